Source: an optimization exercise on an open RTL-to-GDS flow (aim: small area, a short achievable clock period and few clock cycles). Production flows keep margins and buffers that such runs may drop.
The RTL was checked by simulation tests, not by an equivalence proof against the original design.
The runs stand in the order in which they began. Some may have run side by side, so a run need not build on the results above it, and the first need not be the original design.
Not every run is shown, and edits may drop behaviour that the tests do not exercise.
Power is estimated from default activity; no workload was simulated.

==> flow/design.v <==
typedef struct packed {
	logic [2:0] funct3;
	logic [2:0] alu_operation;
	logic	valid;
	logic		instruction_length;
	logic [4:0] rs1_index;
	logic [4:0] rs2_index;
	logic [4:0] rd_index;
	logic [1:0] alu_op1_src;	 
	logic alu_op2_src;	 
	logic [1:0] rd_select;	 
	logic sign;	 
	logic branch;		 
	logic branch_if_zero;	 
	logic jump;		 
	logic jalr;		 
	logic lui;	 
	logic auipc;	 
	logic u_type;	 
	logic rf_write_en;
	logic mem_write_en;
	logic [1:0] instruction_type;
	logic alloc_rob_entry;
	logic alloc_ldq_entry;
	logic alloc_stq_entry;
	logic fold;
	logic [1:0] op1_src;
	logic [1:0] op2_src;
} control_signal_bus;
module alu #(parameter XLEN=32) (
	input logic [XLEN-1:0] a,
	input logic [XLEN-1:0] b,	 
	input logic [2:0] funct3,
	input logic sign,	 
	output logic [XLEN-1:0] result,	 
	output logic zero		 
	);
	logic [XLEN-1:0] sum;	 
	logic [XLEN-1:0] right_shift;	 
	logic [XLEN-1:0] _xor;
	logic [XLEN-1:0] _or;
	logic [XLEN-1:0] _and;
	assign sum = a + (sign ? -b : b);
	assign right_shift = sign
			? $signed($signed(a) >>> b[4:0])	 
			: (a >> b[4:0]);			 
	assign _xor = a ^ b;
	assign _or = a | b;
	assign _and = a & b;
	always_comb
		case (funct3)
			3'b000:	result = sum;			 
			3'b001: result = a << b[4:0];		 
			3'b010: result = ($signed(a) < $signed(b)) ? 1 : 0;	 
			3'b011: result = (a < b) ? 1 : 0;	 
			3'b100: result = _xor;			 
			3'b101: result = right_shift;		 
			3'b110: result = _or;			 
			3'b111: result = _and;			 
		endcase
	assign zero = (result == 0);
endmodule
module alu_operand_select #(parameter XLEN=32) (
	input logic [XLEN-1:0] rs1,
	input logic [XLEN-1:0] rs2,
	input logic [XLEN-1:0] immediate,
	input logic [XLEN-1:0] pc,
	input logic [1:0] alu_op1_src,
	input logic alu_op2_src,
	output logic [XLEN-1:0] alu_op1,
	output logic [XLEN-1:0] alu_op2);
	always_comb
		case (alu_op1_src)
			0:		alu_op1 = rs1;
			1:		alu_op1 = pc;	 
			2:		alu_op1 = 0;	 
			default:	alu_op1 = 0;	 
		endcase
	always_comb
		case (alu_op2_src)
			0:		alu_op2 = rs2;
			1:		alu_op2 = immediate;
			default:	alu_op2 = 0;	 
		endcase
endmodule
module branch_evaluator #(parameter XLEN=32) (
	input logic [XLEN-1:0] pc_plus_four,
	input logic [XLEN-1:0] predicted_next_instruction,
	input logic [XLEN-1:0] evaluated_branch_target,	 
	input logic jump,	 
	input logic branch,
	input logic branch_if_zero,
	input logic zero,
	input logic branch_prediction,
	output logic [XLEN-1:0] next_instruction,
	output logic branch_mispredicted
	);
	logic branch_taken;
	assign branch_taken = jump || (branch && (branch_if_zero == zero));
	always_comb
		if (branch_taken)
			next_instruction = evaluated_branch_target;
		else
			next_instruction = pc_plus_four;
	assign branch_mispredicted = (branch_taken != branch_prediction)
			|| (jump && (next_instruction != predicted_next_instruction));
endmodule
module branch_predictor #(parameter XLEN=32) (
	input logic [XLEN-1:0]	pc,	 
	input logic [XLEN-1:0]	branch_target,
	input logic		jump,
	input logic 		branch,
	output logic		branch_predicted_taken
	);
	always_comb begin
		if (jump)
			branch_predicted_taken = 1;
		else if (branch)
			if (branch_target < pc)
				branch_predicted_taken = 1;
			else
				branch_predicted_taken = 0;
		else
			branch_predicted_taken = 0;
	end
endmodule
module branch_target #(parameter XLEN=32) (
	input logic [XLEN-1:0]	pc,
	input logic [XLEN-1:0]	rs1,
	input logic [XLEN-1:0]	immediate,
	input logic		jalr,
	output logic [XLEN-1:0]	branch_target
);
	assign branch_target = (jalr ? rs1 : pc) + immediate;
endmodule
module data_forwarding_unit #(parameter XLEN=32) (
	input logic [XLEN-1:0] EX_alu_result,
	input logic [1:0] EX_rd_select,
	input logic [4:0] EX_rd_index,
	input logic EX_rf_write_en,
	input logic [XLEN-1:0] DM_alu_result,
	input logic [XLEN-1:0] DM_memory_data_out,
	input logic [1:0] DM_rd_select,
	input logic [4:0] DM_rd_index,
	input logic DM_rf_write_en,
	input logic [XLEN-1:0] WB_rd,
	input logic [4:0] WB_rd_index,
	input logic WB_rf_write_en,
	input logic [XLEN-1:0] register_file_rs,
	input logic [4:0] register_file_rs_index,
	output logic [XLEN-1:0] rs
	);
	always_comb begin
		if (register_file_rs_index == 0)
			rs = register_file_rs;
		else if (register_file_rs_index == EX_rd_index && EX_rf_write_en && EX_rd_select == 0)
			rs = EX_alu_result;
		else if (register_file_rs_index == DM_rd_index && DM_rf_write_en && DM_rd_select == 0)
				rs = DM_alu_result;
		else if (register_file_rs_index == DM_rd_index && DM_rf_write_en && DM_rd_select == 1)
				rs = DM_memory_data_out;
		else if (register_file_rs_index == WB_rd_index && WB_rf_write_en)
			rs = WB_rd;
		else
			rs = register_file_rs;
	end
endmodule
module immediate_decode #(parameter XLEN=32) (
	input logic [31:0] instruction,
	output logic [XLEN-1:0] immediate
	);
	logic [6:0] opcode;
	assign opcode = instruction[6:0];
	always_comb
		case (opcode)
			'b0010011, 'b0000011, 'b1100111:	 
				immediate = {
					{XLEN{instruction[31]}}, instruction[31:20]
				};
			'b1100011:	 
				immediate = {
					{XLEN{instruction[31]}},
					instruction[7],
					instruction[30:25],
					instruction[11:8],
					1'b0
				};
			'b0100011:	 
				immediate = {
					{XLEN{instruction[31]}},
					instruction[31:25],
					instruction[11:7]
				};
			'b1101111:	 
				immediate = {
					{XLEN{instruction[31]}},
					instruction[19:12],
					instruction[20],
					instruction[30:21],
					1'b0
				};
			'b0110111, 'b0010111:	 
				immediate = {
					instruction[31:12],
					{12{1'b0}}
				};
			default:
				immediate = 0;
		endcase
endmodule
module branch_decode (
	input logic [6:0] opcode,
	input logic [2:0] funct3,
	output logic jump,
	output logic jalr,
	output logic branch,
	output logic branch_if_zero
	);
	assign jump = (opcode == 'b1101111 || opcode == 'b1100111) ? 1 : 0;
	assign jalr = opcode == 'b1100111;
	assign branch = (opcode == 'b1100011) ? 1 : 0;	 
	always_comb
		case (funct3)
			'b000,	 
			'b101,	 
			'b111:	 
				branch_if_zero = 1;
			default:
				branch_if_zero = 0;
		endcase
endmodule
module alu_decode (
	input logic [31:0] instruction,
	output logic [2:0] alu_operation,
	output logic sign,
	output logic [1:0] op1_src,
	output logic op2_src
	);
	logic [6:0] opcode;
	logic [2:0] funct3;
	assign opcode = instruction[6:0];
	assign funct3 = instruction[14:12];
	always_comb
		if (opcode == 'b1100011)	 
			unique case (funct3)
				'b000, 'b001:	 
				begin
					alu_operation = 'b000;
					sign = 1;
				end
				'b100, 'b101:	 
				begin
					alu_operation = 'b010;
					sign = 0;
				end
				'b110, 'b111:	 
				begin
					alu_operation = 'b011;
					sign = 0;
				end
				default:	 
				begin
					alu_operation = 'b000;
					sign = 0;
				end
			endcase
		else if (opcode == 'b0110111		 
				|| opcode == 'b0010111	 
				|| opcode == 'b0000011	 
				|| opcode == 'b0100011)	 
		begin
			alu_operation = 'b000;
			sign = 0;
		end
		else	 
		begin
			alu_operation = funct3;
			sign = (opcode == 'b0110011 || (opcode == 'b0010011 && funct3 == 'b101)) ? instruction[30] : 0;
		end
	always_comb
		case (opcode)
			'b0110111:	 
				op1_src = 2;
			'b0010111:	 
				op1_src = 1;
			default:
				op1_src = 0;
		endcase
	always_comb
		case (opcode)
			'b0110011,	 
			'b1100011:	 
				op2_src = 0;
			'b0010011,	 
			'b0000011,	 
			'b1100111,	 
			'b0100011,	 
			'b0110111,	 
			'b0010111:	 
				op2_src = 1;
			default:	 
				op2_src = 0;
		endcase
endmodule
module out_of_order_decode (
	input logic [6:0] opcode,
	output logic [1:0] instruction_type,
	output logic alloc_rob_entry,
	output logic alloc_ldq_entry,
	output logic alloc_stq_entry,
	output logic [1:0]	op1_src,
	output logic [1:0]	op2_src
	);
	always_comb begin
		case (opcode)
			'b0110011,	 
			'b0010011,	 
			'b0110111,	 
			'b0010111:	 
				instruction_type = 'b00;	 
			'b1100111,	 
			'b1100011,	 
			'b1101111:	 
				instruction_type = 'b01;	 
			'b0000011:	 
				instruction_type = 'b10;	 
			'b0100011:	 
				instruction_type = 'b11;	 
			default:
				instruction_type = 'b00;
		endcase
	end
	assign alloc_rob_entry = 1'b1;
	assign alloc_ldq_entry = (opcode == 'b0000011);	 
	assign alloc_stq_entry = (opcode == 'b0100011);	 
	always_comb begin
		unique case (opcode)
			'b0110111,	 
			'b0000000:	 
				op1_src = 2'b00;
			'b1101111,	 
			'b0010111:	 
				op1_src = 2'b01;
			'b0110011,	 
			'b0010011,	 
			'b0000011,	 
			'b1100111,	 
			'b1100011,	 
			'b0100011:	 
				op1_src = 2'b10;
			default:
				op1_src = 2'b00;
		endcase
	end
	always_comb begin
		unique case (opcode)
			'b0000000:
				op2_src = 2'b00;
			'b0010011,	 
			'b0000011,	 
			'b1100111,	 
			'b1101111,	 
			'b0110111,	 
			'b0010111:	 
				op2_src = 2'b01;
			'b0110011,	 
			'b1100011,	 
			'b0100011:	 
				op2_src = 2'b10;
			default:
				op2_src = 2'b00;
		endcase
	end
endmodule
module instruction_decode #(parameter XLEN=32) (
	input logic [31:0] instruction,
	output logic [XLEN-1:0] immediate,
	output control_signal_bus control_signals
	);
	logic [6:0] opcode;
	logic [2:0] funct3;
	assign opcode = instruction[6:0];
	assign funct3 = instruction[14:12];
	assign control_signals.funct3 = funct3;
	assign control_signals.valid =
		opcode == 'b0110011 ||	 
		opcode == 'b0010011 ||	 
		opcode == 'b0000011 ||	 
		opcode == 'b1100111 ||	 
		opcode == 'b1100011 ||	 
		opcode == 'b0100011 ||	 
		opcode == 'b1101111 ||	 
		opcode == 'b0110111 ||	 
		opcode == 'b0010111;	 
	assign control_signals.fold = 0;	 
	assign control_signals.instruction_length = 1;
	assign control_signals.rs1_index = instruction[19:15];
	assign control_signals.rs2_index = instruction[24:20];
	assign control_signals.rd_index = instruction[11:7];
	branch_decode branch_decode(
		.opcode(opcode),
		.funct3(funct3),
		.jump(control_signals.jump),
		.branch(control_signals.branch),
		.branch_if_zero(control_signals.branch_if_zero),
		.jalr(control_signals.jalr));
	immediate_decode #(.XLEN(32)) immediate_decode(
		.instruction(instruction),
		.immediate(immediate));
	alu_decode alu_decode(
		.instruction(instruction),
		.alu_operation(control_signals.alu_operation),
		.sign(control_signals.sign),
		.op1_src(control_signals.alu_op1_src),
		.op2_src(control_signals.alu_op2_src));
	always_comb
		case (opcode)
			'b0110011,	 
			'b0010011,	 
			'b0110111,	 
			'b0010111:	 
				control_signals.rd_select = 0;
			'b0000011:	 
				control_signals.rd_select = 1;
			'b1101111,	 
			'b1100111:	 
				control_signals.rd_select = 2;
			default:
				control_signals.rd_select = 0;
		endcase
	always_comb
		case (opcode)
			'b0110111,	 
			'b0010111,	 
			'b0110011,	 
			'b1101111,	 
			'b0010011,	 
			'b0000011,	 
			'b1100111:	 
				control_signals.rf_write_en = 1;
			default:
				control_signals.rf_write_en = 0;
		endcase
	assign control_signals.mem_write_en = (opcode == 'b0100011) ? 1 : 0;	 
	out_of_order_decode ooo_decode (
		.opcode(opcode),
		.instruction_type(control_signals.instruction_type),
		.alloc_rob_entry(control_signals.alloc_rob_entry),
		.alloc_ldq_entry(control_signals.alloc_ldq_entry),
		.alloc_stq_entry(control_signals.alloc_stq_entry),
		.op1_src(control_signals.op1_src),
		.op2_src(control_signals.op2_src)
	);
	logic lui;
	logic auipc;
	assign lui = (opcode == 'b0110111);
	assign auipc = (opcode == 'b0010111);
	assign control_signals.lui = lui;
	assign control_signals.auipc = auipc;
	assign control_signals.u_type = (lui || auipc);
endmodule
module pc_select #(parameter XLEN=32) (
	input logic [XLEN-1:0] pc_plus_four,
	input logic [XLEN-1:0] evaluated_next_instruction,
	input logic [XLEN-1:0] predicted_next_instruction,
	input logic evaluated_branch_mispredicted,
	input logic predicted_branch_predicted_taken,
	output logic [XLEN-1:0] pc_next
	);
	always_comb
		if (evaluated_branch_mispredicted)
			pc_next = evaluated_next_instruction;
		else if (predicted_branch_predicted_taken)
			pc_next = predicted_next_instruction;
		else
			pc_next = pc_plus_four;
endmodule
module register_file #(parameter XLEN=32) (
	input logic clk,
	input logic reset,
	input logic [4:0]	rs1_index,
	input logic [4:0]	rs2_index,
	input logic [4:0]	rd_index,
	input logic [XLEN-1:0]	rd,
	input logic		write_en,
	output logic [XLEN-1:0]	rs1,
	output logic [XLEN-1:0]	rs2
);
	reg [31:0][XLEN-1:0]	registers;
	always_ff @(posedge clk) begin
		registers[0] <= 0;
		for (int i = 1; i < 32; i = i + 1) begin
			if (!reset)
				registers[i] <= 0;
			else
				if (i[4:0] == rd_index && write_en)
					registers[i] <= rd;
		end
	end
	assign rs1 = registers[rs1_index];
	assign rs2 = registers[rs2_index];
endmodule
module rf_wb_select #(parameter XLEN=32) (
	input logic [XLEN-1:0] alu_result,
	input logic [XLEN-1:0] memory_data_out,
	input logic [XLEN-1:0] pc_plus_four,
	input logic [1:0] select,
	output logic [XLEN-1:0] rd
);
	always_comb
		case (select)
			0:		rd = alu_result;
			1:		rd = memory_data_out;
			2:		rd = pc_plus_four;
			default:	rd = 0;	 
		endcase
endmodule
module stall_generator #(parameter XLEN=32) (
	input logic [4:0] ID_rs1_index,
	input logic [4:0] ID_rs2_index,
	input logic [4:0] RF_rd_index,
	input logic [1:0] RF_rd_select,	 
	input logic RF_rf_write_en,	 
	output logic stall
	);
	assign stall = (RF_rd_select == 1)	 
		&& RF_rf_write_en		 
		&& ((RF_rd_index == ID_rs1_index) || (RF_rd_index == ID_rs2_index));	 
endmodule
module six_stage_pipeline #(parameter XLEN=32) (
	input logic clk,
	input logic reset,	 
	output logic [XLEN-1:0] imem_addr,
	input logic [31:0] imem_rdata,
	output logic [XLEN-1:0] dmem_addr,
	output logic [XLEN-1:0] dmem_wdata,
	output logic dmem_we,
	input logic [XLEN-1:0] dmem_rdata
);
	logic [XLEN-1:0] IF_pc;
	logic [XLEN-1:0] WB_rd;	 
	logic [XLEN-1:0] ID_pc;
	logic [XLEN-1:0] RF_pc;
	logic [XLEN-1:0] EX_pc;
	logic [31:0] IF_instruction;
	logic [31:0] ID_instruction;
	control_signal_bus ID_control_signals;
	control_signal_bus RF_control_signals;
	control_signal_bus EX_control_signals;
	control_signal_bus DM_control_signals;
	control_signal_bus WB_control_signals;
	logic [XLEN-1:0] RF_register_file_rs1;	 
	logic [XLEN-1:0] RF_rs1;	 
	logic [XLEN-1:0] EX_rs1;
	logic [XLEN-1:0] RF_register_file_rs2;	 
	logic [XLEN-1:0] RF_rs2;	 
	logic [XLEN-1:0] EX_rs2;
	logic [XLEN-1:0] DM_rs2;	 
	logic [XLEN-1:0] ID_immediate;
	logic [XLEN-1:0] RF_immediate;
	logic [XLEN-1:0] EX_immediate;
	logic [XLEN-1:0] EX_alu_op1;
	logic [XLEN-1:0] EX_alu_op2;
	logic [XLEN-1:0] EX_alu_result;
	logic [XLEN-1:0] DM_alu_result;
	logic [XLEN-1:0] WB_alu_result;
	logic EX_alu_zero;
	logic DM_alu_zero;
	logic RF_branch_predicted_taken;
	logic EX_branch_predicted_taken;
	logic DM_branch_predicted_taken;
	logic DM_branch_mispredicted;
	logic [XLEN-1:0] RF_predicted_next_instruction;
	logic [XLEN-1:0] EX_predicted_next_instruction;
	logic [XLEN-1:0] DM_predicted_next_instruction;
	logic [XLEN-1:0] DM_memory_data_out;
	logic [XLEN-1:0] WB_memory_data_out;
	logic [XLEN-1:0] IF_pc_plus_four;
	logic [XLEN-1:0] ID_pc_plus_four;
	logic [XLEN-1:0] RF_pc_plus_four;
	logic [XLEN-1:0] EX_pc_plus_four;
	logic [XLEN-1:0] DM_pc_plus_four;
	logic [XLEN-1:0] WB_pc_plus_four;
	logic [XLEN-1:0] RF_branch_target;	 
	logic [XLEN-1:0] EX_branch_target;
	logic [XLEN-1:0] DM_branch_target;	 
	logic [XLEN-1:0] DM_evaluated_next_instruction;
	logic [XLEN-1:0] pc_next;
	logic stall;
	always_ff @(posedge clk) begin: pc_register
		if (!reset)
			IF_pc <= 0;
		else if (!stall || DM_branch_mispredicted)
			IF_pc <= pc_next;
	end: pc_register
	always_ff @(posedge clk) begin: IF_ID_pipeline_register
		if (!reset || RF_branch_predicted_taken || DM_branch_mispredicted) begin
			ID_pc <= 0;
			ID_pc_plus_four <= 0;
			ID_instruction <= 0;
		end else if (!stall) begin
			ID_pc <= IF_pc;
			ID_pc_plus_four <= IF_pc_plus_four;
			ID_instruction <= IF_instruction;
		end
	end: IF_ID_pipeline_register
	always_ff @(posedge clk) begin: ID_RF_pipeline_register
		if (!reset || stall || RF_branch_predicted_taken || DM_branch_mispredicted) begin
			RF_pc <= 0;
			RF_pc_plus_four <= 0;
			RF_control_signals <= 0;
			RF_immediate <= 0;
		end else begin
			RF_pc <= ID_pc;
			RF_pc_plus_four <= ID_pc_plus_four;
			RF_control_signals <= ID_control_signals;
			RF_immediate <= ID_immediate;
		end
	end: ID_RF_pipeline_register
	always_ff @(posedge clk) begin: RF_EX_pipeline_register
		if (!reset || DM_branch_mispredicted) begin
			EX_pc <= 0;
			EX_pc_plus_four <= 0;
			EX_control_signals <= 0;
			EX_branch_predicted_taken <= 0;
			EX_branch_target <= 0;
			EX_predicted_next_instruction <= 0;
			EX_rs1 <= 0;
			EX_rs2 <= 0;
			EX_immediate <= 0;
		end else begin
			EX_pc <= RF_pc;
			EX_pc_plus_four <= RF_pc_plus_four;
			EX_control_signals <= RF_control_signals;
			EX_branch_predicted_taken <= RF_branch_predicted_taken;
			EX_branch_target <= RF_branch_target;
			EX_predicted_next_instruction <= RF_predicted_next_instruction;
			EX_rs1 <= RF_rs1;
			EX_rs2 <= RF_rs2;
			EX_immediate <= RF_immediate;
		end
	end: RF_EX_pipeline_register
	always_ff @(posedge clk) begin: EX_DM_pipeline_register
		if (!reset || DM_branch_mispredicted) begin
			DM_pc_plus_four <= 0;
			DM_control_signals <= 0;
			DM_branch_predicted_taken <= 0;
			DM_branch_target <= 0;
			DM_predicted_next_instruction <= 0;
			DM_rs2 <= 0;
			DM_alu_result <= 0;
			DM_alu_zero <= 0;
		end else begin
			DM_pc_plus_four <= EX_pc_plus_four;
			DM_control_signals <= EX_control_signals;
			DM_branch_predicted_taken <= EX_branch_predicted_taken;
			DM_branch_target <= EX_branch_target;
			DM_predicted_next_instruction <= EX_predicted_next_instruction;
			DM_rs2 <= EX_rs2;
			DM_alu_result <= EX_alu_result;
			DM_alu_zero <= EX_alu_zero;
		end
	end: EX_DM_pipeline_register
	always_ff @(posedge clk) begin: DM_WB_pipeline_register
		if (!reset) begin
			WB_pc_plus_four <= 0;
			WB_control_signals <= 0;
			WB_alu_result <= 0;
			WB_memory_data_out <= 0;
		end else begin
			WB_pc_plus_four <= DM_pc_plus_four;
			WB_control_signals <= DM_control_signals;
			WB_alu_result <= DM_alu_result;
			WB_memory_data_out <= DM_memory_data_out;
		end
	end: DM_WB_pipeline_register
	assign imem_addr = IF_pc;
	assign IF_instruction = imem_rdata;
	instruction_decode #(.XLEN(XLEN)) instruction_decode(
		.instruction(ID_instruction),
		.immediate(ID_immediate),
		.control_signals(ID_control_signals));
	stall_generator #(.XLEN(XLEN)) stall_generator(
		.ID_rs1_index(ID_control_signals.rs1_index),
		.ID_rs2_index(ID_control_signals.rs2_index),
		.RF_rd_index(RF_control_signals.rd_index),
		.RF_rd_select(RF_control_signals.rd_select),
		.RF_rf_write_en(RF_control_signals.rf_write_en),
		.stall(stall));
	rf_wb_select #(.XLEN(XLEN)) rf_wb_select(
		.alu_result(WB_alu_result),
		.memory_data_out(WB_memory_data_out),
		.pc_plus_four(WB_pc_plus_four),
		.select(WB_control_signals.rd_select),
		.rd(WB_rd));
	register_file #(.XLEN(XLEN)) rf(
		.clk(clk),
		.reset(reset),
		.rs1_index(RF_control_signals.rs1_index),
		.rs2_index(RF_control_signals.rs2_index),
		.rd_index(WB_control_signals.rd_index),
		.rd(WB_rd),
		.write_en(WB_control_signals.rf_write_en),
		.rs1(RF_register_file_rs1),
		.rs2(RF_register_file_rs2));
	data_forwarding_unit #(.XLEN(XLEN)) rs1_data_forwarding_unit(
		.EX_alu_result(EX_alu_result),
		.EX_rd_select(EX_control_signals.rd_select),
		.EX_rd_index(EX_control_signals.rd_index),
		.EX_rf_write_en(EX_control_signals.rf_write_en),
		.DM_alu_result(DM_alu_result),
		.DM_memory_data_out(DM_memory_data_out),
		.DM_rd_select(DM_control_signals.rd_select),
		.DM_rd_index(DM_control_signals.rd_index),
		.DM_rf_write_en(DM_control_signals.rf_write_en),
		.WB_rd(WB_rd),
		.WB_rd_index(WB_control_signals.rd_index),
		.WB_rf_write_en(WB_control_signals.rf_write_en),
		.register_file_rs(RF_register_file_rs1),
		.register_file_rs_index(RF_control_signals.rs1_index),
		.rs(RF_rs1));
	data_forwarding_unit #(.XLEN(XLEN)) rs2_data_forwarding_unit(
		.EX_alu_result(EX_alu_result),
		.EX_rd_select(EX_control_signals.rd_select),
		.EX_rd_index(EX_control_signals.rd_index),
		.EX_rf_write_en(EX_control_signals.rf_write_en),
		.DM_alu_result(DM_alu_result),
		.DM_memory_data_out(DM_memory_data_out),
		.DM_rd_select(DM_control_signals.rd_select),
		.DM_rd_index(DM_control_signals.rd_index),
		.DM_rf_write_en(DM_control_signals.rf_write_en),
		.WB_rd(WB_rd),
		.WB_rd_index(WB_control_signals.rd_index),
		.WB_rf_write_en(WB_control_signals.rf_write_en),
		.register_file_rs(RF_register_file_rs2),
		.register_file_rs_index(RF_control_signals.rs2_index),
		.rs(RF_rs2));
	assign IF_pc_plus_four = IF_pc + 4;
	alu_operand_select #(.XLEN(XLEN)) alu_operand_select(
		.rs1(EX_rs1),
		.rs2(EX_rs2),
		.immediate(EX_immediate),
		.pc(EX_pc),
		.alu_op1_src(EX_control_signals.alu_op1_src),
		.alu_op2_src(EX_control_signals.alu_op2_src),
		.alu_op1(EX_alu_op1),
		.alu_op2(EX_alu_op2));
	alu #(.XLEN(XLEN)) alu(
		.a(EX_alu_op1),
		.b(EX_alu_op2),
		.funct3(EX_control_signals.alu_operation),
		.sign(EX_control_signals.sign),
		.result(EX_alu_result),
		.zero(EX_alu_zero));
	assign dmem_addr = DM_alu_result;
	assign dmem_wdata = DM_rs2;
	assign dmem_we = DM_control_signals.mem_write_en;
	assign DM_memory_data_out = dmem_rdata;
	branch_target #(.XLEN(XLEN)) branch_target_calculator (
		.pc(RF_pc),
		.rs1(RF_rs1),
		.immediate(RF_immediate),
		.jalr(RF_control_signals.jalr),
		.branch_target(RF_branch_target)
	);
	branch_predictor #(.XLEN(XLEN)) branch_predictor(
		.pc(RF_pc),
		.branch_target(RF_branch_target),
		.jump(RF_control_signals.jump),
		.branch(RF_control_signals.branch),
		.branch_predicted_taken(RF_branch_predicted_taken));
	assign RF_predicted_next_instruction = RF_branch_predicted_taken ? RF_branch_target : RF_pc_plus_four;
	branch_evaluator #(.XLEN(XLEN)) branch_evaluator(
		.pc_plus_four(DM_pc_plus_four),
		.predicted_next_instruction(DM_predicted_next_instruction),
		.evaluated_branch_target(DM_branch_target),
		.jump(DM_control_signals.jump),
		.branch(DM_control_signals.branch),
		.branch_if_zero(DM_control_signals.branch_if_zero),
		.zero(DM_alu_zero),
		.branch_prediction(DM_branch_predicted_taken),
		.next_instruction(DM_evaluated_next_instruction),
		.branch_mispredicted(DM_branch_mispredicted));
	pc_select #(.XLEN(XLEN)) pc_select(
		.pc_plus_four(IF_pc_plus_four),
		.evaluated_next_instruction(DM_evaluated_next_instruction),
		.predicted_next_instruction(RF_predicted_next_instruction),
		.evaluated_branch_mispredicted(DM_branch_mispredicted),
		.predicted_branch_predicted_taken(RF_branch_predicted_taken),
		.pc_next(pc_next));
endmodule
==> flow/run.sh <==
#!/bin/bash
# synth_recipe.tcl (not shown) runs the flow's synth.tcl, then flattens the netlist and writes it again
# the make line also repeats each setting of config.mk as NAME=value (left out here)
make -C /OpenROAD-flow-scripts/flow DESIGN_CONFIG=/design/flow/config.mk WORK_HOME=/design/flow/orfs CLKGATE_MAP_FILE= SYNTH_SCRIPT=/design/flow/synth_recipe.tcl finish
==> flow/config.mk <==
export PLATFORM = sky130hd
export DESIGN_NAME = six_stage_pipeline
export DESIGN_NICKNAME = six_stage_pipeline
export VERILOG_FILES = /design/flow/design.v
export SDC_FILE = /design/flow/constraint.sdc
export NUM_CORES = 4
export LEC_CHECK = 0
export CAP_MARGIN = 20
export CORE_MARGIN = 2
export CORE_UTILIZATION = 40
export SLEW_MARGIN = 20
==> flow/constraint.sdc <==
create_clock -name core_clock -period 12.0 [get_ports {clk}]
set_input_delay 2.4000 -clock core_clock [delete_from_list [all_inputs] [get_ports {clk}]]
set_output_delay 2.4000 -clock core_clock [all_outputs]
set_load 0.01 [all_outputs]
==> results.sh, run 1 <==
export IMPL_ys_types=93
export IMPL_rows=172
export IMPL_worstSetupStartpointType="flip-flop"
export IMPL_grt_overflow_total=0
export IMPL_firstDrtPassIters=6
export IMPL_hold_start="EX_predicted_next_instruction[17]$_SDFF_PP0_"
export IMPL_hold_worst_slack_ns=0.421
export IMPL_rr_worst_depth=40
export IMPL_grt_pass1_wl_um=510000
export IMPL_die_h_um=474
export IMPL_holdCritPathClass="reg2reg"
export IMPL_die_w_um=474
export IMPL_worstPathRequired_ns=12.81
export IMPL_core_area_um2=220000
export IMPL_floorplan_initialDensity=0.402
export IMPL_hold_end="DM_predicted_next_instruction[17]$_SDFF_PP0_"
export IMPL_fin_nets=9308
export IMPL_portBuffers=162
export IMPL_cts_clk_slew_worst_paths_ns=0.08
export IMPL_drtIter0Drc=8801
export IMPL_crit_type="reg2reg"
export IMPL_cts_root_buf="clkbuf_16"
export IMPL_synth_area_leaders="dfxtp_1, mux4_2, a211oi_1, nor2_1, mux2i_1"
export IMPL_whs_path_depth=1
export IMPL_reg2reg_from="EX_control_signals[22]$_SDFF_PP0_"
export IMPL_syn_area_per_cell_um2=9.46
export IMPL_cp_arrival_ns=11.73
export IMPL_drc=0
export IMPL_worstPathMaxFanout=32
export IMPL_maxCapViolCount=0
export IMPL_grt_total_usage=0.308
export IMPL_vias=75297
export IMPL_synth_ff_type="dfxtp_1"
export IMPL_wirelength_um=356000
export IMPL_cts_resized=0
export IMPL_io_pins=163
export IMPL_cts_buffers_inserted=188
export IMPL_synthDominantCellAreaShare=0.400
export IMPL_h_tree_depth=4
export IMPL_relSlewSlack=0.200
export IMPL_final_util=0.453
export IMPL_status="finished clean"
export IMPL_drive_gt1_frac=0.148
export IMPL_viasPerCell=6.22
export IMPL_power_total_mw=12.9
export IMPL_clock_latency_ns=0.88
export IMPL_die_area_um2=224000
export IMPL_drv_slew=0
export IMPL_final_hold_viol_count=0
export IMPL_leakagePower_nw=33.9
export IMPL_setup_viol=0
export IMPL_ys_warnings_count=18
export IMPL_antenna_left=0
export IMPL_clock_skew_ns=0.0882
export IMPL_synth_seq_cells=1762
export IMPL_crit_top_cell="nor2_1"
export IMPL_hold_buffers=0
export IMPL_place_area_um2=92800
export IMPL_antenna_found_initial=23
export IMPL_fin_tns_setup_ns=0
export IMPL_cts_sinks=1762
export IMPL_period_share=0.910
export IMPL_tightest_slew_ns=1.20
export IMPL_r2r_end="RF_immediate[14]$_SDFF_PP0_"
export IMPL_grt_max_degree=206
export IMPL_yosys_area_top_type="dfxtp_1"
export IMPL_power_density_nw_per_um2=129
export IMPL_syn_inst=9324
export IMPL_cp_slowest_stage_delay_ns=0.90
export IMPL_cts_tree="built"
export IMPL_r2r_setup_slack_ns=1.08
export IMPL_grt_pass1_vias=71196
export IMPL_ys_seq_area_frac=0.400
export IMPL_stdcell_area_um2=99400
export IMPL_peakVddDrop_v=0.000159
export IMPL_clockBufferDepth=3
export IMPL_routedWlPerCell_um=29.5
export IMPL_syn_area_um2=88200
export IMPL_cts_setup_buffers=0
export IMPL_globalplace_congestion=1.04
export IMPL_areaGrowthSynthToFinish_pct=12.7
export IMPL_hpwl_um=237000
export IMPL_synth_edf_count=0
export IMPL_worstSetupEndpointType="flip-flop"
export IMPL_clock_fmax_mhz=91.6
export IMPL_rsz0062_at_grt="no"
export IMPL_critPathSlowestCell="dfxtp_2"
export IMPL_synthArstFlopShare=0
export IMPL_period_minus_slack_ns=10.92
[area by class of cell]
type | instances | area (um^2)
clock inverter | 70 | 981
clock buffer | 278 | 5590
antenna | 20 | 50.0
multi-input combinational | 6515 | 49400
inverter | 150 | 571
sequential | 1762 | 35300
tap | 2871 | 3590
timing repair buffer | 432 | 3900
fill | 20787 | 120000
[synthesized netlist by cell type, drive strengths merged (8+ instances only)]
cell type and n:
dfxtp 1762, nor2 1518, a211oi 1091, clkbuf 750, a21oi 493, mux4 492
and2 450, nand2 434, mux2i 346, o21ai 291, ha 191, mux2 149
buf 147, inv 147, xnor2 113, nor3 81, xor2 78, o22ai 77
nand3 66, a21o 65, a22o 62, o221ai 52, o211ai 47, and3 33
nand4 30, nand2b 28, a221oi 24, nor4 21, o21a 19, o31ai 17
a31oi 16, o21bai 16, or3 15, a22oi 14, nor2b 14, a311oi 12
or2 12, a2111oi 11, a221o 10, o311ai 10, o211a 8
[how the worst max path moves through the flow]
stage          depth (start not counted)  slack [ns]                                            to                              start
4_1_cts                               40        1.45                   RF_immediate[14]$_SDFF_PP0_  EX_control_signals[22]$_SDFF_PP0_
3_3_place_gp                          41        1.46                        IF_pc[27]$_SDFFE_PN0P_  EX_control_signals[22]$_SDFF_PP0_
6_report                              40        1.08                   RF_immediate[14]$_SDFF_PP0_  EX_control_signals[22]$_SDFF_PP0_
2_1_floorplan                         44        1.84  EX_predicted_next_instruction[12]$_SDFF_PP0_  EX_control_signals[22]$_SDFF_PP0_
3_5_place_dp                          40        1.50                   RF_immediate[14]$_SDFF_PP0_  EX_control_signals[22]$_SDFF_PP0_
5_1_grt                               40        0.58                   RF_immediate[14]$_SDFF_PP0_  EX_control_signals[22]$_SDFF_PP0_
[stage by stage]
step	instances	setup slack, ns
after floorplan	9324	1.84
after global placement	11730	1.46
after detailed placement	11730	1.50
after CTS	12078	1.45
after global routing	12080	0.580
final	12098	1.08
[kinds of logic after synthesis]
logic type,share of synthesized area
flip-flops,0.400
AND/OR/NAND/NOR,0.138
buffers and inverters,0.0456
adder cells (fa/ha/maj),0.0276
AO/OA/AOI/OAI,0.186
XOR/XNOR,0.0191
multiplexers,0.184
[per-layer routing]
| metal | up-vias | routed length, um | global-route usage |
|---|---|---|---|
| met5 | - | 48 | 0 |
| met4 | 8 | 24200 | 0.182 |
| met3 | 888 | 32300 | 0.0580 |
| met2 | 3945 | 153000 | 0.456 |
| met1 | 37048 | 147000 | 0.418 |
| li1 | 33408 | - | - |
[sequential cells by signal (all words and copies together), names as in the netlist, 32 cells and up]
| name | flops |
|---|---|
| EX_pc | 32 |
| rf.registers | 992 |
| EX_rs2 | 32 |
| ID_pc | 32 |
| WB_pc_plus_four | 32 |
| EX_branch_target | 32 |
| RF_pc | 32 |
| DM_alu_result | 32 |
| DM_pc_plus_four | 32 |
| EX_predicted_next_instruction | 32 |
| DM_branch_target | 32 |
| IF_pc | 32 |
| ID_instruction | 32 |
| EX_immediate | 32 |
| DM_predicted_next_instruction | 32 |
| DM_rs2 | 32 |
| WB_memory_data_out | 32 |
| WB_alu_result | 32 |
| RF_immediate | 32 |
| EX_rs1 | 32 |
[worst max-delay path: cells and delay by family (launching register included)]
kind	cells	cell delay, ns
mux	3	0.73
xor+xnor	3	0.39
compound gates	17	4.89
buf+inv	3	0.36
flops	1	0.90
fa+ha+maj	3	1.01
simple gates	11	2.60
[power breakdown]
group | leakage [nW] | switching [mW] | total, mW | internal [mW]
clock network | 3.23 | 2.57 | 6.12 | 3.55
logic | 16.5 | 0.544 | 0.781 | 0.237
registers | 14.2 | 0.0710 | 5.96 | 5.88
[cells in the final DEF, fill, tap and decap left out, types with 46 or more instances in the layout]
cell             count
inv_1              144
mux2i_1            341
clkbuf_16          189
o22ai_1             77
a21oi_1            460
mux2_2             149
ha_1               191
o211ai_1            46
xor2_1              77
a22o_1              62
xnor2_1            112
a211oi_1          1090
a21o_1              65
nand2_1            432
o221ai_1            52
nor3_1              70
and2_1             450
nand3_1             65
o21ai_0            288
nor2_1            1493
dfxtp_1           1747
clkbuf_8            53
buf_4              251
mux4_2             492
clkdlybuf4s50_1    161
Testbench counts, summed over its fixed seeds: cycles 123,233.
==> run 2: changes to the inputs <==
==> flow/design.v (replaced) <==
module alu (
	input logic [31:0] a,
	input logic [31:0] b,
	input logic sub,	 
	input logic arith,	 
	input logic op_add,
	input logic op_sll,
	input logic op_srl,	 
	input logic op_slt,
	input logic op_sltu,
	input logic op_xor,
	input logic op_or,
	input logic op_and,
	output logic [31:0] result,
	output logic [31:0] sum,
	output logic eq,
	output logic lt,
	output logic ltu
);
	assign sum = a + (sub ? ~b : b) + {31'b0, sub};
	assign eq = (a == b);
	assign ltu = (a < b);
	assign lt = ($signed(a) < $signed(b));
	logic [31:0] sh_in, sh_out, a_rev, sh_rev;
	always_comb
		for (int i = 0; i < 32; i++) begin
			a_rev[i] = a[31 - i];
			sh_rev[i] = sh_out[31 - i];
		end
	assign sh_in = op_sll ? a_rev : a;
	assign sh_out = 32'($signed({arith & a[31], sh_in}) >>> b[4:0]);
	assign result = ({32{op_add}} & sum)
		| ({32{op_sll}} & sh_rev)
		| ({32{op_srl}} & sh_out)
		| {31'b0, (op_slt & lt) | (op_sltu & ltu)}
		| ({32{op_xor}} & (a ^ b))
		| ({32{op_or}} & (a | b))
		| ({32{op_and}} & (a & b));
endmodule
module register_file (
	input logic clk,
	input logic reset,	 
	input logic [4:0] rs1_index,
	input logic [4:0] rs2_index,
	input logic [4:0] rd_index,
	input logic [31:0] rd,
	input logic write_en,
	output logic [31:0] rs1,
	output logic [31:0] rs2
);
	logic [31:0] registers [1:31];
	logic [31:1] written;
	always_ff @(posedge clk)
		for (int i = 1; i < 32; i++)
			if (write_en && rd_index == i[4:0])
				registers[i] <= rd;
	always_ff @(posedge clk)
		if (!reset)
			written <= '0;
		else
			for (int i = 1; i < 32; i++)
				if (write_en && rd_index == i[4:0])
					written[i] <= 1'b1;
	always_comb begin
		rs1 = '0;
		rs2 = '0;
		for (int i = 1; i < 32; i++) begin
			if (rs1_index == i[4:0] && written[i])
				rs1 = registers[i];
			if (rs2_index == i[4:0] && written[i])
				rs2 = registers[i];
		end
	end
endmodule
module six_stage_pipeline #(parameter XLEN=32) (
	input logic clk,
	input logic reset,	 
	output logic [XLEN-1:0] imem_addr,
	input logic [31:0] imem_rdata,
	output logic [XLEN-1:0] dmem_addr,
	output logic [XLEN-1:0] dmem_wdata,
	output logic dmem_we,
	input logic [XLEN-1:0] dmem_rdata
);
	localparam logic [6:0] OP_R = 7'b0110011, OP_I = 7'b0010011,
		OP_LOAD = 7'b0000011, OP_STORE = 7'b0100011, OP_BRANCH = 7'b1100011,
		OP_JAL = 7'b1101111, OP_JALR = 7'b1100111, OP_LUI = 7'b0110111,
		OP_AUIPC = 7'b0010111;
	logic [11:2] f_pc;
	logic d_valid;
	logic [31:0] d_instr;
	logic [11:2] d_pc;
	logic [31:0] e_a, e_b, e_s;	 
	logic e_fa, e_fb, e_fs;		 
	logic e_rf_we, e_load, e_store, e_branch, e_jalr, e_jump, e_pred;
	logic [2:0] e_f3;
	logic [4:0] e_rd;
	logic e_sub, e_arith, e_add, e_sll, e_srl, e_slt, e_sltu, e_xor, e_or, e_and;
	logic m_rf_we, m_load, m_store;
	logic [4:0] m_rd;
	logic [31:0] m_result, m_sdata;
	logic [31:0] wb_data;
	assign wb_data = m_load ? dmem_rdata : m_result;
	assign dmem_addr = m_result;
	assign dmem_wdata = m_sdata;
	assign dmem_we = m_store;
	logic [6:0] opcode;
	logic [2:0] f3;
	logic [4:0] rs1, rs2, rd;
	assign opcode = d_instr[6:0];
	assign f3 = d_instr[14:12];
	assign rs1 = d_instr[19:15];
	assign rs2 = d_instr[24:20];
	assign rd = d_instr[11:7];
	logic is_r, is_i, is_load, is_store, is_branch, is_jal, is_jalr, is_lui, is_auipc;
	assign is_r = opcode == OP_R;
	assign is_i = opcode == OP_I;
	assign is_load = opcode == OP_LOAD;
	assign is_store = opcode == OP_STORE;
	assign is_branch = opcode == OP_BRANCH;
	assign is_jal = opcode == OP_JAL;
	assign is_jalr = opcode == OP_JALR;
	assign is_lui = opcode == OP_LUI;
	assign is_auipc = opcode == OP_AUIPC;
	logic writes_rd, uses_rs1, uses_rs2;
	assign writes_rd = (is_r | is_i | is_load | is_jal | is_jalr | is_lui | is_auipc) && rd != 0;
	assign uses_rs1 = is_r | is_i | is_load | is_store | is_branch | is_jalr;
	assign uses_rs2 = is_r | is_store | is_branch;
	logic [31:0] imm_i, imm_s, imm_u;
	logic [11:2] imm_bw, imm_jw;
	assign imm_i = {{20{d_instr[31]}}, d_instr[31:20]};
	assign imm_s = {{20{d_instr[31]}}, d_instr[31:25], d_instr[11:7]};
	assign imm_u = {d_instr[31:12], 12'b0};
	assign imm_bw = {d_instr[7], d_instr[30:25], d_instr[11:9]};
	assign imm_jw = {d_instr[20], d_instr[30:22]};
	logic [31:0] rf_rs1, rf_rs2, rs1_val, rs2_val;
	register_file rf(
		.clk(clk), .reset(reset),
		.rs1_index(rs1), .rs2_index(rs2),
		.rd_index(m_rd), .rd(wb_data), .write_en(m_rf_we),
		.rs1(rf_rs1), .rs2(rf_rs2));
	assign rs1_val = (m_rf_we && m_rd == rs1) ? wb_data : rf_rs1;
	assign rs2_val = (m_rf_we && m_rd == rs2) ? wb_data : rf_rs2;
	logic stall;
	assign stall = d_valid && e_load
		&& ((uses_rs1 && e_rd == rs1) || (uses_rs2 && e_rd == rs2));
	logic [11:2] d_target, d_pc_plus1;
	logic d_pred, d_redirect;
	assign d_pc_plus1 = d_pc + 1'b1;
	assign d_target = d_pc + (is_jal ? imm_jw : imm_bw);
	assign d_pred = is_branch && d_instr[31];
	assign d_redirect = d_valid && !stall && (is_jal || d_pred);
	logic [12:0] d_link;
	assign d_link = {{1'b0, d_pc} + 11'd1, 2'b00};
	logic e_fwd_ok;
	assign e_fwd_ok = e_rf_we && !e_load;
	logic [31:0] a, b, s, sum, alu_result;
	logic eq, lt, ltu;
	assign a = e_fa ? m_result : e_a;
	assign b = e_fb ? m_result : e_b;
	assign s = e_fs ? m_result : e_s;
	alu alu(
		.a(a), .b(b),
		.sub(e_sub), .arith(e_arith),
		.op_add(e_add), .op_sll(e_sll), .op_srl(e_srl), .op_slt(e_slt),
		.op_sltu(e_sltu), .op_xor(e_xor), .op_or(e_or), .op_and(e_and),
		.result(alu_result), .sum(sum), .eq(eq), .lt(lt), .ltu(ltu));
	logic taken, e_redirect;
	logic [11:2] e_target;
	assign taken = (e_f3[2] ? (e_f3[1] ? ltu : lt) : eq) ^ e_f3[0];
	assign e_redirect = e_jalr || (e_branch && (taken != e_pred));
	assign e_target = e_jalr ? sum[11:2] : e_s[11:2];
	always_ff @(posedge clk) begin: fetch
		if (!reset)
			f_pc <= 0;
		else if (e_redirect)
			f_pc <= e_target;
		else if (stall)
			f_pc <= f_pc;
		else if (d_redirect)
			f_pc <= d_target;
		else
			f_pc <= f_pc + 1'b1;
	end
	always_ff @(posedge clk) begin: f_to_d
		if (!reset || e_redirect || d_redirect)
			d_valid <= 0;
		else if (!stall)
			d_valid <= 1;
		if (!stall) begin
			d_instr <= imem_rdata;
			d_pc <= f_pc;
		end
	end
	logic go;
	assign go = reset && d_valid && !stall && !e_redirect;
	always_ff @(posedge clk) begin: d_to_e
		e_rf_we <= go && writes_rd;
		e_load <= go && is_load && rd != 0;
		e_store <= go && is_store;
		e_branch <= go && is_branch;
		e_jalr <= go && is_jalr;
		e_jump <= is_jal || is_jalr;
		e_pred <= d_pred;
		e_f3 <= f3;
		e_rd <= rd;
		e_a <= is_lui ? 32'b0 : is_auipc ? {20'b0, d_pc, 2'b00} : rs1_val;
		e_b <= (is_r || is_branch) ? rs2_val
			: is_store ? imm_s
			: (is_lui || is_auipc) ? imm_u
			: imm_i;
		e_s <= is_store ? rs2_val
			: is_branch ? {20'b0, d_pred ? d_pc_plus1 : d_target, 2'b00}
			: {19'b0, d_link};
		e_fa <= e_fwd_ok && uses_rs1 && e_rd == rs1;
		e_fb <= e_fwd_ok && (is_r || is_branch) && e_rd == rs2;
		e_fs <= e_fwd_ok && is_store && e_rd == rs2;
		e_sub <= is_r && f3 == 3'b000 && d_instr[30];
		e_arith <= (is_r || is_i) && f3 == 3'b101 && d_instr[30];
		e_add <= ((is_r || is_i) && f3 == 3'b000) || is_load || is_store
			|| is_jalr || is_lui || is_auipc;
		e_sll <= (is_r || is_i) && f3 == 3'b001;
		e_slt <= (is_r || is_i) && f3 == 3'b010;
		e_sltu <= (is_r || is_i) && f3 == 3'b011;
		e_xor <= (is_r || is_i) && f3 == 3'b100;
		e_srl <= (is_r || is_i) && f3 == 3'b101;
		e_or <= (is_r || is_i) && f3 == 3'b110;
		e_and <= (is_r || is_i) && f3 == 3'b111;
	end
	always_ff @(posedge clk) begin: e_to_m
		if (!reset) begin
			m_rf_we <= 0;
			m_load <= 0;
			m_store <= 0;
		end else begin
			m_rf_we <= e_rf_we;
			m_load <= e_load;
			m_store <= e_store;
		end
		m_rd <= e_rd;
		m_result <= e_jump ? e_s : alu_result;
		m_sdata <= s;
	end
	assign imem_addr = {20'b0, f_pc, 2'b00};
endmodule
==> results.sh, run 2 <==
export IMPL_post_place_cells=7230
export IMPL_grt_pass1_wl_um=341000
export IMPL_die_area_um2=157000
export IMPL_antenna_found_initial=5
export IMPL_crit_type="reg2reg"
export IMPL_r2r_setup_slack_ns=6.53
export IMPL_areaGrowthSynthToFinish_pct=13.9
export IMPL_cts_sinks=1272
export IMPL_peakVddDrop_v=0.000198
export IMPL_worstPathRequired_ns=12.68
export IMPL_synthArstFlopShare=0
export IMPL_whs_path_depth=0
export IMPL_cp_arrival_ns=6.16
export IMPL_relSlewSlack=0.233
export IMPL_r2r_end="f_pc[5]$_SDFFE_PN0P_"
export IMPL_portBuffers=140
export IMPL_ys_warnings_count=4
export IMPL_drc=0
export IMPL_syn_area_per_cell_um2=11.6
export IMPL_n_fill_cell=13938
export IMPL_wirelength_um=239000
export IMPL_synth_edf_count=1034
export IMPL_worstSetupStartpointType="flip-flop"
export IMPL_synth_common_cells="edfxtp_1, nor2_1, o22ai_1"
export IMPL_vias=48992
export IMPL_cts_setup_buffers=0
export IMPL_cp_startpoint="e_fb$_DFF_P_"
export IMPL_crit_top_cell="nor2_1"
export IMPL_largest_register_ffs=992
export IMPL_hold_end="m_rd[0]$_DFF_P_"
export IMPL_cts_root_buf="clkbuf_16"
export IMPL_tightest_slew_ns=1.12
export IMPL_fin_nets=5537
export IMPL_worstPathMaxFanout=35
export IMPL_viasPerCell=6.54
export IMPL_cp_cell_sequence="buf_4 > mux2i_1 > ha_1 > nor4_1 > and3b_1 > nand3_1 > nor3_1 > nor2_1 > o21ai_0 > o2111ai_2 > nor2_1 > mux2_2 > a211oi_1"
export IMPL_hold_buffers=0
export IMPL_hpwl_um=169000
export IMPL_status="finished clean"
export IMPL_rr_worst_depth=13
export IMPL_io_pins=163
export IMPL_grt_total_usage=0.295
export IMPL_synth_ff_type="edfxtp_1"
export IMPL_grt_pass1_vias=46162
export IMPL_firstDrtPassIters=10
export IMPL_syn_inst=5289
export IMPL_yosys_area_top_type="edfxtp_1"
export IMPL_hold_worst_slack_ns=0.409
export IMPL_period_share=0.456
export IMPL_maxCapViolCount=0
export IMPL_final_common_cell="edfxtp_1"
export IMPL_synthDominantCellAreaShare=0.504
export IMPL_period_minus_slack_ns=5.47
export IMPL_setup_viol=0
export IMPL_leakagePower_nw=25.6
export IMPL_ys_seq_area_frac=0.581
export IMPL_fin_cells=7491
export IMPL_ys_types=92
export IMPL_h_tree_depth=4
export IMPL_hold_start="e_rd[0]$_DFF_P_"
export IMPL_synth_area_leaders="edfxtp_1, dfxtp_1, o22ai_1, a22oi_1, ha_1"
export IMPL_fin_tns_setup_ns=0
export IMPL_rsz0062_at_grt="no"
export IMPL_floorplan_initialDensity=0.401
export IMPL_cts_resized=0
export IMPL_cts_tree="built"
export IMPL_power_density_nw_per_um2=138
export IMPL_cts_buffers_inserted=140
export IMPL_synth_seq_cells=1272
export IMPL_cts_clk_slew_worst_paths_ns=0.06
export IMPL_top_register="rf.registers"
export IMPL_grt_overflow_total=0
export IMPL_drive_gt1_frac=0.109
export IMPL_synth_most_common_cell="edfxtp_1"
export IMPL_worstSetupEndpointType="flip-flop"
export IMPL_final_hold_viol_count=0
export IMPL_holdCritPathClass="reg2reg"
export IMPL_timing_final_ws_setup_ns=6.53
export IMPL_clock_fmax_mhz=183
export IMPL_core_area_um2=154000
export IMPL_clock_latency_ns=0.80
export IMPL_drv_slew=0
export IMPL_die_h_um=396
export IMPL_drtIter0Drc=8137
export IMPL_antenna_left=0
export IMPL_rows=144
export IMPL_clockBufferDepth=3
export IMPL_die_w_um=396
export IMPL_dp_slack_ns=6.64
export IMPL_critPathSlowestCell="nor2_1"
export IMPL_grt_max_degree=53
export IMPL_clock_skew_ns=0.0477
export IMPL_routedWlPerCell_um=31.9
export IMPL_cp_slowest_stage_delay_ns=0.80
export IMPL_reg2reg_from="e_fb$_DFF_P_"
export IMPL_globalplace_congestion=0.965
export IMPL_final_cell_mix="edfxtp_1, nor2_1, o22ai_1"
export IMPL_syn_area_um2=61600
## run 2: changes by cell type after synthesis, sizes merged, moves of 205 or more
| cell | previous run | this run |
|---|---|---|
| nor2 | 1518 | 450 |
| clkbuf | 750 | 282 |
| mux2i | 346 | 105 |
| a21oi | 493 | 261 |
| a211oi | 1091 | 63 |
| a22oi | 14 | 232 |
| edfxtp | 0 | 1034 |
| and2 | 450 | 26 |
| dfxtp | 1762 | 238 |
| mux4 | 492 | 29 |
| o22ai | 77 | 282 |
## run 2: worst max-delay path: cells and delay by family (launching register included)
kind | cells | cell delay [ns]
buf+inv | 1 | 0.59
fa+ha+maj | 1 | 0.35
simple gates | 6 | 2.60
flops | 1 | 0.31
mux | 2 | 0.92
compound gates | 3 | 0.57
## run 2: cell families (layout without fill, tap and decap cells)
group | Yosys count | count (layout) | synth area share
fa+ha+maj | 139 | 139 | 0.0285
buf+inv | 545 | 680 | 0.0375
flops | 1272 | 1272 | 0.581
simple gates | 1271 | 1271 | 0.0976
compound gates | 1764 | 1764 | 0.201
mux | 197 | 197 | 0.0402
other cells | 1 | 24 | 0.0000609
xor+xnor | 100 | 100 | 0.0142
## run 2: where the power goes
part | switching, mW | total, mW | internal [mW]
Combinational | 0.239 | 0.354 | 0.115
Sequential | 0.0401 | 4.80 | 4.76
Clock | 1.90 | 4.50 | 2.59
## run 2: routing by layer
metal / vias up / part of all wire / track usage
met5: - / 0.00016 / 0
met4: 6 / 0.039 / 0.108
met3: 436 / 0.096 / 0.0513
met2: 3149 / 0.46 / 0.471
met1: 24310 / 0.40 / 0.403
li1: 21091 / - / -
## run 2: worst max-delay path by stage
| stage | to | slack [ns] | cells after the start |
|---|---|---|---|
| 6_report | f_pc[5]$_SDFFE_PN0P_ | 6.53 | 13 |
| 5_1_grt | f_pc[5]$_SDFFE_PN0P_ | 6.38 | 15 |
| 4_1_cts | f_pc[5]$_SDFFE_PN0P_ | 6.62 | 15 |
| 3_5_place_dp | f_pc[5]$_SDFFE_PN0P_ | 6.64 | 15 |
| 3_3_place_gp | f_pc[5]$_SDFFE_PN0P_ | 6.61 | 15 |
| 2_1_floorplan | f_pc[3]$_SDFFE_PN0P_ | 7.87 | 16 |
## run 2: cell type report
class                      count  area (um^2)  share of cell area
sequential                  1272        35800               0.510
antenna                        2         5.00           0.0000713
inverter                     125          472             0.00672
timing repair buffer         300         2670              0.0380
clock inverter                74          946              0.0135
multi-input combinational   3493        23900               0.340
tap                         2044         2560              0.0364
clock buffer                 181         3840              0.0547
## run 2: stage by stage
stage / util / power [mW] / cell area, um^2
floorplan: - / 5.08 / 61700
global placement: 0.425 / 5.24 / 65300
detailed placement: 0.426 / 5.24 / 65300
CTS: 0.457 / 9.68 / 70100
global route: 0.457 / 9.88 / 70200
finish: 0.457 / 9.65 / 70200
Testbench counts for the RTL of run 2, summed over its fixed seeds: cycles 107,691.
==> run 3: changes to the inputs <==
--- a/flow/design.v
+++ b/flow/design.v
@@ -36,6 +36,37 @@
 		| ({32{op_xor}} & (a ^ b))
 		| ({32{op_or}} & (a | b))
 		| ({32{op_and}} & (a & b));
+endmodule
+module prefix_add #(parameter W = 10) (
+	input logic [W-1:0] a,
+	input logic [W-1:0] b,
+	input logic ci,
+	output logic [W-1:0] sum,
+	output logic co
+);
+	localparam int L = (W > 32) ? 6 : (W > 16) ? 5 : (W > 8) ? 4 : (W > 4) ? 3 : (W > 2) ? 2 : 1;
+	logic [W-1:0] g [0:L];
+	logic [W-1:0] p [0:L];
+	logic [W-1:0] c;
+	assign g[0] = a & b;
+	assign p[0] = a ^ b;
+	for (genvar k = 0; k < L; k++) begin: level
+		for (genvar i = 0; i < W; i++) begin: bit_
+			if (i >= (1 << k)) begin: merge
+				assign g[k+1][i] = g[k][i] | (p[k][i] & g[k][i - (1 << k)]);
+				assign p[k+1][i] = p[k][i] & p[k][i - (1 << k)];
+			end else begin: pass
+				assign g[k+1][i] = g[k][i];
+				assign p[k+1][i] = p[k][i];
+			end
+		end
+	end
+	assign c[0] = ci;
+	for (genvar i = 1; i < W; i++) begin: carry
+		assign c[i] = g[L][i-1] | (p[L][i-1] & ci);
+	end
+	assign sum = p[0] ^ c;
+	assign co = g[L][W-1] | (p[L][W-1] & ci);
 endmodule
 module register_file (
 	input logic clk,
@@ -92,7 +123,8 @@
 	logic [11:2] d_pc;
 	logic [31:0] e_a, e_b, e_s;	 
 	logic e_fa, e_fb, e_fs;		 
-	logic e_rf_we, e_load, e_store, e_branch, e_jalr, e_jump, e_pred;
+	logic e_rf_we, e_load, e_store, e_branch, e_jalr, e_jmis, e_jump, e_pred;
+	logic [11:2] e_alt;	 
 	logic [2:0] e_f3;
 	logic [4:0] e_rd;
 	logic e_sub, e_arith, e_add, e_sll, e_srl, e_slt, e_sltu, e_xor, e_or, e_and;
@@ -145,11 +177,14 @@
 	assign stall = d_valid && e_load
 		&& ((uses_rs1 && e_rd == rs1) || (uses_rs2 && e_rd == rs2));
 	logic [11:2] d_target, d_pc_plus1;
-	logic d_pred, d_redirect;
+	logic d_pred;
 	assign d_pc_plus1 = d_pc + 1'b1;
-	assign d_target = d_pc + (is_jal ? imm_jw : imm_bw);
-	assign d_pred = is_branch && d_instr[31];
-	assign d_redirect = d_valid && !stall && (is_jal || d_pred);
+	assign d_target = d_pc + imm_bw;
+	assign d_pred = is_branch && (d_instr[31] || f3 == 3'b001);
+	logic jalr_in_d;
+	logic [11:0] d_jalr_sum;
+	assign jalr_in_d = !(e_rf_we && e_rd == rs1);
+	assign d_jalr_sum = rs1_val[11:0] + imm_i[11:0];
 	logic [12:0] d_link;
 	assign d_link = {{1'b0, d_pc} + 11'd1, 2'b00};
 	logic e_fwd_ok;
@@ -168,8 +203,26 @@
 	logic taken, e_redirect;
 	logic [11:2] e_target;
 	assign taken = (e_f3[2] ? (e_f3[1] ? ltu : lt) : eq) ^ e_f3[0];
-	assign e_redirect = e_jalr || (e_branch && (taken != e_pred));
-	assign e_target = e_jalr ? sum[11:2] : e_s[11:2];
+	assign e_redirect = e_jalr || e_jmis || (e_branch && (taken != e_pred));
+	assign e_target = e_jalr ? sum[11:2] : e_alt;
+	logic f_jal, f_br, f_jalr, f_pred;
+	logic [11:2] f_target, f_tgt_j, f_tgt_b, f_tgt_r, ras;
+	assign f_jal = imem_rdata[6:0] == OP_JAL;
+	assign f_br = imem_rdata[6:0] == OP_BRANCH;
+	assign f_jalr = imem_rdata[6:0] == OP_JALR;
+	assign f_pred = f_jal || f_jalr || (f_br && (imem_rdata[31] || imem_rdata[14:12] == 3'b001));
+	prefix_add #(.W(10)) f_add_j(.a(f_pc), .b({imem_rdata[20], imem_rdata[30:22]}),
+		.ci(1'b0), .sum(f_tgt_j), .co());
+	prefix_add #(.W(10)) f_add_b(.a(f_pc), .b({imem_rdata[7], imem_rdata[30:25], imem_rdata[11:9]}),
+		.ci(1'b0), .sum(f_tgt_b), .co());
+	prefix_add #(.W(10)) f_add_r(.a(ras), .b(imem_rdata[31:22]),
+		.ci(1'b0), .sum(f_tgt_r), .co());
+	assign f_target = imem_rdata[3] ? f_tgt_j : imem_rdata[2] ? f_tgt_r : f_tgt_b;
+	always_ff @(posedge clk)
+		if (!reset)
+			ras <= 0;
+		else if (f_jal && imem_rdata[11:7] == 5'd1)
+			ras <= f_pc + 1'b1;
 	always_ff @(posedge clk) begin: fetch
 		if (!reset)
 			f_pc <= 0;
@@ -177,13 +230,13 @@
 			f_pc <= e_target;
 		else if (stall)
 			f_pc <= f_pc;
-		else if (d_redirect)
-			f_pc <= d_target;
+		else if (f_pred)
+			f_pc <= f_target;
 		else
 			f_pc <= f_pc + 1'b1;
 	end
 	always_ff @(posedge clk) begin: f_to_d
-		if (!reset || e_redirect || d_redirect)
+		if (!reset || e_redirect)
 			d_valid <= 0;
 		else if (!stall)
 			d_valid <= 1;
@@ -199,7 +252,9 @@
 		e_load <= go && is_load && rd != 0;
 		e_store <= go && is_store;
 		e_branch <= go && is_branch;
-		e_jalr <= go && is_jalr;
+		e_jalr <= go && is_jalr && !jalr_in_d;
+		e_jmis <= go && is_jalr && jalr_in_d && d_jalr_sum[11:2] != f_pc;
+		e_alt <= is_jalr ? d_jalr_sum[11:2] : d_pred ? d_pc_plus1 : d_target;
 		e_jump <= is_jal || is_jalr;
 		e_pred <= d_pred;
 		e_f3 <= f3;
@@ -209,9 +264,7 @@
 			: is_store ? imm_s
 			: (is_lui || is_auipc) ? imm_u
 			: imm_i;
-		e_s <= is_store ? rs2_val
-			: is_branch ? {20'b0, d_pred ? d_pc_plus1 : d_target, 2'b00}
-			: {19'b0, d_link};
+		e_s <= is_store ? rs2_val : {19'b0, d_link};
 		e_fa <= e_fwd_ok && uses_rs1 && e_rd == rs1;
 		e_fb <= e_fwd_ok && (is_r || is_branch) && e_rd == rs2;
 		e_fs <= e_fwd_ok && is_store && e_rd == rs2;
==> flow/flow/run.sh (new file) <==
#!/bin/bash
# Layout flow: the standard ORFS flow (standard.sh, unchanged synthesis),
# with timing repair aimed below the clock period (setup margin), sizing not
# restricted to same-footprint cells, and ordinary buffers on the ports.
set -uo pipefail
MARGIN=${MARGIN:-8}
bash standard.sh SETUP_SLACK_MARGIN=$MARGIN MATCH_CELL_FOOTPRINT=0 \
	"BUFFER_PORTS_ARGS=-buffer_cell sky130_fd_sc_hd__buf_4" finish > standard.log 2>&1
==> flow/standard.sh (new file) <==
#!/bin/bash
# synth_recipe.tcl (not shown) runs the flow's synth.tcl, then flattens the netlist and writes it again
# the make line also repeats each setting of config.mk as NAME=value (left out here)
make -C /OpenROAD-flow-scripts/flow DESIGN_CONFIG=/design/flow/config.mk WORK_HOME=/design/flow/orfs CLKGATE_MAP_FILE= SYNTH_SCRIPT=/design/flow/synth_recipe.tcl "${@:-finish}"
removed: flow/run.sh
==> results.sh, run 3 <==
export IMPL_io_pins=163
export IMPL_p_seq_frac=0.502
export IMPL_die_area_um2=162000
export IMPL_top_register="rf.registers"
export IMPL_cp_arrival_ns=5.97
export IMPL_drc=0
export IMPL_synth_area_leaders="edfxtp_1, dfxtp_1, a22oi_1, ha_1, a21oi_1"
export IMPL_grt_total_usage=0.334
export IMPL_cts_tree="built"
export IMPL_cts_buffers_inserted=141
export IMPL_grt_pass1_vias=50314
export IMPL_final_cell_mix="edfxtp_1, a22oi_1, buf_4"
export IMPL_viasPerCell=6.89
export IMPL_clock_fmax_mhz=188
export IMPL_die_h_um=403
export IMPL_period_minus_slack_ns=5.31
export IMPL_wirelength_um=281000
export IMPL_status="finished clean"
export IMPL_drive_gt1_frac=0.191
export IMPL_power_total_mw=9.73
export IMPL_whs_path_depth=2
export IMPL_vias=54743
export IMPL_routedWlPerCell_um=35.4
export IMPL_cts_root_buf="clkbuf_16"
export IMPL_n_fill_cell=14095
export IMPL_areaGrowthSynthToFinish_pct=18.4
export IMPL_grt_pass1_wl_um=389000
export IMPL_fin_tns_setup_ns=0
export IMPL_peakVddDrop_v=0.000153
export IMPL_p_int_mw=7.45
export IMPL_hold_start="e_s[21]$_SDFF_PN0_"
export IMPL_final_common_cell="edfxtp_1"
export IMPL_portBuffers=140
export IMPL_power_frac_clock=0.453
export IMPL_worstSetupEndpointType="flip-flop"
export IMPL_ys_seq_area_frac=0.569
export IMPL_antenna_found_initial=9
export IMPL_ys_warnings_count=7
export IMPL_worstPathMaxFanout=26
export IMPL_fin_cells=7940
export IMPL_reg2reg_from="d_instr[16]$_DFFE_PN_"
export IMPL_period_share=0.442
export IMPL_hold_buffers=0
export IMPL_fin_nets=5989
export IMPL_tightest_slew_ns=1.12
export IMPL_drtIter0Drc=10315
export IMPL_largest_register_ffs=992
export IMPL_swShare=0.235
export IMPL_r2r_setup_slack_ns=6.69
export IMPL_ys_types=99
export IMPL_synth_edf_count=1034
export IMPL_regArea_um2=36300
export IMPL_drv_slew=0
export IMPL_hold_worst_slack_ns=0.439
export IMPL_setup_viol=0
export IMPL_pwr_share_comb=0.045
export IMPL_core_area_um2=158000
export IMPL_synthArstFlopShare=0
export IMPL_synth_most_common_cell="edfxtp_1"
export IMPL_syn_area_um2=63700
export IMPL_leakagePower_nw=26.4
export IMPL_yosys_area_top_type="edfxtp_1"
export IMPL_antenna_left=0
export IMPL_firstDrtPassIters=8
export IMPL_synth_common_cells="edfxtp_1, nor2_1, a21oi_1"
export IMPL_holdCritPathClass="reg2reg"
export IMPL_grt_overflow_total=0
export IMPL_worstSetupStartpointType="flip-flop"
export IMPL_crit_type="reg2reg"
export IMPL_clock_skew_ns=0.0606
export IMPL_h_tree_depth=4
export IMPL_clock_latency_ns=0.83
export IMPL_hold_end="m_result[21]$_DFF_P_"
export IMPL_synth_seq_cells=1293
export IMPL_clockBufferDepth=3
export IMPL_worstPathRequired_ns=12.66
export IMPL_maxCapViolCount=0
export IMPL_cts_sinks=1293
export IMPL_globalplace_congestion=1.01
export IMPL_post_place_cells=7563
export IMPL_r2r_end="e_jmis$_DFF_P_"
export IMPL_final_hold_viol_count=0
export IMPL_relSlewSlack=0.254
export IMPL_power_density_nw_per_um2=129
export IMPL_floorplan_initialDensity=0.403
export IMPL_grt_max_degree=65
export IMPL_synth_ff_type="edfxtp_1"
export IMPL_rsz0062_at_grt="yes"
export IMPL_multiInputGateArea_um2=27600
export IMPL_syn_inst=5589
export IMPL_cts_clk_slew_worst_paths_ns=0.07
export IMPL_cp_startpoint="d_instr[16]$_DFFE_PN_"
export IMPL_rr_worst_depth=20
export IMPL_rows=146
export IMPL_final_util=0.477
export IMPL_synthDominantCellAreaShare=0.487
export IMPL_p_sw_mw=2.29
export IMPL_die_w_um=403
export IMPL_syn_area_per_cell_um2=11.4
export IMPL_hpwl_um=192000
-- run 3: cell count changes in the layout (fill, tap and decap cells not counted), sizes merged, moves of 28 or more --
cell           before  now
buf               160  404
clkdlybuf4s50     140    0
o22ai             282  160
a22oi             232  347
a21oi             261  362
nand2             250  336
nor2              450  385
nand4              25   76
a222oi            112   65
o21ai             237  272
a221o              39    5
ha                137  168
o211ai             63   35
-- run 3: stage by stage --
step / worst slack, ns / area [um^2]
after floorplan: 6.88 / 64100
after global placement: 5.48 / 67600
after detailed placement: 5.55 / 67600
after CTS: 6.85 / 74600
after global routing: 6.65 / 75400
final: 6.69 / 75400
-- run 3: worst max-delay path: stages (launching register included) --
cell,delay [ns]
edfxtp_1,0.45
buf_4,0.20
and3b_2,0.27
and3_1,0.22
buf_8,0.20
a222oi_1,0.43
a31oi_2,0.24
a221oi_2,0.31
a21oi_2,0.12
o32ai_2,0.27
a31oi_2,0.17
ha_4,0.32
o2111a_1,0.29
o2bb2ai_1,0.16
a211oi_2,0.18
nand4_1,0.13
a311o_1,0.30
a211oi_2,0.20
and4b_1,0.23
nand4_1,0.11
o41a_1,0.31
-- run 3: final cells by class --
| type | count | area share |
|---|---|---|
| sequential | 1293 | 0.481 |
| multi-input combinational | 3747 | 0.366 |
| clock buffer | 178 | 0.0493 |
| timing repair buffer | 414 | 0.0492 |
| tap | 2072 | 0.0344 |
| clock inverter | 80 | 0.0120 |
| inverter | 152 | 0.00761 |
| antenna | 3 | 0.0000995 |
| timing repair inverter | 1 | 0.0000664 |
-- run 3: power by group through the flow --
stage	registers, mW	clock network (mW)	logic (mW)
after detailed placement	4.98	0	0.385
after floorplan	4.95	0	0.241
after CTS	4.88	4.41	0.413
after global placement	4.98	0	0.382
final	4.88	4.41	0.442
after global routing	4.88	4.59	0.465
-- run 3: how the worst max path moves through the flow --
| stage | cells past startpoint | to | slack (ns) |
|---|---|---|---|
| 2_1_floorplan | 14 | e_jmis$_DFF_P_ | 6.88 |
| 3_3_place_gp | 21 | e_jmis$_DFF_P_ | 5.48 |
| 3_5_place_dp | 21 | e_jmis$_DFF_P_ | 5.55 |
| 4_1_cts | 23 | e_jmis$_DFF_P_ | 6.85 |
| 5_1_grt | 20 | e_jmis$_DFF_P_ | 6.65 |
| 6_report | 20 | e_jmis$_DFF_P_ | 6.69 |
-- run 3: what timing repair did --
action / 4_1_cts / 5_1_grt
endpoints found under the hold margin: 0 / 0
pin swaps: 49 / 50
cloned: 10 / 3
buffers inserted: 84 / 18
gates resized for setup: 358 / 144
endpoints found under the setup margin: 166 / 98
-- run 3: cells by family after synthesis --
group | after synthesis | share of synthesized area
compound gates | 1877 | 0.204
simple gates | 1353 | 0.101
flops | 1293 | 0.569
buf+inv | 573 | 0.0364
mux | 180 | 0.0350
fa+ha+maj | 173 | 0.0346
xor+xnor | 139 | 0.0193
other cells | 1 | 0.0000589
-- run 3: metal layers --
layer	GRT usage	wire, um	vias up
li1	-	-	22292
met2	0.480	118000	4598
met3	0.0914	38200	834
met4	0.182	18500	6
met5	0	184	-
met1	0.456	106000	27013
Testbench counts for the RTL of run 3, summed over its fixed seeds: cycles 94,669.
==> run 4: changes to the inputs <==
--- a/flow/design.v
+++ b/flow/design.v
@@ -17,10 +17,13 @@
 	output logic lt,
 	output logic ltu
 );
-	assign sum = a + (sub ? ~b : b) + {31'b0, sub};
+	prefix_add #(.W(32)) adder(.a(a), .b(sub ? ~b : b), .ci(sub), .sum(sum), .co());
+	logic [31:0] diff_unused;
+	logic no_borrow;
+	prefix_add #(.W(32)) comparator(.a(a), .b(~b), .ci(1'b1), .sum(diff_unused), .co(no_borrow));
 	assign eq = (a == b);
-	assign ltu = (a < b);
-	assign lt = ($signed(a) < $signed(b));
+	assign ltu = !no_borrow;
+	assign lt = (a[31] != b[31]) ? a[31] : ltu;
 	logic [31:0] sh_in, sh_out, a_rev, sh_rev;
 	always_comb
 		for (int i = 0; i < 32; i++) begin
@@ -123,17 +126,19 @@
 	logic [11:2] d_pc;
 	logic [31:0] e_a, e_b, e_s;	 
 	logic e_fa, e_fb, e_fs;		 
-	logic e_rf_we, e_load, e_store, e_branch, e_jalr, e_jmis, e_jump, e_pred;
+	logic e_rf_we, e_load, e_store, e_branch, e_jalr, e_jump, e_pred;
 	logic [11:2] e_alt;	 
 	logic [2:0] e_f3;
 	logic [4:0] e_rd;
 	logic e_sub, e_arith, e_add, e_sll, e_srl, e_slt, e_sltu, e_xor, e_or, e_and;
+	logic e_kill;	 
 	logic m_rf_we, m_load, m_store;
 	logic [4:0] m_rd;
 	logic [31:0] m_result, m_sdata;
+	logic [31:0] m_addr;	 
 	logic [31:0] wb_data;
 	assign wb_data = m_load ? dmem_rdata : m_result;
-	assign dmem_addr = m_result;
+	assign dmem_addr = m_addr;
 	assign dmem_wdata = m_sdata;
 	assign dmem_we = m_store;
 	logic [6:0] opcode;
@@ -181,10 +186,11 @@
 	assign d_pc_plus1 = d_pc + 1'b1;
 	assign d_target = d_pc + imm_bw;
 	assign d_pred = is_branch && (d_instr[31] || f3 == 3'b001);
-	logic jalr_in_d;
-	logic [11:0] d_jalr_sum;
+	logic jalr_in_d, jalr_ok;
+	logic [11:0] d_jalr_base;
 	assign jalr_in_d = !(e_rf_we && e_rd == rs1);
-	assign d_jalr_sum = rs1_val[11:0] + imm_i[11:0];
+	assign d_jalr_base = {f_pc, 2'b00} - imm_i[11:0];
+	assign jalr_ok = jalr_in_d && !(m_rf_we && m_rd == rs1) && rf_rs1[11:0] == d_jalr_base;
 	logic [12:0] d_link;
 	assign d_link = {{1'b0, d_pc} + 11'd1, 2'b00};
 	logic e_fwd_ok;
@@ -203,7 +209,7 @@
 	logic taken, e_redirect;
 	logic [11:2] e_target;
 	assign taken = (e_f3[2] ? (e_f3[1] ? ltu : lt) : eq) ^ e_f3[0];
-	assign e_redirect = e_jalr || e_jmis || (e_branch && (taken != e_pred));
+	assign e_redirect = !e_kill && (e_jalr || (e_branch && (taken != e_pred)));
 	assign e_target = e_jalr ? sum[11:2] : e_alt;
 	logic f_jal, f_br, f_jalr, f_pred;
 	logic [11:2] f_target, f_tgt_j, f_tgt_b, f_tgt_r, ras;
@@ -246,15 +252,14 @@
 		end
 	end
 	logic go;
-	assign go = reset && d_valid && !stall && !e_redirect;
+	assign go = reset && d_valid && !stall;
 	always_ff @(posedge clk) begin: d_to_e
 		e_rf_we <= go && writes_rd;
 		e_load <= go && is_load && rd != 0;
 		e_store <= go && is_store;
 		e_branch <= go && is_branch;
-		e_jalr <= go && is_jalr && !jalr_in_d;
-		e_jmis <= go && is_jalr && jalr_in_d && d_jalr_sum[11:2] != f_pc;
-		e_alt <= is_jalr ? d_jalr_sum[11:2] : d_pred ? d_pc_plus1 : d_target;
+		e_jalr <= go && is_jalr && !jalr_ok;
+		e_alt <= d_pred ? d_pc_plus1 : d_target;
 		e_jump <= is_jal || is_jalr;
 		e_pred <= d_pred;
 		e_f3 <= f3;
@@ -286,13 +291,15 @@
 			m_load <= 0;
 			m_store <= 0;
 		end else begin
-			m_rf_we <= e_rf_we;
-			m_load <= e_load;
-			m_store <= e_store;
+			m_rf_we <= e_rf_we && !e_kill;
+			m_load <= e_load && !e_kill;
+			m_store <= e_store && !e_kill;
 		end
 		m_rd <= e_rd;
 		m_result <= e_jump ? e_s : alu_result;
 		m_sdata <= s;
+		m_addr <= sum;
+		e_kill <= e_redirect;
 	end
 	assign imem_addr = {20'b0, f_pc, 2'b00};
 endmodule
--- a/flow/config.mk
+++ b/flow/config.mk
@@ -7,5 +7,5 @@
 export LEC_CHECK = 0
 export CAP_MARGIN = 20
 export CORE_MARGIN = 2
-export CORE_UTILIZATION = 40
+export CORE_UTILIZATION = 60
 export SLEW_MARGIN = 20
==> results.sh, run 4 <==
export IMPL_areaGrowthSynthToFinish_pct=16.4
export IMPL_synth_seq_cells=1325
export IMPL_io_pins=163
export IMPL_relSlewSlack=0.252
export IMPL_synth_ff_type="edfxtp_1"
export IMPL_largest_register_ffs=992
export IMPL_ys_warnings_count=10
export IMPL_final_hold_viol_count=0
export IMPL_status="finished clean"
export IMPL_worstPathMaxFanout=25
export IMPL_swShare=0.234
export IMPL_ys_seq_area_frac=0.560
export IMPL_cts_clk_slew_worst_paths_ns=0.06
export IMPL_worstSetupStartpointType="flip-flop"
export IMPL_r2r_end="e_jalr$_DFF_P_"
export IMPL_rsz0062_at_grt="yes"
export IMPL_hold_start="e_rd[1]$_DFF_P_"
export IMPL_synth_edf_count=1034
export IMPL_cts_sinks=1325
export IMPL_power_density_nw_per_um2=130
export IMPL_setup_viol=0
export IMPL_pwr_share_comb=0.054
export IMPL_place_area_um2=68600
export IMPL_yosys_area_top_type="edfxtp_1"
export IMPL_antenna_left=0
export IMPL_grt_total_usage=0.484
export IMPL_p_sw_mw=2.32
export IMPL_critPathSlowestCell="or4_1"
export IMPL_rows=121
export IMPL_fin_cells=7620
export IMPL_power_frac_clock=0.443
export IMPL_grt_pass1_vias=54555
export IMPL_period_minus_slack_ns=4.27
export IMPL_multiInputGateArea_um2=28600
export IMPL_worstSetupEndpointType="flip-flop"
export IMPL_synth_most_common_cell="edfxtp_1"
export IMPL_peakVddDrop_v=0.000157
export IMPL_clock_latency_ns=0.81
export IMPL_period_share=0.356
export IMPL_r2r_setup_slack_ns=7.73
export IMPL_cp_cell_sequence="buf_4 > and2_1 > and4_2 > buf_6 > a22oi_1 > nand4_1 > nor4_4 > o31a_1 > xnor2_1 > or4_1 > a2111oi_2 > a41oi_1"
export IMPL_synthArstFlopShare=0
export IMPL_cp_startpoint="d_instr[15]$_DFFE_PN_"
export IMPL_clockBufferDepth=3
export IMPL_rr_worst_depth=12
export IMPL_synth_common_cells="edfxtp_1, nor2_1, a21oi_1"
export IMPL_syn_inst=5900
export IMPL_floorplan_initialDensity=0.605
export IMPL_synth_area_leaders="edfxtp_1, dfxtp_1, ha_1, nor2_1, a21oi_1"
export IMPL_drtIter0Drc=12454
export IMPL_clock_fmax_mhz=234
export IMPL_stdcell_area_um2=76600
export IMPL_wirelength_um=280000
export IMPL_vias=58940
export IMPL_cts_root_buf="clkbuf_16"
export IMPL_h_tree_depth=4
export IMPL_viasPerCell=7.73
export IMPL_synthDominantCellAreaShare=0.472
export IMPL_drive_gt1_frac=0.174
export IMPL_hpwl_um=194000
export IMPL_syn_area_um2=65800
export IMPL_antenna_found_initial=13
export IMPL_cp_slowest_stage_delay_ns=0.52
export IMPL_worstPathRequired_ns=12.64
export IMPL_grt_max_degree=65
export IMPL_power_total_mw=9.93
export IMPL_maxCapViolCount=0
export IMPL_drv_slew=0
export IMPL_routedWlPerCell_um=36.7
export IMPL_final_common_cell="edfxtp_1"
export IMPL_drc=0
export IMPL_final_cell_mix="edfxtp_1, nor2_1, buf_4"
export IMPL_grt_pass1_wl_um=390000
export IMPL_crit_type="reg2reg"
export IMPL_portBuffers=140
export IMPL_cp_arrival_ns=4.91
export IMPL_globalplace_congestion=1.07
export IMPL_leakagePower_nw=28.2
export IMPL_tightest_slew_ns=1.12
export IMPL_clock_skew_ns=0.0406
export IMPL_die_h_um=335
export IMPL_fin_nets=6327
export IMPL_regArea_um2=36900
export IMPL_cts_buffers_inserted=140
export IMPL_n_fill_cell=7805
export IMPL_syn_area_per_cell_um2=11.2
export IMPL_firstDrtPassIters=14
export IMPL_holdCritPathClass="reg2reg"
export IMPL_ys_types=86
export IMPL_crit_end="e_jalr$_DFF_P_"
export IMPL_die_w_um=335
export IMPL_fin_tns_setup_ns=0
export IMPL_p_int_mw=7.60
export IMPL_p_seq_frac=0.504
export IMPL_top_register="rf.registers"
export IMPL_grt_overflow_total=0
export IMPL_core_area_um2=109000
export IMPL_die_area_um2=112000
export IMPL_post_place_cells=7199
export IMPL_reg2reg_from="d_instr[15]$_DFFE_PN_"
export IMPL_cts_tree="built"
## run 4: changes by cell type after synthesis, moves of 35 or more
cell / before / now
a221o_1: 5 / 49
a22oi_1: 347 / 200
a31oi_1: 70 / 29
nand4_1: 76 / 38
nor2_1: 385 / 533
o21ai_0: 267 / 303
o22ai_1: 160 / 195
## run 4: kinds of logic (layout without fill, tap and decap cells)
logic type               Yosys count  after routing  synth area share
multiplexers                     204            204            0.0373
buffers and inverters            611            888            0.0373
other                              1             30         0.0000570
AND/OR/NAND/NOR                 1564           1564             0.113
adder cells (fa/ha/maj)          176            176            0.0339
XOR/XNOR                         141            141            0.0188
AO/OA/AOI/OAI                   1878           1878             0.199
flip-flops                      1325           1325             0.560
## run 4: cell type report
type / instances / share of cell area
Clock buffer: 162 / 0.0471
Sequential cell: 1325 / 0.482
Antenna cell: 8 / 0.000261
Timing Repair Buffer: 464 / 0.0531
Clock inverter: 93 / 0.0128
Inverter: 169 / 0.00836
Tap cell: 1414 / 0.0231
Multi-Input combinational cell: 3985 / 0.374
## run 4: through the flow
step	util	hold slack [ns]	setup slack [ns]
global route	0.704	0.415	7.69
detailed placement	0.630	0.402	6.85
floorplan	-	0.371	7.79
global placement	0.630	0.393	6.90
finish	0.704	0.412	7.73
CTS	0.687	0.412	7.78
## run 4: critical path, delay by kind of cell, from the launching register on
family	cells	cell delay (ns)
AOI/OAI and AO/OA	4	1.12
xor gates and xnor gates	1	0.16
buffers and inverters	2	0.44
DFF	1	0.43
and+or+nand+nor	5	1.95
## run 4: layer usage
metal / global-route usage / routed length (um)
met2: 0.678 / 115000
met1: 0.651 / 97400
met3: 0.164 / 46000
met4: 0.291 / 21500
met5: 0 / 166
## run 4: power groups by stage
stage | Combinational [mW] | Clock [mW] | Sequential, mW
4_1_cts | 0.471 | 4.37 | 5.00
3_5_place_dp | 0.434 | 0 | 5.10
6_report | 0.534 | 4.39 | 5.00
5_1_grt | 0.553 | 4.55 | 5.00
2_1_floorplan | 0.265 | 0 | 5.07
3_3_place_gp | 0.430 | 0 | 5.10
## run 4: timing repair
item                       in CTS  in global routing
setup endpoints to repair     169                115
setup buffers                  57                 84
resized for setup             227                195
hold buffers                    0                  0
pin swaps                       7                 48
gates cloned                    6                  5
## run 4: worst min path at each step
stage                 endpoint  cells after the start
6_report       m_rd[1]$_DFF_P_                      0
5_1_grt        m_rd[1]$_DFF_P_                      0
4_1_cts        m_rd[1]$_DFF_P_                      0
3_5_place_dp   m_rd[0]$_DFF_P_                      0
3_3_place_gp   m_rd[0]$_DFF_P_                      0
2_1_floorplan  e_rd[1]$_DFF_P_                      0
Testbench counts for the RTL of run 4, summed over its fixed seeds: cycles 94,889.
==> run 5: changes to the inputs <==
--- a/flow/design.v
+++ b/flow/design.v
@@ -17,10 +17,8 @@
 	output logic lt,
 	output logic ltu
 );
-	prefix_add #(.W(32)) adder(.a(a), .b(sub ? ~b : b), .ci(sub), .sum(sum), .co());
-	logic [31:0] diff_unused;
 	logic no_borrow;
-	prefix_add #(.W(32)) comparator(.a(a), .b(~b), .ci(1'b1), .sum(diff_unused), .co(no_borrow));
+	prefix_add #(.W(32)) adder(.a(a), .b(sub ? ~b : b), .ci(sub), .sum(sum), .co(no_borrow));
 	assign eq = (a == b);
 	assign ltu = !no_borrow;
 	assign lt = (a[31] != b[31]) ? a[31] : ltu;
@@ -71,6 +69,23 @@
 	assign sum = p[0] ^ c;
 	assign co = g[L][W-1] | (p[L][W-1] & ci);
 endmodule
+module pc_select (
+	input logic [11:2] tgt_j,	 
+	input logic [11:2] tgt_b,
+	input logic [11:2] tgt_r,
+	input logic take_j,		 
+	input logic take_b,
+	input logic take_r,
+	input logic [11:2] pc_seq,	 
+	input logic e_sel,		 
+	input logic [11:2] e_pc,
+	output logic [11:2] pc_next
+);
+	logic [11:2] pc_f;
+	assign pc_f = ({10{take_j}} & tgt_j) | ({10{take_b}} & tgt_b)
+		| ({10{take_r}} & tgt_r) | ({10{!(take_j | take_b | take_r)}} & pc_seq);
+	assign pc_next = e_sel ? e_pc : pc_f;
+endmodule
 module register_file (
 	input logic clk,
 	input logic reset,	 
@@ -95,14 +110,15 @@
 			for (int i = 1; i < 32; i++)
 				if (write_en && rd_index == i[4:0])
 					written[i] <= 1'b1;
+	logic [31:1] sel1, sel2;
 	always_comb begin
 		rs1 = '0;
 		rs2 = '0;
 		for (int i = 1; i < 32; i++) begin
-			if (rs1_index == i[4:0] && written[i])
-				rs1 = registers[i];
-			if (rs2_index == i[4:0] && written[i])
-				rs2 = registers[i];
+			sel1[i] = rs1_index == i[4:0] && written[i];
+			sel2[i] = rs2_index == i[4:0] && written[i];
+			rs1 = rs1 | ({32{sel1[i]}} & registers[i]);
+			rs2 = rs2 | ({32{sel2[i]}} & registers[i]);
 		end
 	end
 endmodule
@@ -120,15 +136,17 @@
 		OP_LOAD = 7'b0000011, OP_STORE = 7'b0100011, OP_BRANCH = 7'b1100011,
 		OP_JAL = 7'b1101111, OP_JALR = 7'b1100111, OP_LUI = 7'b0110111,
 		OP_AUIPC = 7'b0010111;
-	logic [11:2] f_pc;
+	logic [11:2] f_pc_out, f_pc_n, f_pc, pc_next;
+	assign f_pc = ~f_pc_n;
 	logic d_valid;
 	logic [31:0] d_instr;
 	logic [11:2] d_pc;
 	logic [31:0] e_a, e_b, e_s;	 
 	logic e_fa, e_fb, e_fs;		 
-	logic e_rf_we, e_load, e_store, e_branch, e_jalr, e_jump, e_pred;
+	logic e_rf_we, e_load, e_store, e_jalr, e_jump;
+	logic e_c_eq, e_c_lt, e_c_ltu, e_c_k;	 
 	logic [11:2] e_alt;	 
-	logic [2:0] e_f3;
+	logic [1:0] e_jbase;	 
 	logic [4:0] e_rd;
 	logic e_sub, e_arith, e_add, e_sll, e_srl, e_slt, e_sltu, e_xor, e_or, e_and;
 	logic e_kill;	 
@@ -186,11 +204,8 @@
 	assign d_pc_plus1 = d_pc + 1'b1;
 	assign d_target = d_pc + imm_bw;
 	assign d_pred = is_branch && (d_instr[31] || f3 == 3'b001);
-	logic jalr_in_d, jalr_ok;
 	logic [11:0] d_jalr_base;
-	assign jalr_in_d = !(e_rf_we && e_rd == rs1);
 	assign d_jalr_base = {f_pc, 2'b00} - imm_i[11:0];
-	assign jalr_ok = jalr_in_d && !(m_rf_we && m_rd == rs1) && rf_rs1[11:0] == d_jalr_base;
 	logic [12:0] d_link;
 	assign d_link = {{1'b0, d_pc} + 11'd1, 2'b00};
 	logic e_fwd_ok;
@@ -206,40 +221,41 @@
 		.op_add(e_add), .op_sll(e_sll), .op_srl(e_srl), .op_slt(e_slt),
 		.op_sltu(e_sltu), .op_xor(e_xor), .op_or(e_or), .op_and(e_and),
 		.result(alu_result), .sum(sum), .eq(eq), .lt(lt), .ltu(ltu));
-	logic taken, e_redirect;
+	logic e_redirect;
 	logic [11:2] e_target;
-	assign taken = (e_f3[2] ? (e_f3[1] ? ltu : lt) : eq) ^ e_f3[0];
-	assign e_redirect = !e_kill && (e_jalr || (e_branch && (taken != e_pred)));
+	assign e_redirect = !e_kill && ((e_jalr && a[11:0] != {e_alt, e_jbase})
+		|| (e_c_eq && (eq != e_c_k)) || (e_c_lt && (lt != e_c_k))
+		|| (e_c_ltu && (ltu != e_c_k)));
 	assign e_target = e_jalr ? sum[11:2] : e_alt;
-	logic f_jal, f_br, f_jalr, f_pred;
-	logic [11:2] f_target, f_tgt_j, f_tgt_b, f_tgt_r, ras;
+	logic f_jal, f_br, f_jalr, f_pred_b;
+	logic [11:2] f_tgt_j, f_tgt_b, f_tgt_r, ras;
 	assign f_jal = imem_rdata[6:0] == OP_JAL;
 	assign f_br = imem_rdata[6:0] == OP_BRANCH;
 	assign f_jalr = imem_rdata[6:0] == OP_JALR;
-	assign f_pred = f_jal || f_jalr || (f_br && (imem_rdata[31] || imem_rdata[14:12] == 3'b001));
+	assign f_pred_b = f_br && (imem_rdata[31] || imem_rdata[14:12] == 3'b001);
 	prefix_add #(.W(10)) f_add_j(.a(f_pc), .b({imem_rdata[20], imem_rdata[30:22]}),
 		.ci(1'b0), .sum(f_tgt_j), .co());
 	prefix_add #(.W(10)) f_add_b(.a(f_pc), .b({imem_rdata[7], imem_rdata[30:25], imem_rdata[11:9]}),
 		.ci(1'b0), .sum(f_tgt_b), .co());
 	prefix_add #(.W(10)) f_add_r(.a(ras), .b(imem_rdata[31:22]),
 		.ci(1'b0), .sum(f_tgt_r), .co());
-	assign f_target = imem_rdata[3] ? f_tgt_j : imem_rdata[2] ? f_tgt_r : f_tgt_b;
 	always_ff @(posedge clk)
 		if (!reset)
 			ras <= 0;
 		else if (f_jal && imem_rdata[11:7] == 5'd1)
 			ras <= f_pc + 1'b1;
+	logic [11:2] pc_seq;
+	assign pc_seq = stall ? f_pc : f_pc + 1'b1;
+	pc_select pc_select(
+		.tgt_j(f_tgt_j), .tgt_b(f_tgt_b), .tgt_r(f_tgt_r),
+		.take_j(f_jal && !stall), .take_b(f_pred_b && !stall),
+		.take_r(f_jalr && !stall),
+		.pc_seq(pc_seq),
+		.e_sel(e_redirect || !reset), .e_pc(e_target & {10{reset}}),
+		.pc_next(pc_next));
 	always_ff @(posedge clk) begin: fetch
-		if (!reset)
-			f_pc <= 0;
-		else if (e_redirect)
-			f_pc <= e_target;
-		else if (stall)
-			f_pc <= f_pc;
-		else if (f_pred)
-			f_pc <= f_target;
-		else
-			f_pc <= f_pc + 1'b1;
+		f_pc_out <= pc_next;
+		f_pc_n <= ~pc_next;
 	end
 	always_ff @(posedge clk) begin: f_to_d
 		if (!reset || e_redirect)
@@ -257,12 +273,14 @@
 		e_rf_we <= go && writes_rd;
 		e_load <= go && is_load && rd != 0;
 		e_store <= go && is_store;
-		e_branch <= go && is_branch;
-		e_jalr <= go && is_jalr && !jalr_ok;
-		e_alt <= d_pred ? d_pc_plus1 : d_target;
+		e_c_eq <= go && is_branch && f3[2] == 1'b0;
+		e_c_lt <= go && is_branch && f3[2:1] == 2'b10;
+		e_c_ltu <= go && is_branch && f3[2:1] == 2'b11;
+		e_c_k <= d_pred ^ f3[0];
+		e_jalr <= go && is_jalr;
+		e_alt <= is_jalr ? d_jalr_base[11:2] : d_pred ? d_pc_plus1 : d_target;
+		e_jbase <= d_jalr_base[1:0];
 		e_jump <= is_jal || is_jalr;
-		e_pred <= d_pred;
-		e_f3 <= f3;
 		e_rd <= rd;
 		e_a <= is_lui ? 32'b0 : is_auipc ? {20'b0, d_pc, 2'b00} : rs1_val;
 		e_b <= (is_r || is_branch) ? rs2_val
@@ -273,7 +291,8 @@
 		e_fa <= e_fwd_ok && uses_rs1 && e_rd == rs1;
 		e_fb <= e_fwd_ok && (is_r || is_branch) && e_rd == rs2;
 		e_fs <= e_fwd_ok && is_store && e_rd == rs2;
-		e_sub <= is_r && f3 == 3'b000 && d_instr[30];
+		e_sub <= (is_r && f3 == 3'b000 && d_instr[30]) || ((is_r || is_i) && f3[2:1] == 2'b01)
+			|| is_branch;
 		e_arith <= (is_r || is_i) && f3 == 3'b101 && d_instr[30];
 		e_add <= ((is_r || is_i) && f3 == 3'b000) || is_load || is_store
 			|| is_jalr || is_lui || is_auipc;
@@ -301,5 +320,5 @@
 		m_addr <= sum;
 		e_kill <= e_redirect;
 	end
-	assign imem_addr = {20'b0, f_pc, 2'b00};
+	assign imem_addr = {20'b0, f_pc_out, 2'b00};
 endmodule
==> flow/flow/run.sh (replaced) <==
#!/bin/bash
# Layout flow: the standard ORFS flow (standard.sh, unchanged synthesis),
# with timing repair aimed below the clock period (setup margin, repairing
# the worst 20% of the violating endpoints), sizing not restricted to
# same-footprint cells and ordinary buffers on the ports.
set -uo pipefail
MARGIN=${MARGIN:-8.3}
bash standard.sh SETUP_SLACK_MARGIN=$MARGIN TNS_END_PERCENT=20 MATCH_CELL_FOOTPRINT=0 \
	"BUFFER_PORTS_ARGS=-buffer_cell sky130_fd_sc_hd__buf_4" finish > standard.log 2>&1
==> results.sh, run 5 <==
export IMPL_clock_fmax_mhz=238
export IMPL_grt_pass1_wl_um=395000
export IMPL_final_cell_mix="edfxtp_1, a22oi_1, buf_4"
export IMPL_syn_inst=5012
export IMPL_worstPathMaxFanout=19
export IMPL_fin_nets=5370
export IMPL_crit_top_cell="o21ai_0"
export IMPL_synth_common_cells="edfxtp_1, a22oi_1, clkbuf_1"
export IMPL_path_buf_inv=1
export IMPL_holdCritPathClass="reg2reg"
export IMPL_synth_area_leaders="edfxtp_1, dfxtp_1, a22oi_1, a221oi_1, a22o_1"
export IMPL_routedWlPerCell_um=43.8
export IMPL_clock_skew_ns=0.0357
export IMPL_cp_cell_sequence="and2_0 > and3_2 > buf_4 > a22oi_1 > nand4_1 > nor4_1 > nand2_1 > o21ai_0 > o21ai_0"
export IMPL_grt_overflow_total=0
export IMPL_cts_tree="built"
export IMPL_fin_tns_setup_ns=0
export IMPL_grt_max_degree=65
export IMPL_relSlewSlack=0.191
export IMPL_grt_pass1_vias=50427
export IMPL_reg2reg_from="d_instr[18]$_DFFE_PN_"
export IMPL_clockBufferDepth=3
export IMPL_setup_viol=0
export IMPL_worstSetupEndpointType="flip-flop"
export IMPL_multiInputGateArea_um2=24800
export IMPL_period_share=0.351
export IMPL_drive_gt1_frac=0.190
export IMPL_ys_types=80
export IMPL_dp_slack_ns=6.81
export IMPL_synthArstFlopShare=0
export IMPL_antenna_left=0
export IMPL_vias=54904
export IMPL_crit_type="reg2reg"
export IMPL_antenna_found_initial=23
export IMPL_period_minus_slack_ns=4.21
export IMPL_p_int_mw=7.77
export IMPL_maxCapViolCount=0
export IMPL_worstSetupStartpointType="flip-flop"
export IMPL_timing_final_ws_setup_ns=7.79
export IMPL_fin_cells=6668
export IMPL_final_common_cell="edfxtp_1"
export IMPL_pwr_share_comb=0.052
export IMPL_floorplan_initialDensity=0.603
export IMPL_critPathSlowestCell="and3_2"
export IMPL_peakVddDrop_v=0.000126
export IMPL_cts_buffers_inserted=140
export IMPL_io_pins=163
export IMPL_grt_total_usage=0.536
export IMPL_clock_latency_ns=0.79
export IMPL_cts_sinks=1336
export IMPL_leakagePower_nw=27.0
export IMPL_p_seq_frac=0.503
export IMPL_largest_register_ffs=992
export IMPL_areaGrowthSynthToFinish_pct=16.4
export IMPL_ys_warnings_count=10
export IMPL_cts_clk_slew_worst_paths_ns=0.06
export IMPL_final_util=0.702
export IMPL_firstDrtPassIters=14
export IMPL_power_density_nw_per_um2=139
export IMPL_swShare=0.229
export IMPL_final_hold_viol_count=0
export IMPL_syn_area_um2=62100
export IMPL_tightest_slew_ns=1.21
export IMPL_ys_seq_area_frac=0.597
export IMPL_syn_area_per_cell_um2=12.4
export IMPL_cts_root_buf="clkbuf_16"
export IMPL_die_h_um=326
export IMPL_cp_slowest_stage_delay_ns=0.84
export IMPL_h_tree_depth=4
export IMPL_core_area_um2=103000
export IMPL_cp_arrival_ns=4.84
export IMPL_die_w_um=326
export IMPL_rsz0062_at_grt="yes"
export IMPL_portBuffers=140
export IMPL_synth_ff_type="edfxtp_1"
export IMPL_yosys_area_top_type="edfxtp_1"
export IMPL_drv_slew=0
export IMPL_rows=118
export IMPL_worstPathRequired_ns=12.63
export IMPL_cp_startpoint="d_instr[18]$_DFFE_PN_"
export IMPL_drtIter0Drc=14081
export IMPL_die_area_um2=106000
export IMPL_synth_most_common_cell="edfxtp_1"
export IMPL_viasPerCell=8.23
export IMPL_wirelength_um=292000
export IMPL_power_frac_clock=0.445
export IMPL_synthDominantCellAreaShare=0.500
export IMPL_drc=0
export IMPL_p_sw_mw=2.31
export IMPL_top_register="rf.registers"
export IMPL_post_place_cells=6264
export IMPL_regArea_um2=37100
export IMPL_status="finished clean"
export IMPL_globalplace_congestion=1.03
export IMPL_cp_top_family="simple AND/OR/NAND/NOR gates"
export IMPL_n_fill_cell=7257
export IMPL_hpwl_um=164000
export IMPL_hold_start="e_rd[4]$_DFF_P_"
export IMPL_synth_seq_cells=1336
export IMPL_synth_edf_count=1034
-- run 5: cell count changes after synthesis, moves of 32 or more --
cell,previous run,this run
nand3_1,188,119
a21oi_1,364,184
nand2_1,340,202
o221ai_1,72,6
o211ai_1,60,28
a22oi_1,200,473
o22ai_1,195,8
o21ai_0,303,145
nand4_1,38,152
a22o_1,58,224
a221oi_1,136,246
a211oi_1,70,18
nor2_1,533,256
-- run 5: cell type report --
class | instances | area share
Inverter | 145 | 0.00761
Multi-Input combinational cell | 3139 | 0.342
Clock buffer | 177 | 0.0530
Antenna cell | 15 | 0.000519
Sequential cell | 1336 | 0.513
Tap cell | 1380 | 0.0239
Clock inverter | 79 | 0.0118
Timing Repair Buffer | 397 | 0.0479
-- run 5: worst paths after layout --
| kind | end | slack (ns) | cells past startpoint |
|---|---|---|---|
| min | m_rd[4]$_DFF_P_ | 0.40 | 0 |
| max reg2reg | e_a[11]$_SDFF_PP0_ | 7.79 | 9 |
| max | e_a[11]$_SDFF_PP0_ | 7.79 | 9 |
| min reg2reg | m_rd[4]$_DFF_P_ | 0.40 | 0 |
-- run 5: power by group through the flow --
stage               sequential (mW)  combinational (mW)  clock [mW]
global route                   5.07               0.550        4.63
CTS                            5.07               0.489        4.45
detailed placement             5.17               0.437           0
floorplan                      5.13               0.284           0
global placement               5.17               0.435           0
finish                         5.07               0.524        4.49
-- run 5: through the flow --
step | hold WS [ns] | total power, mW | area, um^2
final | 0.395 | 10.1 | 72300
after global routing | 0.406 | 10.3 | 72300
after CTS | 0.393 | 10.0 | 71700
after detailed placement | 0.384 | 5.61 | 64800
after global placement | 0.385 | 5.61 | 64800
after floorplan | 0.371 | 5.42 | 62400
-- run 5: kinds of logic after synthesis --
group | Yosys count | share of synthesized area
muxes | 205 | 0.0418
AOI/OAI and AO/OA | 1563 | 0.190
buffers and inverters | 560 | 0.0366
xor gates and xnor gates | 137 | 0.0193
DFF | 1336 | 0.597
other | 1 | 0.0000604
adders and majority gates | 145 | 0.0297
and+or+nand+nor | 1065 | 0.0857
-- run 5: timing repair --
| item | in CTS | in global routing |
|---|---|---|
| pin swaps | 54 | 28 |
| gates cloned | 11 | 0 |
| gates resized for setup | 220 | 76 |
| setup endpoints to repair | 171 | 127 |
| hold endpoints to repair | 0 | 0 |
| buffers inserted | 87 | 35 |
| hold buffers | 0 | 0 |
-- run 5: routing by layer --
layer	vias to the layer above	track usage	routed length [um]
li1	20345	-	-
met1	25890	0.640	91200
met2	6518	0.734	116000
met3	2120	0.270	53600
met4	31	0.417	31100
met5	-	0.0115	366
Testbench counts for the RTL of run 5, summed over its fixed seeds: cycles 94,669.
==> run 6: changes to the inputs <==
--- a/flow/design.v
+++ b/flow/design.v
@@ -69,23 +69,6 @@
 	assign sum = p[0] ^ c;
 	assign co = g[L][W-1] | (p[L][W-1] & ci);
 endmodule
-module pc_select (
-	input logic [11:2] tgt_j,	 
-	input logic [11:2] tgt_b,
-	input logic [11:2] tgt_r,
-	input logic take_j,		 
-	input logic take_b,
-	input logic take_r,
-	input logic [11:2] pc_seq,	 
-	input logic e_sel,		 
-	input logic [11:2] e_pc,
-	output logic [11:2] pc_next
-);
-	logic [11:2] pc_f;
-	assign pc_f = ({10{take_j}} & tgt_j) | ({10{take_b}} & tgt_b)
-		| ({10{take_r}} & tgt_r) | ({10{!(take_j | take_b | take_r)}} & pc_seq);
-	assign pc_next = e_sel ? e_pc : pc_f;
-endmodule
 module register_file (
 	input logic clk,
 	input logic reset,	 
@@ -227,32 +210,32 @@
 		|| (e_c_eq && (eq != e_c_k)) || (e_c_lt && (lt != e_c_k))
 		|| (e_c_ltu && (ltu != e_c_k)));
 	assign e_target = e_jalr ? sum[11:2] : e_alt;
-	logic f_jal, f_br, f_jalr, f_pred_b;
-	logic [11:2] f_tgt_j, f_tgt_b, f_tgt_r, ras;
+	logic f_jal, f_br, f_jalr, f_pred;
+	logic [11:2] f_target, f_tgt_j, f_tgt_b, f_tgt_r, ras;
 	assign f_jal = imem_rdata[6:0] == OP_JAL;
 	assign f_br = imem_rdata[6:0] == OP_BRANCH;
 	assign f_jalr = imem_rdata[6:0] == OP_JALR;
-	assign f_pred_b = f_br && (imem_rdata[31] || imem_rdata[14:12] == 3'b001);
+	assign f_pred = f_jal || f_jalr || (f_br && (imem_rdata[31] || imem_rdata[14:12] == 3'b001));
 	prefix_add #(.W(10)) f_add_j(.a(f_pc), .b({imem_rdata[20], imem_rdata[30:22]}),
 		.ci(1'b0), .sum(f_tgt_j), .co());
 	prefix_add #(.W(10)) f_add_b(.a(f_pc), .b({imem_rdata[7], imem_rdata[30:25], imem_rdata[11:9]}),
 		.ci(1'b0), .sum(f_tgt_b), .co());
 	prefix_add #(.W(10)) f_add_r(.a(ras), .b(imem_rdata[31:22]),
 		.ci(1'b0), .sum(f_tgt_r), .co());
+	assign f_target = ({10{f_jal}} & f_tgt_j) | ({10{f_jalr}} & f_tgt_r)
+		| ({10{f_br}} & f_tgt_b);
 	always_ff @(posedge clk)
 		if (!reset)
 			ras <= 0;
 		else if (f_jal && imem_rdata[11:7] == 5'd1)
 			ras <= f_pc + 1'b1;
-	logic [11:2] pc_seq;
+	logic [11:2] pc_seq, pc_f;
+	logic e_sel, f_take;
 	assign pc_seq = stall ? f_pc : f_pc + 1'b1;
-	pc_select pc_select(
-		.tgt_j(f_tgt_j), .tgt_b(f_tgt_b), .tgt_r(f_tgt_r),
-		.take_j(f_jal && !stall), .take_b(f_pred_b && !stall),
-		.take_r(f_jalr && !stall),
-		.pc_seq(pc_seq),
-		.e_sel(e_redirect || !reset), .e_pc(e_target & {10{reset}}),
-		.pc_next(pc_next));
+	assign f_take = f_pred && !stall;
+	assign pc_f = f_take ? f_target : pc_seq;
+	assign e_sel = e_redirect || !reset;
+	assign pc_next = e_sel ? (e_target & {10{reset}}) : pc_f;
 	always_ff @(posedge clk) begin: fetch
 		f_pc_out <= pc_next;
 		f_pc_n <= ~pc_next;
==> flow/flow/run.sh (replaced) <==
#!/bin/bash
# Layout flow: the standard ORFS flow (standard.sh, unchanged synthesis),
# with timing repair aimed below the clock period (setup margin, repairing
# the worst 20% of the violating endpoints), sizing not restricted to
# same-footprint cells, ordinary buffers on the ports and larger clock-tree
# sink clusters (fewer clock buffers).
set -uo pipefail
MARGIN=${MARGIN:-8.3}
bash standard.sh SETUP_SLACK_MARGIN=$MARGIN TNS_END_PERCENT=20 MATCH_CELL_FOOTPRINT=0 \
	"BUFFER_PORTS_ARGS=-buffer_cell sky130_fd_sc_hd__buf_4" \
	CTS_CLUSTER_SIZE=25 CTS_CLUSTER_DIAMETER=70 finish > standard.log 2>&1
==> results.sh, run 6 <==
export IMPL_drc=0
export IMPL_synthArstFlopShare=0
export IMPL_tightest_slew_ns=1.19
export IMPL_hold_buffers=0
export IMPL_synth_seq_cells=1336
export IMPL_met1_usage=0.706
export IMPL_vias=54467
export IMPL_drive_gt1_frac=0.175
export IMPL_grt_pass1_wl_um=397000
export IMPL_ys_types=89
export IMPL_rsz0062_at_grt="yes"
export IMPL_drtIter0Drc=14756
export IMPL_rows=118
export IMPL_crit_top_cell="buf_4"
export IMPL_grt_use_met3=0.257
export IMPL_antenna_left=0
export IMPL_setup_viol=0
export IMPL_relSlewSlack=0.210
export IMPL_areaGrowthSynthToFinish_pct=12.5
export IMPL_portBuffers=140
export IMPL_peakVddDrop_v=0.000212
export IMPL_viasPerCell=8.33
export IMPL_die_area_um2=106000
export IMPL_antenna_found_initial=16
export IMPL_cts_sinks=1336
export IMPL_holdCritPathClass="reg2reg"
export IMPL_fin_tns_setup_ns=0
export IMPL_worstPathMaxFanout=18
export IMPL_h_tree_depth=3
export IMPL_cp_arrival_ns=4.64
export IMPL_maxCapViolCount=0
export IMPL_power_density_nw_per_um2=124
export IMPL_clockBufferDepth=3
export IMPL_syn_area_um2=62200
export IMPL_period_share=0.336
export IMPL_wirelength_um=295000
export IMPL_final_cell_mix="edfxtp_1, a22oi_1, buf_4"
export IMPL_worstSetupStartpointType="flip-flop"
export IMPL_die_w_um=326
export IMPL_leakagePower_nw=26.4
export IMPL_worstSetupEndpointType="flip-flop"
export IMPL_period_minus_slack_ns=4.04
export IMPL_synth_edf_count=1034
export IMPL_syn_area_per_cell_um2=12.4
export IMPL_syn_inst=5006
export IMPL_ys_warnings_count=10
export IMPL_ys_seq_area_frac=0.597
export IMPL_synth_ff_type="edfxtp_1"
export IMPL_firstDrtPassIters=14
export IMPL_clock_latency_ns=0.74
export IMPL_crit_type="reg2reg"
export IMPL_routedWlPerCell_um=45.1
export IMPL_critPathSlowestCell="and3_2"
export IMPL_status="finished clean"
export IMPL_floorplan_initialDensity=0.602
export IMPL_grt_overflow_total=0
export IMPL_use_met2=0.710
export IMPL_synth_most_common_cell="edfxtp_1"
export IMPL_yosys_area_top_type="edfxtp_1"
export IMPL_clock_skew_ns=0.0493
export IMPL_top_usage_layer="met2"
export IMPL_cts_tree="built"
export IMPL_synthDominantCellAreaShare=0.500
export IMPL_final_hold_viol_count=0
export IMPL_drv_slew=0
export IMPL_cts_buffers_inserted=81
export IMPL_cts_clk_slew_worst_paths_ns=0.09
export IMPL_cts_root_buf="clkbuf_16"
export IMPL_grt_max_degree=65
export IMPL_final_common_cell="edfxtp_1"
export IMPL_synth_common_cells="edfxtp_1, a22oi_1, clkbuf_1"
export IMPL_top_register="rf.registers"
export IMPL_largest_register_ffs=992
export IMPL_grt_total_usage=0.541
export IMPL_worstPathRequired_ns=12.60
export IMPL_grt_pass1_vias=49696
export IMPL_clock_fmax_mhz=248
export IMPL_hold_worst_slack_ns=0.400
export IMPL_cp_slowest_stage_delay_ns=0.59
export IMPL_io_pins=163
export IMPL_hpwl_um=170000
export IMPL_globalplace_congestion=1.03
export IMPL_core_area_um2=103000
export IMPL_synth_area_leaders="edfxtp_1, dfxtp_1, a22oi_1, a221oi_1, a22o_1"
export IMPL_die_h_um=326
export IMPL_fin_nets=5300
export IMPL_cp_cell_sequence="buf_4 > inv_1 > ha_1 > and3_2 > buf_4 > a22o_1 > a221oi_1 > nand4_1 > nor3_1 > a21oi_1 > a221o_1"
[run 6: changes by cell type in the layout (fill, tap and decap cells not counted), sizes merged, moves of 19 or more]
cell	before	now
a221oi	246	223
a22oi	473	518
clkbuf	185	95
clkinv	56	25
nand2	202	234
nand3	119	138
nor2	257	182
o21a	7	37
[run 6: cell families after synthesis]
family	synth area share
flip-flops	0.597
adder cells (fa/ha/maj)	0.0297
XOR/XNOR	0.0204
buffers and inverters	0.0371
AO/OA/AOI/OAI	0.194
multiplexers	0.0413
AND/OR/NAND/NOR	0.0811
other	0.0000603
[run 6: critical path, delay by kind of cell (launching register included)]
kind / cells / cell delay, ns
simple gates: 3 / 1.34
compound gates: 4 / 1.07
buf+inv: 3 / 0.85
flops: 1 / 0.33
fa+ha+maj: 1 / 0.30
[run 6: timing repair]
action / CTS / global route
hold endpoints to repair: 0 / 0
gates resized for setup: 175 / 58
setup buffers: 72 / 44
cloned: 10 / 0
pin swaps: 39 / 21
setup endpoints to repair: 166 / 130
[run 6: path summary, 6_finish.rpt]
kind	cells past startpoint	startpoint	slack, ns	to
setup / recovery	11	d_instr[21]$_DFFE_PN_	7.96	e_b[22]$_DFF_P_
hold / removal	0	e_rd[0]$_DFF_P_	0.40	m_rd[0]$_DFF_P_
setup reg to reg	11	d_instr[21]$_DFFE_PN_	7.96	e_b[22]$_DFF_P_
hold reg to reg	0	e_rd[0]$_DFF_P_	0.40	m_rd[0]$_DFF_P_
[run 6: final cells by class]
class                           instances  area, um^2
Sequential cell                      1336       37100
Fill cell                            7460       33300
Multi-Input combinational cell       3125       24300
Timing Repair Buffer                  404        3430
Clock buffer                           87        2090
Tap cell                             1380        1730
Clock inverter                         49         683
Inverter                              141         532
Antenna cell                           18        45.0
[run 6: through the flow]
stage | power (mW) | area (um^2) | util | worst slack (ns) | std cells
finish | 8.65 | 69900 | 0.678 | 7.96 | 6540
global route | 8.79 | 69900 | 0.677 | 7.98 | 6523
CTS | 8.58 | 69300 | 0.671 | 8.11 | 6477
detailed placement | 5.52 | 64800 | 0.627 | 6.86 | 6259
global placement | 5.52 | 64700 | 0.627 | 7.00 | 6259
floorplan | 5.34 | 62300 | - | 7.70 | 5027
[run 6: power breakdown]
group | total, mW | leakage (nW) | internal [mW] | switching, mW
Combinational | 0.455 | 10.9 | 0.168 | 0.287
Clock | 3.16 | 1.33 | 1.38 | 1.78
Sequential | 5.04 | 14.2 | 4.98 | 0.0576
Total | 8.65 | 26.4 | 6.53 | 2.12
[run 6: metal layers]
| metal | vias to the layer above | part of all wire |
|---|---|---|
| met4 | 20 | 0.094 |
| met3 | 1908 | 0.20 |
| li1 | 20105 | - |
| met5 | - | 0.0018 |
| met1 | 25612 | 0.33 |
| met2 | 6822 | 0.38 |
Testbench counts for the RTL of run 6, summed over its fixed seeds: cycles 94,669.
==> run 7: changes to the inputs <==
==> flow/flow/run.sh (replaced) <==
#!/bin/bash
# Layout flow: the standard ORFS flow (standard.sh, unchanged synthesis),
# with timing repair aimed below the clock period (setup margin), sizing not
# restricted to same-footprint cells, ordinary buffers on the ports and larger clock-tree
# sink clusters (fewer clock buffers).
set -uo pipefail
MARGIN=${MARGIN:-8.3}
bash standard.sh SETUP_SLACK_MARGIN=$MARGIN MATCH_CELL_FOOTPRINT=0 \
	"BUFFER_PORTS_ARGS=-buffer_cell sky130_fd_sc_hd__buf_4" \
	CTS_CLUSTER_SIZE=25 CTS_CLUSTER_DIAMETER=70 finish > standard.log 2>&1
==> results.sh, run 7 <==
export IMPL_relSlewSlack=0.170
export IMPL_fin_tns_setup_ns=0
export IMPL_drv_slew=0
export IMPL_cts_buffers_inserted=78
export IMPL_syn_area_um2=62200
export IMPL_die_h_um=326
export IMPL_synthDominantCellAreaShare=0.500
export IMPL_power_density_nw_per_um2=122
export IMPL_antenna_found_initial=16
export IMPL_grt_max_degree=65
export IMPL_firstDrtPassIters=12
export IMPL_swShare=0.242
export IMPL_grt_total_usage=0.535
export IMPL_tightest_slew_ns=1.24
export IMPL_critPathSlowestCell="dfxtp_4"
export IMPL_die_w_um=326
export IMPL_drc=0
export IMPL_holdCritPathClass="reg2reg"
export IMPL_synth_seq_cells=1336
export IMPL_maxCapViolCount=0
export IMPL_final_hold_viol_count=0
export IMPL_io_pins=163
export IMPL_final_common_cell="edfxtp_1"
export IMPL_cp_slowest_stage_delay_ns=0.46
export IMPL_grt_use_met3=0.257
export IMPL_drive_gt1_frac=0.193
export IMPL_core_area_um2=103000
export IMPL_grt_pass1_wl_um=393000
export IMPL_ys_seq_area_frac=0.597
export IMPL_clock_skew_ns=0.0530
export IMPL_vias=54369
export IMPL_period_share=0.325
export IMPL_portBuffers=140
export IMPL_p_int_mw=6.52
export IMPL_areaGrowthSynthToFinish_pct=13.9
export IMPL_timing_final_ws_setup_ns=8.10
export IMPL_hold_buffers=0
export IMPL_crit_type="reg2reg"
export IMPL_antenna_left=0
export IMPL_clockBufferDepth=3
export IMPL_cts_sinks=1336
export IMPL_final_cell_mix="edfxtp_1, a22oi_1, buf_4"
export IMPL_viasPerCell=8.29
export IMPL_fin_cells=6562
export IMPL_leakagePower_nw=26.6
export IMPL_whs_path_depth=0
export IMPL_h_tree_depth=3
export IMPL_n_fill_cell=7391
export IMPL_peakVddDrop_v=0.000160
export IMPL_rsz0062_at_grt="yes"
export IMPL_cp_top_family="buffers and inverters"
export IMPL_rr_worst_depth=18
export IMPL_status="finished clean"
export IMPL_largest_register_ffs=992
export IMPL_cts_root_buf="clkbuf_16"
export IMPL_ys_warnings_count=10
export IMPL_die_area_um2=106000
export IMPL_power_total_mw=8.60
export IMPL_wirelength_um=292000
export IMPL_ys_types=89
export IMPL_synth_edf_count=1034
export IMPL_fin_nets=5323
export IMPL_p_seq_frac=0.585
export IMPL_drtIter0Drc=14142
export IMPL_worstPathMaxFanout=8
export IMPL_post_place_cells=6256
export IMPL_syn_area_per_cell_um2=12.4
export IMPL_rows=118
export IMPL_globalplace_congestion=0.997
export IMPL_grt_overflow_total=0
export IMPL_cts_clk_slew_worst_paths_ns=0.09
export IMPL_met1_usage=0.702
export IMPL_power_frac_clock=0.360
export IMPL_top_usage_layer="met2"
export IMPL_floorplan_initialDensity=0.602
export IMPL_worstPathRequired_ns=12.60
export IMPL_period_minus_slack_ns=3.90
export IMPL_synth_area_leaders="edfxtp_1, dfxtp_1, a22oi_1, a221oi_1, a22o_1"
export IMPL_syn_inst=5006
export IMPL_path_depth=18
export IMPL_pwr_share_comb=0.055
export IMPL_routedWlPerCell_um=44.6
export IMPL_hpwl_um=165000
export IMPL_worstSetupStartpointType="flip-flop"
export IMPL_grt_pass1_vias=50232
export IMPL_synthArstFlopShare=0
export IMPL_crit_top_cell="buf_12"
export IMPL_synth_common_cells="edfxtp_1, a22oi_1, clkbuf_1"
export IMPL_use_met2=0.703
export IMPL_clock_fmax_mhz=256
export IMPL_clock_latency_ns=0.76
export IMPL_cp_cell_sequence="buf_12 > buf_6 > buf_12 > mux2i_4 > xnor2_2 > ha_1 > inv_2 > nor3_4 > nand4_1 > buf_6 > a211oi_4 > nor2_4 > a31oi_4 > xnor2_1 > buf_4 > a21oi_4 > buf_12 > mux2_2"
export IMPL_setup_viol=0
export IMPL_yosys_area_top_type="edfxtp_1"
export IMPL_cts_tree="built"
export IMPL_cp_arrival_ns=4.50
export IMPL_top_register="rf.registers"
export IMPL_dp_slack_ns=6.95
export IMPL_p_sw_mw=2.08
export IMPL_hold_worst_slack_ns=0.402
export IMPL_worstSetupEndpointType="flip-flop"
export IMPL_synth_most_common_cell="edfxtp_1"
export IMPL_synth_ff_type="edfxtp_1"
export IMPL_path_buf_inv=7
==> run 7: logic make-up after synthesis <==
family                     share of synthesized area
AOI/OAI and AO/OA                              0.194
xor gates and xnor gates                      0.0204
adders and majority gates                     0.0297
buffers and inverters                         0.0371
DFF                                            0.597
muxes                                         0.0413
other                                      0.0000603
and+or+nand+nor                               0.0811
==> run 7: final cells by class <==
class / instances / area [um^2] / share of cell area
repair inverters: 1 / 5.00 / 0.0000707
diodes: 15 / 37.5 / 0.000530
multi-input cells: 3126 / 25000 / 0.353
well taps: 1380 / 1730 / 0.0244
flip-flops and latches: 1336 / 37100 / 0.524
clock buffers: 90 / 2050 / 0.0290
inverters: 141 / 536 / 0.00756
repair buffers: 428 / 3700 / 0.0523
clock inverters: 45 / 622 / 0.00878
==> run 7: final timing paths <==
kind,start,end,slack [ns]
hold / removal,e_rd[0]$_DFF_P_,m_rd[0]$_DFF_P_,0.40
setup reg to reg,e_fb$_DFF_P_,f_pc_out[6]$_DFF_P_,8.10
setup / recovery,e_fb$_DFF_P_,f_pc_out[6]$_DFF_P_,8.10
hold reg to reg,e_rd[0]$_DFF_P_,m_rd[0]$_DFF_P_,0.40
==> run 7: through the flow <==
stage / cell area, um^2 / utilization
6_report: 70800 / 0.686
5_1_grt: 70800 / 0.686
3_3_place_gp: 64800 / 0.628
2_1_floorplan: 62400 / -
4_1_cts: 69900 / 0.677
3_5_place_dp: 64800 / 0.628
==> run 7: layer usage <==
metal	wire [um]	vias to the layer above
met5	36	-
met4	26900	6
met3	57900	1810
met2	112000	6707
met1	95900	25676
li1	-	20170
==> run 7: timing repair <==
| item | CTS | global route |
|---|---|---|
| pin swaps | 54 | 37 |
| setup endpoints to repair | 177 | 98 |
| gates cloned | 10 | 3 |
| resized for setup | 243 | 98 |
| buffers inserted | 104 | 39 |
| hold endpoints to repair | 0 | 0 |
==> run 7: worst reg2reg max path, cell delays in order, from the launching register on <==
cell and delay, ns:
dfxtp_4 0.46, buf_12 0.21, buf_6 0.14, buf_12 0.10
mux2i_4 0.26, xnor2_2 0.10, ha_1 0.35, inv_2 0.07
nor3_4 0.25, nand4_1 0.14, buf_6 0.17, a211oi_4 0.26
nor2_4 0.10, a31oi_4 0.19, xnor2_1 0.08, buf_4 0.15
a21oi_4 0.27, buf_12 0.17, mux2_2 0.33
==> run 7: power groups by stage <==
stage               clock network (mW)  logic (mW)  registers [mW]
floorplan                            0       0.234            5.11
global placement                     0       0.372            5.14
detailed placement                   0       0.375            5.14
CTS                               3.06       0.430            5.03
global route                      3.22       0.492            5.04
finish                            3.09       0.472            5.04
==> run 8: changes to the inputs <==
--- a/flow/config.mk
+++ b/flow/config.mk
@@ -7,5 +7,5 @@
 export LEC_CHECK = 0
 export CAP_MARGIN = 20
 export CORE_MARGIN = 2
-export CORE_UTILIZATION = 60
+export CORE_UTILIZATION = 55
 export SLEW_MARGIN = 20
==> results.sh, run 8 <==
export IMPL_p_int_mw=6.82
export IMPL_crit_top_cell="buf_4"
export IMPL_synthDominantCellAreaShare=0.500
export IMPL_viasPerCell=8.12
export IMPL_floorplan_initialDensity=0.553
export IMPL_final_hold_viol_count=0
export IMPL_grt_pass1_vias=49825
export IMPL_grt_overflow_total=0
export IMPL_worstSetupEndpointType="flip-flop"
export IMPL_r2r_end="e_a[21]$_SDFF_PP0_"
export IMPL_clock_fmax_mhz=255
export IMPL_yosys_area_top_type="edfxtp_1"
export IMPL_antenna_left=0
export IMPL_relSlewSlack=0.197
export IMPL_status="finished clean"
export IMPL_grt_total_usage=0.513
export IMPL_fin_tns_setup_ns=0
export IMPL_top_register="rf.registers"
export IMPL_post_place_cells=6370
export IMPL_globalplace_congestion=0.991
export IMPL_die_w_um=340
export IMPL_clock_skew_ns=0.0696
export IMPL_cts_buffers_inserted=86
export IMPL_die_h_um=340
export IMPL_ys_warnings_count=10
export IMPL_stdcell_area_um2=71900
export IMPL_period_minus_slack_ns=3.93
export IMPL_h_tree_depth=3
export IMPL_rows=123
export IMPL_period_share=0.327
export IMPL_wirelength_um=306000
export IMPL_cts_root_buf="clkbuf_16"
export IMPL_critPathSlowestCell="and3_2"
export IMPL_cts_clk_slew_worst_paths_ns=0.10
export IMPL_core_area_um2=112000
export IMPL_maxCapViolCount=0
export IMPL_synth_seq_cells=1336
export IMPL_cts_tree="built"
export IMPL_final_cell_mix="edfxtp_1, a22oi_1, buf_4"
export IMPL_setup_viol=0
export IMPL_ys_types=89
export IMPL_clockBufferDepth=3
export IMPL_hold_worst_slack_ns=0.432
export IMPL_fin_nets=5322
export IMPL_routedWlPerCell_um=45.7
export IMPL_drive_gt1_frac=0.204
export IMPL_peakVddDrop_v=0.000161
export IMPL_synth_common_cells="edfxtp_1, a22oi_1, clkbuf_1"
export IMPL_worstPathRequired_ns=12.55
export IMPL_synthArstFlopShare=0
export IMPL_largest_register_ffs=992
export IMPL_holdCritPathClass="reg2reg"
export IMPL_vias=54315
export IMPL_power_frac_clock=0.393
export IMPL_syn_inst=5006
export IMPL_portBuffers=140
export IMPL_hold_end="e_rd[0]$_DFF_P_"
export IMPL_synth_ff_type="edfxtp_1"
export IMPL_grt_pass1_wl_um=409000
export IMPL_antenna_found_initial=17
export IMPL_tightest_slew_ns=1.20
export IMPL_hold_start="d_instr[7]$_DFFE_PN_"
export IMPL_synth_edf_count=1034
export IMPL_worstSetupStartpointType="flip-flop"
export IMPL_r2r_setup_slack_ns=8.07
export IMPL_clock_latency_ns=0.79
export IMPL_power_density_nw_per_um2=126
export IMPL_ys_seq_area_frac=0.597
export IMPL_areaGrowthSynthToFinish_pct=15.7
export IMPL_synth_area_leaders="edfxtp_1, dfxtp_1, a22oi_1, a221oi_1, a22o_1"
export IMPL_syn_area_um2=62200
export IMPL_syn_area_per_cell_um2=12.4
export IMPL_cp_cell_sequence="buf_4 > buf_4 > nor3b_1 > and3_2 > buf_4 > a22oi_1 > nand4_1 > nor4_1 > a21oi_1"
export IMPL_p_seq_frac=0.553
export IMPL_fin_cells=6686
export IMPL_place_area_um2=65000
export IMPL_drv_slew=0
export IMPL_crit_type="reg2reg"
export IMPL_reg2reg_from="d_instr[18]$_DFFE_PN_"
export IMPL_drc=0
export IMPL_firstDrtPassIters=13
export IMPL_worstPathMaxFanout=22
export IMPL_cts_sinks=1336
export IMPL_synth_most_common_cell="edfxtp_1"
export IMPL_hold_buffers=0
export IMPL_pwr_share_comb=0.053
export IMPL_rr_worst_depth=9
export IMPL_cp_slowest_stage_delay_ns=0.70
export IMPL_die_area_um2=116000
export IMPL_whs_path_depth=0
export IMPL_final_common_cell="edfxtp_1"
export IMPL_hpwl_um=181000
export IMPL_drtIter0Drc=14044
export IMPL_io_pins=163
export IMPL_p_sw_mw=2.28
export IMPL_swShare=0.251
export IMPL_grt_max_degree=65
export IMPL_cp_arrival_ns=4.48
export IMPL_leakagePower_nw=26.9
export IMPL_rsz0062_at_grt="yes"
## run 8: changes by cell type in the layout (fill, tap and decap cells not counted), sizes merged
cell	change
diode	-11
clkinv	+10
buf	-8
clkbuf	+7
bufinv	+5
clkinvlp	+4
inv	-2
nand3	-1
## run 8: per-stage QoR
stage	worst slack (ns)	utilization	power, mW
3_5_place_dp	7.04	0.578	5.52
4_1_cts	8.19	0.626	9.00
5_1_grt	8.05	0.640	9.25
6_report	8.07	0.640	9.10
2_1_floorplan	7.70	-	5.34
3_3_place_gp	7.06	0.577	5.52
## run 8: logic make-up after synthesis
kind of cell,synth area share
AND/OR/NAND/NOR,0.0811
adder cells (fa/ha/maj),0.0297
flip-flops,0.597
AO/OA/AOI/OAI,0.194
other,0.0000603
buffers and inverters,0.0371
multiplexers,0.0413
XOR/XNOR,0.0204
## run 8: power groups by stage
| stage | logic [mW] | registers (mW) | clock network [mW] |
|---|---|---|---|
| global placement | 0.376 | 5.14 | 0 |
| finish | 0.486 | 5.04 | 3.58 |
| floorplan | 0.234 | 5.11 | 0 |
| detailed placement | 0.378 | 5.14 | 0 |
| CTS | 0.430 | 5.03 | 3.54 |
| global route | 0.506 | 5.04 | 3.71 |
## run 8: layout make-up
class	count	area, um^2
Timing Repair Buffer	420	3760
Timing Repair inverter	1	5.00
Fill cell	8593	40400
Clock inverter	62	1080
Sequential cell	1336	37100
Antenna cell	4	10.0
Inverter	141	553
Clock buffer	97	2270
Tap cell	1500	1880
Multi-Input combinational cell	3125	25300
## run 8: per-layer routing
layer	up-vias	part of all wire	global-route usage
met4	26	0.088	0.320
met1	25939	0.34	0.677
met2	6462	0.38	0.682
li1	20167	-	-
met3	1721	0.19	0.236
met5	-	0.00064	0
## run 8: timing repair
item,in CTS,in global routing
pin swaps,39,57
resized for setup,249,180
buffers inserted,71,70
gates cloned,11,1
setup endpoints to repair,164,104
## run 8: worst max path at each step
stage,start,endpoint,slack [ns],depth (start not counted)
3_3_place_gp,e_fb$_DFF_P_,f_pc_n[9]$_DFF_P_,7.06,15
6_report,d_instr[18]$_DFFE_PN_,e_a[21]$_SDFF_PP0_,8.07,9
5_1_grt,e_fb$_DFF_P_,f_pc_n[4]$_DFF_P_,8.05,18
4_1_cts,imem_rdata[9],f_pc_n[8]$_DFF_P_,8.19,13
3_5_place_dp,e_fa$_DFF_P_,f_pc_out[7]$_DFF_P_,7.04,13
2_1_floorplan,imem_rdata[9],f_pc_n[8]$_DFF_P_,7.70,12
## run 8: worst max-delay path: cells and delay by family, from the launching register on
family                 cells  cell delay (ns)
DFF                        1             0.38
buffers and inverters      3             1.05
and+or+nand+nor            4             1.39
AOI/OAI and AO/OA          2             0.82

-- port drivers added, routing unchanged --
How much do the figures lean on ideal ports? The routed layouts below were timed once more, with nothing changed but the port constraints.
Step 1 sets driving cells, clkbuf_16 on the clock port and buf_2 on the other inputs (assumed; they add their load-dependent delay and slew).
Step 2 times the ports against the registers' clock, not the clock port: input delays grow and output delays shrink by t, the midpoint of the rising clock arrivals with the driver on.
Three values: ideal ports, drivers, drivers and shift; two values: the first two.
run	t (ns)	slack for setup (ns)	hold slack, ns
run 1	0.932	1.079 / 1.079 / 1.079	0.421 / 0.421 / 0.421
run 2	0.852	6.526 / 6.526 / 6.526	0.409 / 0.409 / 0.409
run 3	0.881	6.694 / 6.694 / 6.108	0.439 / 0.439 / 0.439
run 4	0.873	7.728 / 7.728 / 7.222	0.412 / 0.412 / 0.412
run 5	0.860	7.790 / 7.790 / 7.353	0.395 / 0.395 / 0.395
run 6	0.790	7.962 / 7.962 / 7.248	0.400 / 0.400 / 0.400
run 7	0.798	8.099 / 8.099 / 7.374	0.402 / 0.402 / 0.402
run 8	0.830	8.073 / 8.073 / 7.321	0.432 / 0.432 / 0.432
After both steps setup and hold are still met in every run listed. The setup slack of run 8, which loses most, moves by 0.000 ns with the drivers and by -0.752 ns with both steps.
